Background: an optimization exercise with open tools, aiming at small area. Do not read the settings as production practice.
Function was checked by simulation only, so behaviour that the tests miss may differ from the original.
The runs stand in the order in which they began. Some may have run side by side, so a run need not build on the results above it, and the first need not be the original design.
Not every run is shown, and edits may drop behaviour that the tests do not exercise.
Power figures rest on the tool's default switching activity, not on a simulated workload.

==> design/flow/design.v <==
module adder_32b (a , b, cin, cout, sum);
  input [31:0] a, b;
  input cin;
  output cout;
  output [31:0] sum;
  assign {cout, sum} = a + b + cin;
endmodule
module alu (a, b, ctrl, y, zero);
  input [31:0] a, b;
  input [2:0] ctrl;
  output [31:0] y;
  output zero;
  assign y =  (ctrl == 3'b000) ? (a & b) :
              (ctrl == 3'b001) ? (a | b) : 
              (ctrl == 3'b010) ? (a + b) :
              (ctrl == 3'b110) ? (a - b) : ((a<b) ? 32'd1: 32'd0);
  assign zero = (y == 32'd0) ? 1'b1 : 1'b0;
endmodule
module alu_controller (alu_op, func, operation);
  input [1:0] alu_op;
  input [5:0] func;
  output [2:0] operation;
  reg [2:0] operation;
  always @(alu_op, func)
  begin
    operation = 3'b000;
    if (alu_op == 2'b00)         
      operation = 3'b010;
    else if (alu_op == 2'b01)    
      operation = 3'b110;
    else if (alu_op == 2'b11)    
      operation = 3'b111;        
    else
      begin
        case (func)
          6'b100000: operation = 3'b010;   
          6'b100011: operation = 3'b110;   
          6'b100100: operation = 3'b000;   
          6'b100101: operation = 3'b001;   
          6'b101010: operation = 3'b111;   
          default:   operation = 3'b000;
        endcase
      end
  end
endmodule
module controller ( opcode, func, zero, reg_dst, mem_to_reg, reg_write, 
                    alu_src, mem_read, mem_write, pc_src, operation, J, write_dst
                  );
    input [5:0] opcode;
    input [5:0] func;
    input zero;
    output  write_dst, mem_to_reg, reg_write, alu_src, 
            mem_read, mem_write, pc_src;
    reg     write_dst, mem_to_reg, reg_write, 
            alu_src, mem_read, mem_write; 
    output [2:0] operation;
    output [1:0]J, reg_dst;
    reg [1:0] alu_op, J, reg_dst;     
    reg branch;   
    alu_controller ALU_CTRL(alu_op, func, operation);
    always @(opcode)
    begin
      {reg_dst, alu_src, mem_to_reg, reg_write, mem_read, mem_write, branch, alu_op, J, write_dst} = 12'd0;
      case (opcode)
        6'b000000 : {reg_dst, reg_write, alu_op, write_dst} = 6'b011100;   
        6'b100011 : {alu_src, mem_to_reg, reg_write, mem_read} = 4'b1111; 
        6'b101011 : {alu_src, mem_write} = 2'b11;                                 
        6'b000100 : {branch, alu_op} = 3'b101; 
        6'b001001: {reg_write, alu_src} = 2'b11; 
	6'b000010: J= 2'b01;  
	6'b000110: J= 2'b10;  
	6'b000011:  {reg_dst, write_dst, reg_write, J} = 6'b101110;  
	6'b001010: {reg_write, alu_src, alu_op, mem_to_reg} = 5'b11110;   
      endcase
    end
    assign pc_src = branch & zero;
endmodule
module mux2to1_32b (i0, i1, sel, y);
  input [31:0] i0, i1;
  input sel;
  output [31:0] y;
  assign y = (sel==1'b1) ? i1 : i0;
endmodule
module mux3to1_32b (i0, i1, i2, sel, y);
  input [31:0] i0, i1, i2;
  input [1:0]sel;
  output [31:0] y;
  assign y = (sel==2'b00) ? i0 :
	     (sel==2'b01) ? i1 :
	     (sel==2'b10) ? i2 : 5'bx;
endmodule
module mux3to1_5b (i0, i1, i2, sel, y);
  input [4:0] i0, i1, i2;
  input [1:0]sel;
  output [4:0] y;
  assign y = (sel==2'b00) ? i0 :
	     (sel==2'b01) ? i1 :
	     (sel==2'b10) ? i2 : 5'bx;
endmodule
module reg_32b (d_in, sclr, ld, clk, d_out);
  input [31:0] d_in;
  input sclr, ld, clk;
  output [31:0] d_out;
  reg [31:0] d_out;
  always @(posedge clk)
  begin
    if (sclr==1'b1)
      d_out <= 32'd0;
    else if (ld)
      d_out <= d_in;
  end
endmodule
module reg_file (wr_data, rd_reg1, rd_reg2, wr_reg, reg_write, rst, clk, rd_data1, rd_data2);
  input [31:0] wr_data;
  input [4:0] rd_reg1, rd_reg2, wr_reg;
  input reg_write, rst, clk;
  output [31:0] rd_data1, rd_data2;
  reg [31:0] register_file [0:31];
  integer i;
  assign rd_data1 = (rd_reg1 == 5'b0) ? 32'd0 : register_file[rd_reg1];
  assign rd_data2 = (rd_reg2 == 5'b0) ? 32'd0 : register_file[rd_reg2];
  always @(posedge clk)
    if (rst == 1'b1)
      for (i=0; i<32 ; i=i+1 )
        register_file[i] <= 32'd0;
    else if (reg_write == 1'b1)
      if(wr_reg != 5'd0)
        register_file[wr_reg] <= wr_data;
endmodule
module shl2 (d_in, d_out);
  input [31:0] d_in;
  output [31:0] d_out;
  assign d_out = d_in << 2;
endmodule
module shl2_26 (d_in, d_out);
  input [25:0] d_in;
  output [27:0] d_out;
  assign d_out = d_in << 2;
endmodule
module sign_ext (d_in, d_out);
  input [15:0] d_in;
  output [31:0] d_out;
  assign d_out = {{16{d_in[15]}}, d_in};
endmodule
module datapath ( clk, rst, inst_adr, inst,
                  data_adr, data_out, data_in, 
                  reg_dst, mem_to_reg, alu_src, pc_src, alu_ctrl, reg_write,
                  zero, J, write_dst
                 );
  input  clk, rst;
  output [31:0] inst_adr;
  input  [31:0] inst;
  output [31:0] data_adr;
  output [31:0] data_out;
  input  [31:0] data_in;
  input  write_dst, mem_to_reg, alu_src, pc_src, reg_write;
  input  [2:0] alu_ctrl;
  input  [1:0] J;
  input  [1:0] reg_dst;
  output zero;
  wire [31:0] pc_out;
  wire [31:0] adder1_out;
  wire [31:0] read_data1, read_data2;
  wire [31:0] sgn_ext_out;
  wire [31:0] mux2_out;
  wire [31:0] alu_out;
  wire [31:0] adder2_out;
  wire [31:0] shl2_out;
  wire [31:0] mux3_out;
  wire [31:0] mux4_out;
  wire [31:0] mux33_out;
  wire [27:0] shift;
  wire [31:0] mux44_out;
  wire [4:0]  mux1_out;
  reg_32b PC(mux33_out, rst, 1'b1, clk, pc_out);
  adder_32b ADDER_1 (pc_out , 32'd4, 1'b0, , adder1_out);
  mux3to1_5b MUX_1(inst[20:16], inst[15:11], 5'b11111, reg_dst, mux1_out);
  mux2to1_32b MUX_11(mux4_out, adder1_out, write_dst, mux44_out);
  reg_file  RF(mux44_out, inst[25:21], inst[20:16], mux1_out, reg_write, rst, clk, read_data1, read_data2);
  sign_ext SGN_EXT(inst[15:0], sgn_ext_out);
  mux2to1_32b MUX_2(read_data2, sgn_ext_out, alu_src, mux2_out);
  alu ALU(read_data1, mux2_out, alu_ctrl, alu_out, zero);
  shl2 SHL2(sgn_ext_out, shl2_out);
  adder_32b ADDER_2(adder1_out, shl2_out, 1'b0, , adder2_out);
  mux2to1_32b MUX_3(adder1_out, adder2_out, pc_src, mux3_out);
  shl2_26 SHL22(inst[25:0],shift);
  mux3to1_32b MUX_33(mux3_out, {adder1_out[31:28],shift}, sgn_ext_out, J, mux33_out);
  mux2to1_32b MUX_4(alu_out, data_in, mem_to_reg, mux4_out);
  assign inst_adr = pc_out;
  assign data_adr = alu_out;
  assign data_out = read_data2;
endmodule
module mips_single_cycle (rst, clk, inst_adr, inst, data_adr, data_in, data_out, mem_read, mem_write);
  input rst, clk;
  output [31:0] inst_adr;
  input  [31:0] inst;
  output [31:0] data_adr;
  input  [31:0] data_in;
  output [31:0] data_out;
  output mem_read, mem_write;
  wire write_dst, mem_to_reg, alu_src, pc_src, reg_write, zero;
  wire [2:0] alu_ctrl;
  wire [1:0] reg_dst, J;
  datapath DP(  clk, rst, inst_adr, inst, data_adr, data_out, data_in, 
                reg_dst, mem_to_reg, alu_src, pc_src, alu_ctrl, reg_write, zero, J, write_dst
            );
  controller CU(  inst[31:26], inst[5:0], zero, reg_dst, mem_to_reg, reg_write, 
                  alu_src, mem_read, mem_write, pc_src, alu_ctrl, J, write_dst
                );
endmodule
==> design/flow/run.sh <==
#!/bin/bash
# synth_recipe.tcl (not shown) runs the flow's synth.tcl, then flattens the netlist and writes it again
# the make line also repeats each setting of config.mk as NAME=value (left out here)
make -C /OpenROAD-flow-scripts/flow DESIGN_CONFIG=/design/flow/config.mk WORK_HOME=/design/flow/orfs CLKGATE_MAP_FILE= SYNTH_SCRIPT=/design/flow/synth_recipe.tcl finish
==> design/flow/config.mk <==
export PLATFORM = sky130hd
export DESIGN_NAME = mips_single_cycle
export DESIGN_NICKNAME = mips_single_cycle
export VERILOG_FILES = /design/flow/design.v
export SDC_FILE = /design/flow/constraint.sdc
export NUM_CORES = 4
export LEC_CHECK = 0
export CAP_MARGIN = 20
export CORE_MARGIN = 2
export CORE_UTILIZATION = 40
export SETUP_SLACK_MARGIN = 0.15
export SLEW_MARGIN = 20
==> design/flow/constraint.sdc <==
create_clock -name core_clock -period 10.0 [get_ports {clk}]
set_input_delay 2.0000 -clock core_clock [delete_from_list [all_inputs] [get_ports {clk}]]
set_output_delay 2.0000 -clock core_clock [all_outputs]
set_load 0.01 [all_outputs]
==> impl_metrics.toml, run 1 <==
[clocking]
cts-hold-fix-buffers = 0
clockBufferDepth = 3
htree_levels = 3
cts_tree = "yes"
clk_pin_slew_ps = 70
cts_made_buffers = 114
clock_sink_count = 1056
cts-root-buf = "clkbuf_16"
insertion_delay_ps = 730

[global_route]
grt_pass1_vias = 45171
grt_max_degree = 61
grt_pass1_wl_mm = 334
antenna_found_initial = 6
grt_usage = 0.298
gr-total-overflow = 0

[floorplanning]
row_count = 144
die_w_um = 397
start_util = 0.402
die_h_um = 397
core_sq_um = 154000
die_area_sq_um = 158000
ioPinCount = 164

[placement]
gp_congestion = 0.994
placedCellCount = 6885
io_buffers = 163
dp_hpwl_mm = 152
placed_cell_area_sq_um = 67300

[timing]
fin_crit_sh = 0.971
final_hold_viol_count = 0
finalMaxSlewViolations = 0
tightest_slew_ps = 1070
fin_crit_ps = 9710
fmax_mhz = 103
tns_ps = 0
setup_viol = 0
maxSlewHeadroom = 0.284
fin_skew_ps = 30.2
rsz0062_at_grt = "true"

[detailed_routing]
vias_per_cell = 6.49
drt-total-wl_mm = 238
wl_per_cell_um = 33.4
dr.pass1.iters = 6
drt_iter0_drc = 7501
via_count = 46079
ant_nets = 0
route.detailed.drc = 0

[synthesis]
synth_compound_area_frac = 0.0637
syn-cell-area_sq_um = 61800
synth_adder_area_share = 0.0265
synthSimpleGateAreaFrac = 0.117
synth_async_sr_flop_share = 0
ys_seq_area_frac = 0.508
synth_mux_area_frac = 0.242
yosys.area_share.xor_xnor = 0.00850
syn_inst = 4814
yosys_register_bits = 1056
ys_types = 85
synth.avg_cell_area_sq_um = 12.8
synthFlopType = "edfxtp_1"
synth_edf_count = 1024
synth_top_family_by_area = "multiplexers"
yosysWarnings = 4

[status]
status = "no timing/DRC/antenna violations"

[setup_path]
critPathRequiredTime_ps = 8000
worstPathMaxFanout = 57
r2r_cells = 20
crit_type = "in2out"
cp-start-kind = "input port"
cp-end-kind = "output port"
cp.arrival_ps = 7710

[layout]
area_growth_syn_to_layout_pct = 15.0
final_cell_area_sq_um = 71100
final_nets = 5155
drive_gt1_frac = 0.251
fin_cells = 7104

[power]
p_int_uw = 8470
p_comb_frac = 0.276
ir_worst_vdd_mv = 0.148
power_density_nw_per_um2 = 179
pwr-share-seq = 0.399
netSwitchingPower_uw = 4280
p_leak_uw = 0.0254
power_frac_clock = 0.325
sw_frac_of_total = 0.335

[hold_path]
hold_path_class = "reg2reg"
worstHoldPathCells = 3

[job]
cap_violations = 0
cell usage in the layout (no fill, tap or decap), types with 48 or more instances in the layout:
master	synthesis	routed
clkbuf_16	0	115
nand3_1	54	53
nand2b_1	95	64
clkdlybuf4s50_1	0	152
nor2_1	1201	1199
a21o_1	56	56
inv_1	118	118
mux4_2	640	640
ha_1	126	122
o21ai_0	109	86
mux2i_1	52	48
edfxtp_1	1024	1024
a21oi_1	163	144
nand2_1	197	166
buf_4	4	252
flip-flops by register name (all words and copies together) (netlist names):
| name | count |
|---|---|
| DP.PC.d_out | 32 |
| DP.RF.register_file | 1024 |
cells by family after synthesis:
kind of cell,after synthesis
other,1
AND/OR/NAND/NOR,1723
buffers and inverters,564
adder cells (fa/ha/maj),129
flip-flops,1056
multiplexers,693
XOR/XNOR,60
AO/OA/AOI/OAI,588
Yosys cell counts (14+ instances only):
master	number	share of area
o22ai_1	14	0.0014
o21ai_0	109	0.0088
xnor2_1	39	0.0055
buf_1	64	0.0039
o21bai_1	17	0.0021
nor3_1	41	0.0033
nor4_1	20	0.0020
inv_1	118	0.0072
nand2b_1	95	0.0096
nor2_1	1201	0.073
a21o_1	56	0.0068
a22oi_1	17	0.0021
dfxtp_1	32	0.010
and3_1	18	0.0018
clkbuf_1	369	0.022
nand2_1	197	0.012
nand4_1	22	0.0022
a21oi_1	163	0.013
mux2i_1	52	0.0084
ha_1	126	0.026
edfxtp_1	1024	0.50
o211ai_1	29	0.0035
xor2_1	21	0.0030
o221ai_1	23	0.0033
a211oi_1	27	0.0033
nand3_1	54	0.0044
mux4_2	640	0.23
critical path, stage by stage:
cell and delay [ps]:
buf_12 270, buf_12 240, buf_12 350, mux4_2 360, mux4_2 470, mux2i_1 390
nor2_1 160, mux2i_1 280, ha_1 440, a21oi_1 200, o21ai_0 390, a22oi_1 210
o211ai_1 180, nand2_1 150, a21oi_2 270, a2111oi_0 160, a32oi_1 340, buf_4 210
clkdlybuf4s50_1 540
timing repair:
item,in CTS,in global routing
pin swaps,0,3
cloned,0,1
setup buffers,0,1
endpoints found under the hold margin,0,0
gates resized for setup,1,45
setup endpoints to repair,1,13
area by class of cell:
class | instances | area (sq um)
Clock buffer | 135 | 2930
Antenna cell | 3 | 7.51
Sequential cell | 1056 | 31400
Clock inverter | 78 | 627
Tap cell | 2044 | 2560
Inverter | 120 | 454
Multi-Input combinational cell | 3225 | 29000
Fill cell | 13515 | 82600
Timing Repair Buffer | 443 | 4160
path summary, 6_finish.rpt:
check                        startpoint         endpoint  slack [ps]
max                            inst[17]     data_adr[29]         290
min                      DP.PC.d_out[1]   DP.PC.d_out[1]         660
max reg2reg  DP.RF.register_file[15][2]  DP.PC.d_out[29]        2960
min reg2reg              DP.PC.d_out[1]   DP.PC.d_out[1]         660
per-layer routing:
layer / part of all wire / global-route usage / vias up
li1: - / - / 18592
met1: 0.36 / 0.392 / 23454
met2: 0.46 / 0.463 / 3418
met3: 0.13 / 0.0668 / 613
met4: 0.059 / 0.157 / 2
met5: 0.000055 / 0 / -
power groups by stage:
| stage | combinational (uW) | clock (uW) | sequential, uW |
|---|---|---|---|
| global placement | 3380 | 0 | 5160 |
| floorplan | 1880 | 0 | 5150 |
| detailed placement | 3390 | 0 | 5170 |
| CTS | 3400 | 4150 | 5080 |
| global route | 3650 | 4310 | 5100 |
| finish | 3520 | 4140 | 5080 |
through the flow:
stage | utilization | setup slack, ps | hold WS [ps] | power [uW]
global placement | 0.438 | 112 | 648 | 8540
floorplan | - | 906 | 651 | 7030
CTS | 0.461 | 184 | 665 | 12600
global route | 0.463 | 96.7 | 693 | 13100
detailed placement | 0.438 | 82.7 | 655 | 8560
finish | 0.463 | 285 | 656 | 12700
==> inputs of run 2 (changes only) <==
==> design/flow/design.v (replaced) <==
module adder_32b (a, b, ci, y, co, p, g);
  input  [31:0] a, b;
  input  ci;
  output [31:0] y;
  output co;
  output [31:0] p, g;
  assign p = a ^ b;
  wire [31:0] g0 = {a[31:1] & b[31:1], (a[0] & b[0]) | (p[0] & ci)};
  assign g = g0;
  wire [31:0] G [0:5];
  wire [31:0] P [0:5];
  assign G[0] = g0;
  assign P[0] = p;
  genvar l, i;
  generate
    for (l = 1; l <= 5; l = l + 1) begin : up
      for (i = 0; i < 32; i = i + 1) begin : n
        if (((i + 1) % (1 << l)) == 0) begin : c
          assign G[l][i] = G[l-1][i] | (P[l-1][i] & G[l-1][i - (1 << (l-1))]);
          assign P[l][i] = P[l-1][i] & P[l-1][i - (1 << (l-1))];
        end else begin : t
          assign G[l][i] = G[l-1][i];
          assign P[l][i] = P[l-1][i];
        end
      end
    end
  endgenerate
  wire [31:0] C;
  generate
    for (i = 0; i < 32; i = i + 1) begin : d
      if (((i + 1) & i) == 0) begin : full
        assign C[i] = G[5][i];
      end else begin : part
        localparam integer J = (i + 1) & ~i;
        localparam integer L = (J == 1) ? 0 : (J == 2) ? 1 : (J == 4) ? 2 : (J == 8) ? 3 : 4;
        assign C[i] = G[L][i] | (P[L][i] & C[i - J]);
      end
    end
  endgenerate
  assign y = p ^ {C[30:0], ci};
  assign co = C[31];
endmodule
module alu (a, b, sub, logic_op, do_or, do_slt, y_n, sum, eq);
  input  [31:0] a, b;
  input  sub, logic_op, do_or, do_slt;
  output [31:0] y_n, sum;    
  output eq;
  wire [31:0] bx = b ^ {32{sub}};
  wire [31:0] p, g;
  wire co;
  adder_32b ADD (.a(a), .b(bx), .ci(sub), .y(sum), .co(co), .p(p), .g(g));
  assign eq = &p;
  wire c_or  = logic_op & do_or;
  wire c_sum = ~logic_op & ~do_slt;
  wire t0_n;
  genvar i;
  generate
    for (i = 1; i < 32; i = i + 1) begin : r
      aoi3 R (logic_op, g[i], c_or, p[i], c_sum, sum[i], y_n[i]);
    end
  endgenerate
  aoi3 R0 (logic_op, g[0], c_or, p[0], c_sum, sum[0], t0_n);
  assign y_n[0] = t0_n & ~(do_slt & ~co);
endmodule
module aoi3 (a0, b0, a1, b1, a2, b2, y);
  input a0, b0, a1, b1, a2, b2;
  output y;
  assign y = ~((a0 & b0) | (a1 & b1) | (a2 & b2));
endmodule
module nand11 (x, y);
  input [10:0] x;
  output y;
  assign y = ~&x;
endmodule
module rd_bit (d, s, y);
  input  [30:0] d, s;
  output y;
  wire [10:0] t;
  genvar k;
  generate
    for (k = 0; k < 10; k = k + 1) begin : a
      aoi3 A (d[3*k], s[3*k], d[3*k+1], s[3*k+1], d[3*k+2], s[3*k+2], t[k]);
    end
  endgenerate
  assign t[10] = ~(d[30] & s[30]);
  nand11 N (t, y);
endmodule
module reg_file (clk, rst, we, wr_reg, wr_data, rd_reg1, rd_reg2, rd_data1, rd_data2);
  input clk, rst, we;
  input [4:0] wr_reg, rd_reg1, rd_reg2;
  input [31:0] wr_data;
  output [31:0] rd_data1, rd_data2;
  reg  [31:0] rf [1:31];
  wire [30:0] s1, s2;
  wire [30:0] col [0:31];
  genvar i, j;
  generate
    for (i = 1; i < 32; i = i + 1) begin : g
      wire wen = rst | (we & (wr_reg == i));
      always @(posedge clk)
        if (wen) rf[i] <= wr_data;
      assign s1[i-1] = (rd_reg1 == i);
      assign s2[i-1] = (rd_reg2 == i);
      for (j = 0; j < 32; j = j + 1) begin : c
        assign col[j][i-1] = rf[i][j];
      end
    end
    for (j = 0; j < 32; j = j + 1) begin : b
      rd_bit P1 (.d(col[j]), .s(s1), .y(rd_data1[j]));
      rd_bit P2 (.d(col[j]), .s(s2), .y(rd_data2[j]));
    end
  endgenerate
endmodule
module shl2 (pc, imm, pc4, btgt);
  input  [31:0] pc;
  input  [15:0] imm;
  output [31:0] pc4, btgt;
  wire [15:0] lo = pc[17:2];
  wire [13:0] hi = pc[31:18];
  wire [13:0] hi_inc = hi + 14'd1;
  wire [13:0] hi_dec = hi - 14'd1;
  wire [15:0] lo_inc = lo + 16'd1;
  wire lo_all = &lo;
  assign pc4 = {lo_all ? hi_inc : hi, lo_inc, pc[1:0]};
  wire [16:0] c;
  wire [15:0] blo;
  assign c[0] = 1'b1;
  genvar i;
  generate
    for (i = 0; i < 16; i = i + 1) begin : r
      assign blo[i] = lo[i] ^ imm[i] ^ c[i];
      assign c[i+1] = (lo[i] & imm[i]) | (lo[i] & c[i]) | (imm[i] & c[i]);
    end
  endgenerate
  wire s = imm[15];
  wire [13:0] bhi = (s == c[16]) ? hi : (c[16] ? hi_inc : hi_dec);
  assign btgt = {bhi, blo, pc[1:0]};
endmodule
module mips_single_cycle (rst, clk, inst_adr, inst, data_adr, data_in, data_out, mem_read, mem_write);
  input rst, clk;
  output [31:0] inst_adr;
  input  [31:0] inst;
  output [31:0] data_adr;
  input  [31:0] data_in;
  output [31:0] data_out;
  output mem_read, mem_write;
  wire [5:0] op = inst[31:26];
  wire [5:0] fn = inst[5:0];
  wire [4:0] rs = inst[25:21];
  wire [4:0] rt = inst[20:16];
  wire [4:0] rd = inst[15:11];
  wire [31:0] se = {{16{inst[15]}}, inst[15:0]};
  wire is_r    = (op == 6'b000000);
  wire is_lw   = (op == 6'b100011);
  wire is_sw   = (op == 6'b101011);
  wire is_beq  = (op == 6'b000100);
  wire is_addi = (op == 6'b001001);
  wire is_slti = (op == 6'b001010);
  wire is_j    = (op == 6'b000010);
  wire is_jal  = (op == 6'b000011);
  wire is_jr   = (op == 6'b000110);
  wire f_add = (fn == 6'b100000);
  wire f_sub = (fn == 6'b100011);
  wire f_or  = (fn == 6'b100101);
  wire f_slt = (fn == 6'b101010);
  wire do_sub   = is_beq | is_slti | (is_r & (f_sub | f_slt));
  wire do_slt   = is_slti | (is_r & f_slt);
  wire logic_op = is_r & ~(f_add | f_sub | f_slt);
  wire do_or    = f_or;
  wire alu_src  = ~(is_r | is_beq);
  reg  [31:0] pc;
  wire [31:0] a, b_reg;
  wire [31:0] alu_y_n, sum;
  wire eq;
  alu ALU (.a(a), .b(alu_src ? se : b_reg), .sub(do_sub), .logic_op(logic_op),
           .do_or(do_or), .do_slt(do_slt), .y_n(alu_y_n), .sum(sum), .eq(eq));
  wire [31:0] pc4, btgt;
  shl2 NPC (.pc(pc), .imm(inst[15:0]), .pc4(pc4), .btgt(btgt));
  always @(posedge clk)
    if (rst) pc <= 32'd0;
    else if (is_j) pc <= {pc4[31:28], inst[25:0], 2'b00};
    else if (is_jal | is_jr) pc <= se;
    else if (is_beq & eq) pc <= btgt;
    else pc <= pc4;
  wire reg_write = is_r | is_lw | is_addi | is_slti | is_jal;
  wire [4:0] wr_reg = is_jal ? 5'd31 : is_r ? rd : rt;
  wire [31:0] wr_data = rst ? 32'd0 : is_jal ? pc4 : is_lw ? data_in : ~alu_y_n;
  reg_file RF (.clk(clk), .rst(rst), .we(reg_write), .wr_reg(wr_reg), .wr_data(wr_data),
               .rd_reg1(rs), .rd_reg2(rt), .rd_data1(a), .rd_data2(b_reg));
  assign inst_adr  = pc;
  assign data_adr  = sum;
  assign data_out  = b_reg;
  assign mem_read  = is_lw;
  assign mem_write = is_sw;
endmodule
==> design/flow/flow/run.sh (new file) <==
#!/bin/bash
set -euo pipefail
export BUFFER_PORTS_ARGS="-buffer_cell sky130_fd_sc_hd__buf_2"
export CTS_ARGS="-sink_clustering_enable -repair_clock_nets -dont_use_dummy_load"
export FASTROUTE_TCL="$(pwd)/flow/fastroute.tcl"
bash standard.sh > standard.log 2>&1
==> design/flow/flow/fastroute.tcl (new file) <==
# Global routing layers: reserve more of met1/met2 for pin access so that
# the global router moves long wires up to met3/met4.
set_global_routing_layer_adjustment met1 0.6
set_global_routing_layer_adjustment met2 0.4
set_global_routing_layer_adjustment met3 0.2
set_global_routing_layer_adjustment met4 0.2
set_global_routing_layer_adjustment met5 0.2
set_routing_layers -clock met3-met5
set_routing_layers -signal met1-met5
==> design/flow/standard.sh (new file) <==
#!/bin/bash
# synth_recipe.tcl (not shown) runs the flow's synth.tcl, then flattens the netlist and writes it again
# the make line also repeats each setting of config.mk as NAME=value (left out here)
make -C /OpenROAD-flow-scripts/flow DESIGN_CONFIG=/design/flow/config.mk WORK_HOME=/design/flow/orfs CLKGATE_MAP_FILE= SYNTH_SCRIPT=/design/flow/synth_recipe.tcl "${@:-finish}"
--- a/design/flow/config.mk
+++ b/design/flow/config.mk
@@ -8,5 +8,8 @@
 export CAP_MARGIN = 20
+export CELL_PAD_IN_SITES_DETAIL_PLACEMENT = 1
 export CORE_MARGIN = 2
-export CORE_UTILIZATION = 40
-export SETUP_SLACK_MARGIN = 0.15
+export CORE_UTILIZATION = 45
+export PLACE_DENSITY = 0.5
+export SETUP_SLACK_MARGIN = 0.0
 export SLEW_MARGIN = 20
+export SYNTH_HIERARCHICAL = 1
removed: design/flow/run.sh
==> run 2 against run 1 <==
- sequential power increased by about 30%
- hold slack got worse by 75 ps
- sequential cell count decreased by 32
- worst setup slack got worse by 0.96 ps
- clock skew increased by 54 ps
- combinational power decreased by 32%
- area after synthesis decreased by 27%
- first-iteration DRC count decreased by 44%
- still clean
- wire length decreased by 16%
- power decreased by 2.1%
- clock power decreased by 17%
- synthesized cell count decreased by 39%
==> impl_metrics.toml, run 2 <==
[setup_path]
cp_num_buf_inv = 4
cp_slowest_cell = "o31ai_1"
cp-end-kind = "output port"
critPathRequiredTime_ps = 8000
cp.arrival_ps = 7720
crit_type = "in2out"
cp-start-kind = "input port"
worstPathMaxFanout = 32
path_cells = "buf_2, nand2b_1, nor3_2, buf_4, a222oi_1, nand4_1, or3_1, mux2_2, xor2_1, ha_1, o211ai_2, o21ai_2, o2111ai_4, o31ai_1, buf_4, fa_1, xor2_1, buf_2"
cp_top_family = "compound AO/OA/AOI/OAI gates"
slowest_delay_ps = 700

[placement]
dp_hpwl_mm = 128
io_buffers = 163
placed_cell_area_sq_um = 49900
placedCellCount = 4468
gp_congestion = 1.06

[synthesis]
netlist.area_leader.share = 0.657
synth_common_cells = "edfxtp_1 (992), a222oi_1 (672), nand4_1 (146), nand2_1 (134), nor2_1 (105)"
synthFlopType = "edfxtp_1"
synth.avg_cell_area_sq_um = 15.6
synth_area_leaders = "edfxtp_1 (66%), a222oi_1 (15%), nand4_1 (2.0%)"
synth_edf_count = 992
ys_seq_area_frac = 0.671
synth_async_sr_flop_share = 0
yosysMostFrequentCell = "edfxtp_1"
yosysWarnings = 11
ys_types = 80
syn_inst = 2913
yosys_register_bits = 1024
yosysTopAreaCell = "edfxtp_1"
syn-cell-area_sq_um = 45300

[layout]
final_common_cell = "edfxtp_1"
reg_top3 = "RF.rf: 992 flops, pc: 32 flops"
top_register = "RF.rf"
final_cell_area_sq_um = 52700
drive_gt1_frac = 0.188
fin_cells = 4586
area_growth_syn_to_layout_pct = 16.3
largest_reg_flops = 992
final_nets = 3417
layout.cells.most_common_list = "edfxtp_1 (992), a222oi_1 (672), buf_4 (165)"

[detailed_routing]
via_count = 34863
wl_per_cell_um = 43.3
dr.pass1.iters = 10
drt_iter0_drc = 4169
drt-total-wl_mm = 198
route.detailed.drc = 0
ant_nets = 0
vias_per_cell = 7.60

[power]
netSwitchingPower_uw = 3780
sw_frac_of_total = 0.303
pwr-share-seq = 0.531
power_frac_clock = 0.276
power_density_nw_per_um2 = 237
p_leak_uw = 0.0183
p_comb_frac = 0.193
p_int_uw = 8700
ir_worst_vdd_mv = 0.146

[clocking]
cts_resized = 0
cts_made_buffers = 108
cts-root-buf = "clkbuf_16"
clk_pin_slew_ps = 50
clock_sink_count = 1024
clockBufferDepth = 3
cts_setup_buffers = 0
htree_levels = 3
cts-hold-fix-buffers = 0
cts_tree = "yes"
insertion_delay_ps = 740

[global_route]
grt_usage = 0.512
antenna_found_initial = 15
grt_pass1_vias = 39600
grt_max_degree = 49
grt_pass1_wl_mm = 280
gr-total-overflow = 0

[floorplanning]
die_h_um = 321
die_w_um = 321
start_util = 0.453
ioPinCount = 164
row_count = 116
core_sq_um = 100000
die_area_sq_um = 103000

[timing]
fin_crit_sh = 0.972
fin_crit_ps = 9720
setup_viol = 0
tightest_slew_ps = 1200
maxSlewHeadroom = 0.203
fmax_mhz = 103
rsz0062_at_grt = "false"
final_hold_viol_count = 0
fin_skew_ps = 84.3
finalMaxSlewViolations = 0

[status]
status = "no timing/DRC/antenna violations"

[job]
cap_violations = 0

[hold_path]
hold_path_class = "reg2reg"
-- run 2: through the flow --
step | hold slack, ps | setup TNS [ps] | power (uW) | worst slack, ps | util
6_report | 581 | 0 | 12500 | 284 | 0.527
3_5_place_dp | 571 | -14.6 | 9040 | -9.95 | 0.499
4_1_cts | 580 | 0 | 12400 | 458 | 0.526
2_1_floorplan | 666 | 0 | 7650 | 606 | -
3_3_place_gp | 558 | -68.6 | 8870 | -53.7 | 0.499
5_1_grt | 621 | 0 | 12900 | 52.2 | 0.527
-- run 2: area by class of cell --
type,instances,area (sq um)
fill,9397,47300
sequential,1024,30400
multi-input combinational,1773,15600
clock buffer,108,2700
timing repair buffer,331,2140
tap,1298,1620
inverter,45,169
antenna,7,17.5
-- run 2: per-module statistics from Yosys (local to each module, per instance) --
module | copies in the design | area [sq um]
adder_32b | 1 | 1410
alu | 1 | 395
aoi3 | 672 | 10.0
mips_single_cycle | 1 | 3060
nand11 | 64 | 23.8
rd_bit | 64 | 3.75
reg_file | 1 | 30600
shl2 | 1 | 1370
-- run 2: final timing paths --
path | to | slack [ps] | depth (start not counted) | from
min | pc[1] | 580 | 2 | pc[1]
max reg2reg | pc[24] | 1660 | 24 | pc[2]
max | data_adr[17] | 280 | 18 | inst[20]
min reg2reg | pc[1] | 580 | 2 | pc[1]
-- run 2: per-layer routing --
layer / wire [um] / part of all wire / track usage
met4: 19500 / 0.098 / 0.368
met5: 189 / 0.00095 / 0.0331
met3: 36700 / 0.18 / 0.346
met1: 60700 / 0.31 / 0.715
met2: 81500 / 0.41 / 0.693
-- run 2: logic make-up (layout without fill, tap and decap cells) --
group,Yosys count,in the layout,share of synthesized area
AOI/OAI and AO/OA,896,896,0.185
DFF,1024,1024,0.671
other,0,7,0
adders and majority gates,68,68,0.0241
and+or+nand+nor,668,668,0.0795
xor gates and xnor gates,91,91,0.0176
muxes,50,50,0.0115
buffers and inverters,116,484,0.0115
-- run 2: worst reg2reg max path: cells and delay by family (launching register included) --
family	cells	cell delay (ps)
XOR/XNOR	1	150
buffers and inverters	2	210
flip-flops	1	390
AO/OA/AOI/OAI	2	180
multiplexers	1	150
AND/OR/NAND/NOR	2	850
adder cells (fa/ha/maj)	16	6300
-- run 2: power groups by stage --
stage / sequential (uW) / combinational (uW) / clock (uW)
after floorplan: 6560 / 1090 / 0
after global placement: 6590 / 2280 / 0
after detailed placement: 6690 / 2340 / 0
after CTS: 6610 / 2350 / 3470
after global routing: 6740 / 2550 / 3610
final: 6620 / 2410 / 3440
==> inputs of run 3 (changes only) <==
==> design/flow/flow/run.sh (replaced) <==
#!/bin/bash
set -euo pipefail
export BUFFER_PORTS_ARGS="-buffer_cell sky130_fd_sc_hd__buf_2"
export CTS_ARGS="-sink_clustering_enable -repair_clock_nets -dont_use_dummy_load -buf_list {sky130_fd_sc_hd__clkbuf_16} -sink_clustering_size 18 -sink_clustering_max_diameter 60"
export FASTROUTE_TCL="$(pwd)/flow/fastroute.tcl"
bash standard.sh > standard.log 2>&1
==> run 3 against run 2 <==
- still clean on timing, DRC and antenna
- critical path depth rose by 1
- synthesized cell count did not move
- via count is 0.36% higher
- worst setup slack got worse by 79 ps
- first-iteration DRC count increased by 4.0%
- non-clock buffer count shrank 1
- core utilization down 0.28 points
- final area down 0.54%
- sequential share of layout area grew 0.31 points
==> impl_metrics.toml, run 3 <==
[synthesis]
syn-cell-area_sq_um = 45300
yosysMostFrequentCell = "edfxtp_1"
synth_common_cells = "edfxtp_1 (992), a222oi_1 (672), nand4_1 (146), nand2_1 (134), nor2_1 (105)"
ys_types = 80
ys_seq_area_frac = 0.671
yosys_register_bits = 1024
yosysTopAreaCell = "edfxtp_1"
yosysWarnings = 11
synth_area_leaders = "edfxtp_1 (66%), a222oi_1 (15%), nand4_1 (2.0%)"
synth.avg_cell_area_sq_um = 15.6
syn_inst = 2913
netlist.area_leader.share = 0.657
synth_async_sr_flop_share = 0
synth_edf_count = 992
synthFlopType = "edfxtp_1"

[detailed_routing]
drt_iter0_drc = 4337
ant_nets = 0
dr.pass1.iters = 10
drt-total-wl_mm = 198
via_count = 34987
vias_per_cell = 7.65
route.detailed.drc = 0
wl_per_cell_um = 43.2

[setup_path]
worstPathMaxFanout = 12
cp.arrival_ps = 7790
crit_type = "in2out"
path_cells = "buf_2, nand2b_2, nor3_2, buf_4, a222oi_1, nand4_1, or3_1, mux2_2, xor2_1, ha_1, a21oi_1, o21ai_0, a21oi_1, o22ai_4, a21boi_1, inv_1, fa_1, xor2_1, buf_2"
cp_num_buf_inv = 4
cp-end-kind = "output port"
cp-start-kind = "input port"
critPathRequiredTime_ps = 8000
slowest_delay_ps = 920
cp_slowest_cell = "nor3_2"
cp_top_family = "simple AND/OR/NAND/NOR gates"

[clocking]
clock_sink_count = 1024
clockBufferDepth = 3
cts-hold-fix-buffers = 0
cts_tree = "yes"
cts_setup_buffers = 0
htree_levels = 3
cts-root-buf = "clkbuf_16"
cts_made_buffers = 98
clk_pin_slew_ps = 30
insertion_delay_ps = 720

[global_route]
grt_pass1_wl_mm = 280
grt_usage = 0.510
grt_max_degree = 49
gr-total-overflow = 0
antenna_found_initial = 16
grt_pass1_vias = 39349

[hold_path]
hold_path_class = "reg2reg"

[layout]
final_nets = 3406
drive_gt1_frac = 0.185
largest_reg_flops = 992
area_growth_syn_to_layout_pct = 15.7
final_common_cell = "edfxtp_1"
top_register = "RF.rf"
layout.cells.most_common_list = "edfxtp_1 (992), a222oi_1 (672), buf_4 (165)"
fin_cells = 4575
final_core_util = 0.524
final_cell_area_sq_um = 52400
reg_top3 = "RF.rf: 992 flops, pc: 32 flops"

[timing]
fin_crit_sh = 0.979
fin_skew_ps = 87.5
rsz0062_at_grt = "false"
fmax_mhz = 102
setup_viol = 0
tightest_slew_ps = 1190
finalMaxSlewViolations = 0
fin_crit_ps = 9790
maxSlewHeadroom = 0.209
timing.final.ws_setup_ps = 206
final_hold_viol_count = 0

[placement]
placedCellCount = 4468
dp_hpwl_mm = 128
placed_cell_area_sq_um = 49900
gp_congestion = 1.06
post-place-ws_ps = -9.95
io_buffers = 163

[power]
ir_worst_vdd_mv = 0.159
power_density_nw_per_um2 = 233
p_leak_uw = 0.0181

[floorplanning]
row_count = 116
die_area_sq_um = 103000
core_sq_um = 100000
die_h_um = 321
start_util = 0.453
ioPinCount = 164
die_w_um = 321

[job]
cap_violations = 0

[status]
status = "no timing/DRC/antenna violations"
-- run 3: path summary, 6_finish.rpt --
path | from | slack [ps] | depth (start not counted) | to
setup reg to reg | pc[2] | 1560 | 24 | pc[24]
setup / recovery | inst[17] | 210 | 19 | data_adr[25]
hold reg to reg | pc[1] | 580 | 2 | pc[1]
hold / removal | pc[1] | 580 | 2 | pc[1]
-- run 3: per-module statistics from Yosys (local to each module, per instance) --
module / copies in the design / flops+latches / cell area (sq um)
reg_file: 1 / 992 / 30600
nand11: 64 / 0 / 23.8
rd_bit: 64 / 0 / 3.75
alu: 1 / 0 / 395
mips_single_cycle: 1 / 32 / 3060
aoi3: 672 / 0 / 10.0
adder_32b: 1 / 0 / 1410
shl2: 1 / 0 / 1370
-- run 3: layer usage --
metal  share of wire  global-route usage
met5          0.0010              0.0307
met4           0.099               0.354
met3            0.18               0.347
met2            0.41               0.697
met1            0.31               0.712
-- run 3: what timing repair did --
action | 4_1_cts | 5_1_grt
hold endpoints to repair | 0 | 0
gates resized for setup | 0 | 1
setup endpoints to repair | 0 | 1
-- run 3: cell families after synthesis --
logic type | count (synthesis) | synth area share
fa+ha+maj | 68 | 0.0241
flops | 1024 | 0.671
buf+inv | 116 | 0.0115
mux | 50 | 0.0115
xor+xnor | 91 | 0.0176
compound gates | 896 | 0.185
simple gates | 668 | 0.0795
-- run 3: cell type report --
type | count | area (sq um)
clock buffers | 98 | 2450
flip-flops and latches | 1024 | 30400
fillers | 9433 | 47600
diodes | 7 | 17.5
multi-input cells | 1773 | 15600
well taps | 1298 | 1620
inverters | 45 | 169
repair buffers | 330 | 2120
-- run 3: worst register-to-register path, stage by stage, from the launching register on --
cell,delay (ps)
dfxtp_1,400
inv_1,170
ha_1,160
inv_1,50
fa_1,430
fa_1,400
fa_1,390
fa_1,400
fa_1,390
fa_1,410
fa_1,400
fa_1,430
fa_1,400
fa_1,400
fa_1,400
fa_1,420
fa_1,410
fa_1,390
fa_1,510
or4b_4,570
nor4b_1,280
a31oi_1,90
xnor2_1,150
mux2i_1,140
o22ai_1,90
-- run 3: per-stage QoR --
stage | hold slack (ps) | TNS [ps] | total power [uW]
after floorplan | 666 | 0 | 7650
after global placement | 558 | -68.6 | 8870
after detailed placement | 571 | -14.6 | 9040
after CTS | 578 | 0 | 12200
after global routing | 619 | 0 | 12700
final | 577 | 0 | 12200
-- run 3: where the power goes --
| part | total (uW) | internal [uW] | switching (uW) |
|---|---|---|---|
| clock network | 3210 | 1710 | 1500 |
| registers | 6620 | 6120 | 498 |
| logic | 2410 | 700 | 1710 |
| total | 12200 | 8530 | 3710 |
==> inputs of run 4 (changes only) <==
==> design/flow/flow/run.sh (replaced) <==
#!/bin/bash
set -euo pipefail
export BUFFER_PORTS_ARGS="-buffer_cell sky130_fd_sc_hd__buf_2"
export CTS_ARGS="-sink_clustering_enable -repair_clock_nets -dont_use_dummy_load -buf_list {sky130_fd_sc_hd__clkbuf_16} -sink_clustering_size 24 -sink_clustering_max_diameter 100"
export FASTROUTE_TCL="$(pwd)/flow/fastroute.tcl"
bash standard.sh > standard.log 2>&1
--- a/design/flow/config.mk
+++ b/design/flow/config.mk
@@ -7,3 +7,3 @@
 export LEC_CHECK = 0
-export CAP_MARGIN = 20
+export CAP_MARGIN = 5
 export CELL_PAD_IN_SITES_DETAIL_PLACEMENT = 1
@@ -13,3 +13,3 @@
 export SETUP_SLACK_MARGIN = 0.0
-export SLEW_MARGIN = 20
+export SLEW_MARGIN = 5
 export SYNTH_HIERARCHICAL = 1
==> run 4 against run 3 <==
- sequential power about the same
- area after synthesis unchanged
- clock skew decreased by 0.80 ps
- via count decreased by 1.6%
- critical path depth increased by 2
- sequential cell count unchanged
- fmax increased by 0.54%
- worst setup slack improved by 52 ps
- sequential share of layout area increased by 1.4 points
- highest routed layer unchanged
- synthesized cell count unchanged
- critical path type unchanged
- hold slack improved by 1.4 ps
- non-clock buffer count decreased by 2
==> impl_metrics.toml, run 4 <==
[synthesis]
netlist.area_leader.share = 0.657
synthFlopType = "edfxtp_1"
yosys_register_bits = 1024
yosysTopAreaCell = "edfxtp_1"
synth_area_leaders = "edfxtp_1 (66%), a222oi_1 (15%), nand4_1 (2.0%)"
synth_common_cells = "edfxtp_1 (992), a222oi_1 (672), nand4_1 (146), nand2_1 (134), nor2_1 (105)"
synth_edf_count = 992
synth_async_sr_flop_share = 0
syn_inst = 2913
ys_seq_area_frac = 0.671
syn-cell-area_sq_um = 45300
yosysMostFrequentCell = "edfxtp_1"
yosysWarnings = 11
synth.avg_cell_area_sq_um = 15.6
ys_types = 80

[clocking]
cts_tree = "yes"
clk_pin_slew_ps = 50
cts-root-buf = "clkbuf_16"
cts-hold-fix-buffers = 0
htree_levels = 2
insertion_delay_ps = 710
cts_made_buffers = 51
clock_sink_count = 1024
clockBufferDepth = 3

[layout]
seq_area_sq_um = 30400
top_register = "RF.rf"
final_common_cell = "edfxtp_1"
final_cell_area_sq_um = 51200
largest_reg_flops = 992
reg_top3 = "RF.rf: 992 flops, pc: 32 flops"
drive_gt1_frac = 0.172
layout.cells.most_common_list = "edfxtp_1 (992), a222oi_1 (672), buf_4 (165)"
final_nets = 3357
nFillCells = 9509
area_growth_syn_to_layout_pct = 12.9
multiInputGateArea_sq_um = 15600

[global_route]
grt_max_degree = 49
grt_pass1_wl_mm = 277
use_met2 = 0.700
grt_pass1_vias = 38611
antenna_found_initial = 10
gr-total-overflow = 0
grt_usage = 0.506
use_met3 = 0.346
grt.met1_usage = 0.706
top_usage_layer = "met1"

[setup_path]
cp_slowest_cell = "fa_1"
slowest_delay_ps = 500
reg2reg_from = "pc[2]"
rr_endpoint = "pc[24]"
rrSetupSlack_ps = 1580
cp-end-kind = "output port"
cp-start-kind = "input port"
r2r_cells = 24
worstPathMaxFanout = 17
path_cells = "buf_2, nand2b_1, nor2_4, a222oi_1, nand4_1, or3_1, mux2_2, xor2_1, inv_1, fa_1, inv_1, fa_1, a211oi_2, o21ai_2, o2111ai_4, o22ai_4, a21boi_1, inv_1, fa_1, xor2_1, buf_2"
cp.arrival_ps = 7740
critPathRequiredTime_ps = 8000
crit_type = "in2out"

[status]
status = "no timing/DRC/antenna violations"

[timing]
fin_crit_sh = 0.974
rsz0062_at_grt = "false"
final_hold_viol_count = 0
setup_viol = 0
fin_crit_ps = 9740
fmax_mhz = 103
finalMaxSlewViolations = 0
fin_skew_ps = 86.7
timing.hold.ws_ps = 579
maxSlewHeadroom = 0.121
tightest_slew_ps = 1320

[detailed_routing]
ant_nets = 0
drt_iter0_drc = 4066
wl_per_cell_um = 43.4
via_count = 34411
route.detailed.drc = 0
vias_per_cell = 7.60
dr.pass1.iters = 11
drt-total-wl_mm = 196

[placement]
gp_congestion = 1.06
dp_hpwl_mm = 128
io_buffers = 163
placed_cell_area_sq_um = 49900

[floorplanning]
core_sq_um = 100000
die_w_um = 321
row_count = 116
die_h_um = 321
start_util = 0.453
ioPinCount = 164
die_area_sq_um = 103000

[power]
power_density_nw_per_um2 = 220
p_leak_uw = 0.0175
ir_worst_vdd_mv = 0.165

[hold_path]
worstHoldStart = "pc[1]"
worstHoldPathCells = 2
hold_path_class = "reg2reg"
min_delay_worst_endpoint = "pc[1]"

[job]
cap_violations = 0
-- run 4: per-stage QoR --
step	total power (uW)	utilization	TNS (ps)	cells	setup slack [ps]
after floorplan	7650	-	0	2913	606
after global placement	8870	0.499	-68.6	4468	-53.7
after detailed placement	9040	0.499	-37.7	4468	-32.0
after CTS	11200	0.512	0	4519	452
after global routing	11700	0.512	0	4521	26.6
final	11300	0.512	0	4525	258
-- run 4: routing by layer --
metal | part of all wire | routed length, um | vias up
li1 | - | - | 14017
met1 | 0.31 | 60700 | 16798
met2 | 0.41 | 81100 | 2826
met3 | 0.18 | 35900 | 768
met4 | 0.095 | 18700 | 2
met5 | 0.000066 | 13 | -
-- run 4: how the worst max path moves through the flow --
stage / startpoint / to / slack, ps / cells after the start
floorplan: inst[19] / RF.rf[10][13] / 610 / 22
global placement: inst[0] / pc[31] / -50 / 25
detailed placement: inst[0] / pc[24] / -30 / 25
CTS: inst[20] / data_adr[25] / 450 / 22
global route: inst[17] / data_adr[25] / 30 / 21
finish: inst[17] / data_adr[25] / 260 / 21
-- run 4: worst max-delay path: cells and delay by family --
| kind | cells | cell delay [ps] |
|---|---|---|
| AO/OA/AOI/OAI | 6 | 1600 |
| AND/OR/NAND/NOR | 4 | 1450 |
| adder cells (fa/ha/maj) | 3 | 1050 |
| buffers and inverters | 5 | 710 |
| XOR/XNOR | 2 | 600 |
| multiplexers | 1 | 300 |
-- run 4: per-module statistics from Yosys, one instance, submodules excluded --
module | area, sq um | cells
mips_single_cycle | 3060 | 409
reg_file | 30600 | 1136
aoi3 | 10.0 | 1
adder_32b | 1410 | 154
shl2 | 1370 | 171
rd_bit | 3.75 | 1
alu | 395 | 51
nand11 | 23.8 | 4
-- run 4: repair_timing --
item | in CTS | in global routing
setup endpoints to repair | 0 | 1
resized for setup | 0 | 3
setup buffers | 0 | 0
-- run 4: cell type report --
cell class	instances	share of cell area
well taps	1298	0.0317
inverters	45	0.00330
multi-input cells	1773	0.305
flip-flops and latches	1024	0.594
repair buffers	328	0.0404
clock buffers	51	0.0249
diodes	6	0.000293
-- run 4: report_power, final --
part / switching [uW] / internal, uW / total [uW]
combinational: 1700 / 699 / 2400
clock: 1340 / 908 / 2250
sequential: 498 / 6110 / 6610
total: 3540 / 7720 / 11300
-- run 4: cells by family (layout without fill, tap and decap cells) --
group | Yosys count | after routing | share of synthesized area
other cells | 0 | 6 | 0
flops | 1024 | 1024 | 0.671
fa+ha+maj | 68 | 68 | 0.0241
simple gates | 668 | 668 | 0.0795
buf+inv | 116 | 424 | 0.0115
xor+xnor | 91 | 91 | 0.0176
mux | 50 | 50 | 0.0115
compound gates | 896 | 896 | 0.185
==> inputs of run 5 (changes only) <==
--- a/design/flow/design.v
+++ b/design/flow/design.v
@@ -186,3 +186,10 @@
   wire [4:0] wr_reg = is_jal ? 5'd31 : is_r ? rd : rt;
-  wire [31:0] wr_data = rst ? 32'd0 : is_jal ? pc4 : is_lw ? data_in : ~alu_y_n;
+  wire [31:0] wr_data_n = rst ? 32'hffffffff : is_jal ? ~pc4 : is_lw ? ~data_in : alu_y_n;
+  wire [31:0] wr_data;
+  genvar k;
+  generate
+    for (k = 0; k < 32; k = k + 1) begin : wd
+      inv_cell I (.a(wr_data_n[k]), .y(wr_data[k]));
+    end
+  endgenerate
   reg_file RF (.clk(clk), .rst(rst), .we(reg_write), .wr_reg(wr_reg), .wr_data(wr_data),
@@ -195 +202,6 @@
 endmodule
+module inv_cell (a, y);
+  input a;
+  output y;
+  assign y = ~a;
+endmodule
==> run 5 against run 4 <==
- clock-buffer cell count grew 1
- combinational power barely moved
- area after synthesis rose by 0.57%
- register-to-register slack lost 370 ps
- core utilization fell by 0.48 points
- sequential cell count unchanged
- first-iteration DRC count rose by 8.6%
- wire length is 1.1% higher
- synthesized cell count is 1.7% higher
- critical endpoint is now data_adr[31]
==> impl_metrics.toml, run 5 <==
[synthesis]
synth_top_family_by_area = "compound AO/OA/AOI/OAI gates"
ys_types = 87
synth_edf_count = 992
synth_area_leaders = "edfxtp_1 (65%), a222oi_1 (15%), nand4_1 (2.0%)"
synth_adder_area_share = 0.0239
synth_common_cells = "edfxtp_1 (992), a222oi_1 (672), nand4_1 (148), nor2_1 (120), nand2_1 (97)"
yosysMostFrequentCell = "edfxtp_1"
yosysTopAreaCell = "edfxtp_1"
ys_seq_area_frac = 0.667
synthSimpleGateAreaFrac = 0.0748
synth.avg_cell_area_sq_um = 15.4
synth_async_sr_flop_share = 0
synth_mux_area_frac = 0.00895
netlist.area_leader.share = 0.653
syn-cell-area_sq_um = 45600
syn_inst = 2963
yosys.area_share.xor_xnor = 0.0175
yosysWarnings = 11
yosys_register_bits = 1024
synth_compound_area_frac = 0.192
synthFlopType = "edfxtp_1"

[timing]
finalMaxSlewViolations = 0
final_hold_viol_count = 0
setup_viol = 0
timing.final.ws_setup_ps = 364
timing.hold.ws_ps = 581
rsz0062_at_grt = "false"
fin_skew_ps = 62.5
fin_crit_ps = 9640
tightest_slew_ps = 1280
maxSlewHeadroom = 0.143
fmax_mhz = 104
fin_crit_sh = 0.964
tns_ps = 0

[setup_path]
crit_top_cell = "a21oi_1"
cp_num_buf_inv = 4
slowest_delay_ps = 560
crit_type = "in2out"
cp.arrival_ps = 7640
reg2reg_from = "pc[2]"
cp-end-kind = "output port"
cp-start-kind = "input port"
worstPathMaxFanout = 19
critPathRequiredTime_ps = 8000
cp_slowest_cell = "or3_1"
startpoint = "inst[19]"
r2r_cells = 26
cp_top_family = "compound AO/OA/AOI/OAI gates"
critical_path_cell_count = 20
path_cells = "buf_2, nand2b_1, buf_4, nor2_4, buf_4, a222oi_1, nand4_1, or3_1, mux2_2, xor2_1, ha_1, a21oi_1, o21ai_0, a21oi_1, o22ai_4, a21oi_2, a21oi_1, fa_1, xor2_1, buf_2"

[layout]
reg_top3 = "RF.rf: 992 flops, pc: 32 flops"
drive_gt1_frac = 0.156
layout.cells.most_common_list = "edfxtp_1 (992), a222oi_1 (672), buf_2 (163)"
area_growth_syn_to_layout_pct = 11.6
final_common_cell = "edfxtp_1"
largest_reg_flops = 992
final_nets = 3383
nFillCells = 9638
fin_cells = 4607
top_register = "RF.rf"

[power]
p_leak_uw = 0.0179
sw_frac_of_total = 0.322
p_comb_frac = 0.213
ir_worst_vdd_mv = 0.163
total_power_uw = 11300
power_density_nw_per_um2 = 222
pwr-share-seq = 0.585
power_frac_clock = 0.201
netSwitchingPower_uw = 3640
p_int_uw = 7680

[global_route]
antenna_found_initial = 10
grt_usage = 0.508
grt_pass1_wl_mm = 280
gr-total-overflow = 0
grt_pass1_vias = 38781
grt_max_degree = 78

[detailed_routing]
drt_iter0_drc = 4417
via_count = 34821
ant_nets = 0
route.detailed.drc = 0
drt-total-wl_mm = 199
dr.pass1.iters = 13
wl_per_cell_um = 43.1
vias_per_cell = 7.56

[floorplanning]
start_util = 0.455
row_count = 116
die_h_um = 322
die_area_sq_um = 104000
die_w_um = 322
ioPinCount = 164
core_sq_um = 100000

[placement]
gp_congestion = 1.07
dp_hpwl_mm = 128
placedCellCount = 4552
post-place-ws_ps = -131
io_buffers = 163

[clocking]
cts_made_buffers = 52
cts_setup_buffers = 0
cts_tree = "yes"
clk_pin_slew_ps = 50
clock_sink_count = 1024
cts_resized = 0
cts-root-buf = "clkbuf_16"
clockBufferDepth = 3
insertion_delay_ps = 700
cts-hold-fix-buffers = 0
htree_levels = 2

[hold_path]
hold_path_class = "reg2reg"
worstHoldStart = "pc[1]"
worstHoldPathCells = 2

[job]
cap_violations = 0

[status]
status = "no timing/DRC/antenna violations"
==> run 5: changes by cell type after synthesis, sizes merged, moves of 13 or more <==
cell,before,now
inv,45,77
a31oi,3,35
o22ai,30,4
a211o,1,34
a311oi,33,0
a21oi,21,65
o221ai,0,13
a22oi,15,2
nand2b,44,10
a211oi,1,14
nor2,106,122
nand2,135,98
==> run 5: layer usage <==
metal	routed length, um	up-vias	GRT usage
met5	989	-	0.0639
met4	17800	20	0.324
met3	35000	721	0.337
met2	83900	2884	0.718
met1	61000	17064	0.709
li1	-	14132	-
==> run 5: area by class of cell <==
type / count / area (sq um) / area share
clock buffers: 52 / 1300 / 0.0256
inverters: 78 / 293 / 0.00576
well taps: 1357 / 1700 / 0.0334
diodes: 3 / 7.51 / 0.000148
repair buffers: 311 / 1990 / 0.0391
flip-flops and latches: 1024 / 30400 / 0.598
multi-input cells: 1782 / 15100 / 0.298
==> run 5: metrics by stage <==
step,util,instance area [sq um]
after CTS,0.507,50900
after global routing,0.507,50900
final,0.507,50900
after detailed placement,0.494,49600
after global placement,0.494,49600
after floorplan,-,45600
==> run 5: worst register-to-register path, cell delays in order (launching register included) <==
cell      delay (ps)
dfxtp_1          460
inv_1            250
ha_1             200
inv_1             60
fa_1             370
fa_1             390
fa_1             400
fa_1             410
fa_1             390
fa_1             390
fa_1             410
fa_1             420
fa_1             420
fa_1             410
fa_1             400
fa_1             400
fa_1             390
fa_1             410
fa_1             500
or4_4            590
buf_4            160
nor2_1            90
a32oi_1          120
xnor2_1          150
and3_1           160
o21ai_0           90
a211oi_1         240
==> run 5: logic make-up (layout without fill, tap and decap cells) <==
family	count (synthesis)	count (layout)
multiplexers	39	39
buffers and inverters	157	441
AND/OR/NAND/NOR	621	621
other	0	3
adder cells (fa/ha/maj)	68	68
XOR/XNOR	91	91
flip-flops	1024	1024
AO/OA/AOI/OAI	963	963
==> run 5: final timing paths <==
check / slack [ps] / to
max: 360 / data_adr[31]
min: 580 / pc[1]
max reg2reg: 1210 / pc[23]
min reg2reg: 580 / pc[1]
==> run 5: modules after synthesis (local to each module, per instance) <==
module | cells | times used
aoi3 | 1 | 672
reg_file | 1136 | 1
alu | 51 | 1
rd_bit | 1 | 64
nand11 | 4 | 64
adder_32b | 154 | 1
inv_cell | 1 | 32
mips_single_cycle | 427 | 1
shl2 | 171 | 1
==> run 5: power groups by stage <==
stage	registers [uW]	logic [uW]	clock network (uW)
floorplan	6530	1150	0
global placement	6610	2280	0
detailed placement	6710	2340	0
CTS	6610	2350	2310
global route	6740	2560	2430
finish	6620	2410	2280
==> inputs of run 6 (changes only) <==
--- a/design/flow/design.v
+++ b/design/flow/design.v
@@ -87,2 +87,12 @@
 endmodule
+module dec31 (a, s);
+  input  [4:0] a;
+  output [30:0] s;
+  genvar i;
+  generate
+    for (i = 1; i < 32; i = i + 1) begin : d
+      assign s[i-1] = (a == i);
+    end
+  endgenerate
+endmodule
 module reg_file (clk, rst, we, wr_reg, wr_data, rd_reg1, rd_reg2, rd_data1, rd_data2);
@@ -93,3 +103,7 @@
   reg  [31:0] rf [1:31];
-  wire [30:0] s1, s2;
+  wire [30:0] s1a, s1b, s2a, s2b;
+  dec31 D1A (rd_reg1, s1a);
+  dec31 D1B (rd_reg1, s1b);
+  dec31 D2A (rd_reg2, s2a);
+  dec31 D2B (rd_reg2, s2b);
   wire [30:0] col [0:31];
@@ -101,4 +115,2 @@
         if (wen) rf[i] <= wr_data;
-      assign s1[i-1] = (rd_reg1 == i);
-      assign s2[i-1] = (rd_reg2 == i);
       for (j = 0; j < 32; j = j + 1) begin : c
@@ -108,4 +120,4 @@
     for (j = 0; j < 32; j = j + 1) begin : b
-      rd_bit P1 (.d(col[j]), .s(s1), .y(rd_data1[j]));
-      rd_bit P2 (.d(col[j]), .s(s2), .y(rd_data2[j]));
+      rd_bit P1 (.d(col[j]), .s(j < 16 ? s1a : s1b), .y(rd_data1[j]));
+      rd_bit P2 (.d(col[j]), .s(j < 16 ? s2a : s2b), .y(rd_data2[j]));
     end
==> run 6 against run 5 <==
- clock-buffer cell count down 1
- highest routed layer unchanged
- area after synthesis rose by 1.0%
- sequential share of layout area fell by 0.22 points
==> impl_metrics.toml, run 6 <==
[placement]
gp_congestion = 1.04
io_buffers = 163
dp_hpwl_mm = 131
placedCellCount = 4682

[global_route]
use_met2 = 0.710
grt_pass1_vias = 40226
gr-total-overflow = 0
grt_usage = 0.500
use_met3 = 0.306
top_usage_layer = "met2"
antenna_found_initial = 25
grt_max_degree = 65
grt_pass1_wl_mm = 279
grt.met1_usage = 0.684

[setup_path]
critPathRequiredTime_ps = 8000
r2r_cells = 25
cp.arrival_ps = 7630
startpoint = "inst[20]"
crit_path_end = "data_adr[21]"
worstPathMaxFanout = 10
rrSetupSlack_ps = 1410
crit_type = "in2out"
reg2reg_from = "pc[2]"
cp-end-kind = "output port"
rr_endpoint = "pc[31]"
cp-start-kind = "input port"

[timing]
rsz0062_at_grt = "false"
maxSlewHeadroom = 0.119
fin_crit_ps = 9630
finalMaxSlewViolations = 0
fin_skew_ps = 113
final_hold_viol_count = 0
fmax_mhz = 104
tightest_slew_ps = 1320
fin_crit_sh = 0.963
setup_viol = 0

[detailed_routing]
wl_per_cell_um = 41.4
vias_per_cell = 7.46
dr.pass1.iters = 13
route.detailed.drc = 0
drt-total-wl_mm = 196
drt_iter0_drc = 4344
via_count = 35415
ant_nets = 0

[hold_path]
hold_path_class = "reg2reg"

[power]
pwr-share-seq = 0.590
power_density_nw_per_um2 = 221
p_comb_frac = 0.211
total_power_uw = 11300
power_frac_clock = 0.200
p_int_uw = 7640
sw_frac_of_total = 0.322
p_leak_uw = 0.0181
ir_worst_vdd_mv = 0.183
netSwitchingPower_uw = 3630

[synthesis]
yosysTopAreaCell = "edfxtp_1"
synth_area_leaders = "edfxtp_1 (65%), a222oi_1 (15%), nand4_1 (2.0%)"
syn-cell-area_sq_um = 46100
netlist.area_leader.share = 0.647
ys_seq_area_frac = 0.661
synth_async_sr_flop_share = 0
ys_types = 86
synth_common_cells = "edfxtp_1 (992), a222oi_1 (672), nor2_1 (193), nand4_1 (148), nand2_1 (100)"
synth_edf_count = 992
syn_inst = 3064
synthFlopType = "edfxtp_1"
yosys_register_bits = 1024
yosysWarnings = 11
synth.avg_cell_area_sq_um = 15.0
yosysMostFrequentCell = "edfxtp_1"

[layout]
fin_cells = 4749
reg_top3 = "RF.rf: 992 flops, pc: 32 flops"
area_growth_syn_to_layout_pct = 10.8
final_nets = 3501
largest_reg_flops = 992
drive_gt1_frac = 0.147
final_common_cell = "edfxtp_1"
top_register = "RF.rf"
layout.cells.most_common_list = "edfxtp_1 (992), a222oi_1 (672), nor2_1 (188)"

[clocking]
cts_resized = 0
cts_setup_buffers = 0
clockBufferDepth = 3
insertion_delay_ps = 730
cts-hold-fix-buffers = 0
cts_made_buffers = 51
clk_pin_slew_ps = 70
cts_tree = "yes"
clock_sink_count = 1024
cts-root-buf = "clkbuf_16"
htree_levels = 2

[status]
status = "no timing/DRC/antenna violations"

[floorplanning]
die_area_sq_um = 105000
start_util = 0.453
die_w_um = 324
core_sq_um = 102000
row_count = 117
ioPinCount = 164
die_h_um = 324

[job]
cap_violations = 0
run 6: Yosys stat by module, one instance, submodules excluded, excerpt:
module	flip-flops and latches	cells inside	cell area, sq um	copies in the design
dec31	0	46	218	4
shl2	0	173	1380	1
mips_single_cycle	32	427	3200	1
inv_cell	0	1	3.75	32
nand11	0	4	23.8	64
rd_bit	0	1	3.75	64
run 6: metrics by stage:
step,TNS (ps),hold slack [ps],util,setup slack (ps),instance area [sq um]
floorplan,0,676,-,480,46100
global placement,0,561,0.489,32.4,49700
detailed placement,-207,569,0.489,-97.5,49700
CTS,0,581,0.502,406,51000
global route,0,621,0.502,17.2,51000
finish,0,582,0.503,375,51100
run 6: worst min-delay path by stage:
stage | from | to | slack [ps] | cells past startpoint
detailed placement | pc[1] | pc[1] | 570 | 2
global placement | pc[1] | pc[1] | 560 | 2
finish | pc[1] | pc[1] | 580 | 2
floorplan | pc[2] | pc[2] | 680 | 3
global route | pc[1] | pc[1] | 620 | 2
CTS | pc[1] | pc[1] | 580 | 2
run 6: power by group through the flow:
| stage | combinational (uW) | clock [uW] | sequential, uW |
|---|---|---|---|
| after detailed placement | 2300 | 0 | 6730 |
| after global routing | 2520 | 2390 | 6760 |
| final | 2380 | 2250 | 6650 |
| after CTS | 2310 | 2280 | 6640 |
| after global placement | 2230 | 0 | 6640 |
| after floorplan | 1160 | 0 | 6540 |
run 6: cell families after synthesis:
logic type               Yosys count  share of synthesized area
flip-flops                      1024                      0.661
AO/OA/AOI/OAI                    963                      0.190
AND/OR/NAND/NOR                  711                     0.0839
buffers and inverters            168                     0.0162
XOR/XNOR                          91                     0.0173
adder cells (fa/ha/maj)           68                     0.0237
multiplexers                      39                    0.00885
run 6: routing by layer:
layer  wire length [um]  up-vias  part of all wire
met3              32400      906              0.16
met2              83500     2734              0.42
met4              21200       18              0.11
li1                   -    14468                 -
met5                210        -            0.0011
met1              59100    17289              0.30
run 6: final cells by class:
type	instances	area (sq um)
clock buffer	51	1280
inverter	80	300
timing repair buffer	338	2130
sequential	1024	30400
multi-input combinational	1872	15200
tap	1368	1710
antenna	16	40.0
fill	9976	50500
run 6: worst max-delay path, stage by stage:
cell and delay [ps]:
buf_2 360, or2_2 320, nor2_1 230, buf_4 280, a222oi_1 390, nand4_1 430
or3_1 570, mux2_2 300, xor2_1 140, ha_1 400, a21oi_1 250, o21ai_0 120
a21oi_1 320, o22ai_4 200, o21a_1 230, fa_1 370, xor2_1 460, buf_2 230
==> inputs of run 7 (changes only) <==
--- a/design/flow/design.v
+++ b/design/flow/design.v
@@ -87,12 +87,2 @@
 endmodule
-module dec31 (a, s);
-  input  [4:0] a;
-  output [30:0] s;
-  genvar i;
-  generate
-    for (i = 1; i < 32; i = i + 1) begin : d
-      assign s[i-1] = (a == i);
-    end
-  endgenerate
-endmodule
 module reg_file (clk, rst, we, wr_reg, wr_data, rd_reg1, rd_reg2, rd_data1, rd_data2);
@@ -103,7 +93,3 @@
   reg  [31:0] rf [1:31];
-  wire [30:0] s1a, s1b, s2a, s2b;
-  dec31 D1A (rd_reg1, s1a);
-  dec31 D1B (rd_reg1, s1b);
-  dec31 D2A (rd_reg2, s2a);
-  dec31 D2B (rd_reg2, s2b);
+  wire [30:0] s1, s2;
   wire [30:0] col [0:31];
@@ -115,2 +101,4 @@
         if (wen) rf[i] <= wr_data;
+      assign s1[i-1] = (rd_reg1 == i);
+      assign s2[i-1] = (rd_reg2 == i);
       for (j = 0; j < 32; j = j + 1) begin : c
@@ -120,4 +108,4 @@
     for (j = 0; j < 32; j = j + 1) begin : b
-      rd_bit P1 (.d(col[j]), .s(j < 16 ? s1a : s1b), .y(rd_data1[j]));
-      rd_bit P2 (.d(col[j]), .s(j < 16 ? s2a : s2b), .y(rd_data2[j]));
+      rd_bit P1 (.d(col[j]), .s(s1), .y(rd_data1[j]));
+      rd_bit P2 (.d(col[j]), .s(s2), .y(rd_data2[j]));
     end
==> design/flow/flow/run.sh (replaced) <==
#!/bin/bash
set -euo pipefail
export BUFFER_PORTS_ARGS="-buffer_cell sky130_fd_sc_hd__buf_1"
export CTS_ARGS="-sink_clustering_enable -repair_clock_nets -dont_use_dummy_load -buf_list {sky130_fd_sc_hd__clkbuf_16} -sink_clustering_size 24 -sink_clustering_max_diameter 100"
export FASTROUTE_TCL="$(pwd)/flow/fastroute.tcl"
bash standard.sh > standard.log 2>&1
==> run 7 against run 6 <==
- area after synthesis shrank 1.0%
- clock-buffer cell count grew 1
- critical path depth grew 2
- synthesized cell count shrank 3.3%
- sequential cell count is the same
- highest routed layer unchanged
- still clean
- final area shrank 0.56%
==> impl_metrics.toml, run 7 <==
[status]
status = "no timing/DRC/antenna violations"

[clocking]
insertion_delay_ps = 730
cts_resized = 0
cts-root-buf = "clkbuf_16"
cts_tree = "yes"
cts_made_buffers = 52
clk_pin_slew_ps = 40
clock_sink_count = 1024
htree_levels = 2
cts_setup_buffers = 0
cts-hold-fix-buffers = 0
clockBufferDepth = 3

[setup_path]
critPathRequiredTime_ps = 8000
cp_slowest_cell = "nor3_2"
cp-end-kind = "output port"
slowest_delay_ps = 600
cp_num_buf_inv = 4
worstPathMaxFanout = 23
cp-start-kind = "input port"
cp_top_family = "simple AND/OR/NAND/NOR gates"
crit_top_cell = "a21oi_1"
cp.arrival_ps = 7790
crit_type = "in2out"
path_cells = "buf_1, nand2_1, nor3_2, buf_4, buf_4, a222oi_1, nand4_1, or3_1, a21o_1, xor2_1, ha_1, a21oi_1, o21ai_0, a21oi_1, o22ai_4, a21oi_2, a21oi_1, fa_1, xor2_2, buf_1"

[floorplanning]
die_h_um = 322
ioPinCount = 164
row_count = 116
core_sq_um = 100000
die_w_um = 322
die_area_sq_um = 104000
start_util = 0.455

[global_route]
grt_usage = 0.510
grt_max_degree = 78
gr-total-overflow = 0
antenna_found_initial = 13
grt_pass1_vias = 38723
grt_pass1_wl_mm = 280

[layout]
area_growth_syn_to_layout_pct = 11.4
final_cell_area_sq_um = 50800
final_core_util = 0.506
top_register = "RF.rf"
layout.cells.most_common_list = "edfxtp_1 (992), a222oi_1 (672), buf_1 (160)"
final_nets = 3386
drive_gt1_frac = 0.108
final_common_cell = "edfxtp_1"
largest_reg_flops = 992
reg_top3 = "RF.rf: 992 flops, pc: 32 flops"

[synthesis]
ys_types = 87
yosysMostFrequentCell = "edfxtp_1"
synth_edf_count = 992
yosys_register_bits = 1024
synth_area_leaders = "edfxtp_1 (65%), a222oi_1 (15%), nand4_1 (2.0%)"
syn-cell-area_sq_um = 45600
yosysTopAreaCell = "edfxtp_1"
ys_seq_area_frac = 0.667
synth_async_sr_flop_share = 0
synthFlopType = "edfxtp_1"
syn_inst = 2963
synth.avg_cell_area_sq_um = 15.4
netlist.area_leader.share = 0.653
synth_common_cells = "edfxtp_1 (992), a222oi_1 (672), nand4_1 (148), nor2_1 (120), nand2_1 (97)"
yosysWarnings = 11

[timing]
fin_crit_ps = 9790
fin_skew_ps = 105
finalMaxSlewViolations = 0
setup_viol = 0
rsz0062_at_grt = "false"
final_hold_viol_count = 0
fin_crit_sh = 0.979
tns_ps = 0
tightest_slew_ps = 1290
maxSlewHeadroom = 0.140
fmax_mhz = 102

[detailed_routing]
ant_nets = 0
wl_per_cell_um = 43.2
vias_per_cell = 7.53
drt_iter0_drc = 4500
drt-total-wl_mm = 199
dr.pass1.iters = 10
route.detailed.drc = 0
via_count = 34722

[placement]
io_buffers = 163
dp_hpwl_mm = 129
gp_congestion = 1.00
placed_cell_area_sq_um = 49400

[hold_path]
hold_path_class = "reg2reg"

[job]
cap_violations = 0

[power]
ir_worst_vdd_mv = 0.145
power_density_nw_per_um2 = 222
p_leak_uw = 0.0174
[run 7: path summary, 6_finish.rpt]
path,from,to,slack [ps],cells after the start
hold reg to reg,pc[1],pc[1],600,2
hold / removal,pc[1],pc[1],600,2
setup / recovery,inst[19],data_adr[31],210,20
setup reg to reg,pc[2],pc[31],1370,25
[run 7: routing by layer]
| metal | part of all wire | GRT usage |
|---|---|---|
| met5 | 0.0011 | 0.0190 |
| met4 | 0.094 | 0.337 |
| met3 | 0.19 | 0.343 |
| met2 | 0.41 | 0.710 |
| met1 | 0.30 | 0.714 |
[run 7: power by group]
group	internal, uW	switching, uW
clock network	924	1330
registers	6130	501
logic	590	1790
[run 7: cell type report]
cell class / count / area, sq um
fill: 9608 / 49500
sequential: 1024 / 30400
clock buffer: 52 / 1300
tap: 1357 / 1700
antenna: 6 / 15.0
inverter: 78 / 293
timing repair buffer: 314 / 1900
multi-input combinational: 1782 / 15100
[run 7: Yosys stat by module (local to each module, per instance)]
module / cells / area [sq um]
adder_32b: 154 / 1410
alu: 51 / 395
aoi3: 1 / 10.0
inv_cell: 1 / 3.75
mips_single_cycle: 427 / 3200
nand11: 4 / 23.8
rd_bit: 1 / 3.75
reg_file: 1136 / 30600
shl2: 171 / 1370
[run 7: kinds of logic (layout without fill, tap and decap cells)]
group | count (synthesis) | in the layout | synth area share
adder cells (fa/ha/maj) | 68 | 68 | 0.0239
other | 0 | 6 | 0
multiplexers | 39 | 39 | 0.00895
AND/OR/NAND/NOR | 621 | 621 | 0.0748
XOR/XNOR | 91 | 91 | 0.0175
AO/OA/AOI/OAI | 963 | 963 | 0.192
flip-flops | 1024 | 1024 | 0.667
buffers and inverters | 157 | 444 | 0.0150
[run 7: through the flow]
| step | hold slack [ps] | cells | power (uW) | worst slack (ps) |
|---|---|---|---|---|
| floorplan | 676 | 2963 | 7680 | 482 |
| global placement | 565 | 4555 | 8840 | -30.4 |
| detailed placement | 596 | 4555 | 9010 | -135 |
| CTS | 602 | 4607 | 11200 | 332 |
| global route | 615 | 4610 | 11700 | 74.2 |
| finish | 600 | 4613 | 11300 | 214 |
[run 7: tightest hold or removal path, stage by stage (launching register included)]
cell and delay (ps):
dfxtp_1 330, mux2i_1 130, a21oi_1 80
==> inputs of run 8 (changes only) <==
==> design/flow/flow/run.sh (replaced) <==
#!/bin/bash
set -euo pipefail
export BUFFER_PORTS_ARGS="-buffer_cell sky130_fd_sc_hd__buf_1"
export CTS_ARGS="-sink_clustering_enable -repair_clock_nets -dont_use_dummy_load -buf_list {sky130_fd_sc_hd__clkbuf_16} -sink_clustering_size 24 -sink_clustering_max_diameter 100 -root_buf sky130_fd_sc_hd__clkbuf_8 -tree_buf sky130_fd_sc_hd__clkbuf_8"
export FASTROUTE_TCL="$(pwd)/flow/fastroute.tcl"
bash standard.sh > standard.log 2>&1
==> run 8 against run 7 <==
- critical path depth unchanged
- final cell count barely moved
- sequential power is essentially flat
- die area unchanged
- area after synthesis unchanged
- clock-buffer cell count stayed put
- wire length barely moved
- largest power group unchanged
==> impl_metrics.toml, run 8 <==
[status]
status = "no timing/DRC/antenna violations"

[setup_path]
path_cells = "buf_1, nand2_1, nor3_2, buf_4, buf_4, a222oi_1, nand4_1, or3_1, a21o_1, xor2_1, ha_1, a21oi_1, o21ai_0, a21oi_1, o22ai_4, a21oi_2, a21oi_1, fa_1, xor2_2, buf_1"
reg2reg_from = "pc[2]"
rrSetupSlack_ps = 1330
cp-end-kind = "output port"
crit_type = "in2out"
cp_num_buf_inv = 4
worstPathMaxFanout = 23
cp_slowest_cell = "nor3_2"
cp_top_family = "simple AND/OR/NAND/NOR gates"
crit_top_cell = "a21oi_1"
slowest_delay_ps = 540
rr_endpoint = "pc[31]"
cp-start-kind = "input port"
critPathRequiredTime_ps = 8000
r2r_cells = 25
startpoint = "inst[18]"
cp.arrival_ps = 7710

[layout]
multiInputGateArea_sq_um = 15100
seq_area_sq_um = 30400
final_common_cell = "edfxtp_1"
largest_reg_flops = 992
area_growth_syn_to_layout_pct = 11.3
layout.cells.most_common_list = "edfxtp_1 (992), a222oi_1 (672), buf_1 (160)"
drive_gt1_frac = 0.108
nFillCells = 9610
reg_top3 = "RF.rf: 992 flops, pc: 32 flops"
fin_cells = 4617
final_nets = 3386
top_register = "RF.rf"

[timing]
tightest_slew_ps = 1270
timing.hold.ws_ps = 601
fmax_mhz = 103
rsz0062_at_grt = "false"
fin_crit_ps = 9710
setup_viol = 0
fin_crit_sh = 0.971
maxSlewHeadroom = 0.151
finalMaxSlewViolations = 0
fin_skew_ps = 163
final_hold_viol_count = 0

[hold_path]
hold_path_class = "reg2reg"
min_delay_worst_endpoint = "pc[1]"
worstHoldPathCells = 2
worstHoldStart = "pc[1]"

[clocking]
cts-hold-fix-buffers = 0
insertion_delay_ps = 920
cts-root-buf = "clkbuf_8"
clockBufferDepth = 3
cts_setup_buffers = 0
cts_made_buffers = 52
clock_sink_count = 1024
cts_resized = 0
cts_tree = "yes"
htree_levels = 2
clk_pin_slew_ps = 40

[floorplanning]
core_sq_um = 100000
die_area_sq_um = 104000
die_w_um = 322
ioPinCount = 164
start_util = 0.455
row_count = 116
die_h_um = 322

[synthesis]
synthFlopType = "edfxtp_1"
ys_types = 87
synth.avg_cell_area_sq_um = 15.4
ys_seq_area_frac = 0.667
synth_area_leaders = "edfxtp_1 (65%), a222oi_1 (15%), nand4_1 (2.0%)"
netlist.area_leader.share = 0.653
yosysTopAreaCell = "edfxtp_1"
synth_async_sr_flop_share = 0
syn-cell-area_sq_um = 45600
syn_inst = 2963
yosysWarnings = 11
synth_common_cells = "edfxtp_1 (992), a222oi_1 (672), nand4_1 (148), nor2_1 (120), nand2_1 (97)"
synth_edf_count = 992
yosysMostFrequentCell = "edfxtp_1"
yosys_register_bits = 1024

[detailed_routing]
drt-total-wl_mm = 199
drt_iter0_drc = 4427
vias_per_cell = 7.54
wl_per_cell_um = 43.2
via_count = 34827
dr.pass1.iters = 9
route.detailed.drc = 0
ant_nets = 0

[power]
total_power_uw = 11200
ir_worst_vdd_mv = 0.145
p_leak_uw = 0.0174
power_density_nw_per_um2 = 221

[global_route]
grt_pass1_vias = 38702
grt_max_degree = 78
grt_usage = 0.510
gr-total-overflow = 0
antenna_found_initial = 15
grt_pass1_wl_mm = 281

[placement]
placedCellCount = 4555
gp_congestion = 1.00
io_buffers = 163
dp_hpwl_mm = 129

[job]
cap_violations = 0
run 8: power by group:
part	switching, uW	total, uW	leakage, uW	internal [uW]
Combinational	1790	2380	0.00636	589
Clock	1330	2190	0.000615	870
Sequential	501	6630	0.0104	6130
run 8: how the worst max path moves through the flow:
stage / cells after the start / to
3_5_place_dp: 26 / pc[31]
5_1_grt: 20 / data_adr[31]
3_3_place_gp: 26 / pc[31]
2_1_floorplan: 26 / pc[31]
6_report: 20 / data_adr[31]
4_1_cts: 22 / data_adr[31]
run 8: layer usage:
metal	vias up	track usage	routed length [um]
li1	14137	-	-
met1	16996	0.717	60700
met2	2921	0.707	82200
met3	755	0.342	36900
met4	18	0.339	19100
met5	-	0.0356	439
run 8: logic make-up after synthesis:
kind of cell	Yosys count	synth area share
adders and majority gates	68	0.0239
xor gates and xnor gates	91	0.0175
and+or+nand+nor	621	0.0748
buffers and inverters	157	0.0150
AOI/OAI and AO/OA	963	0.192
DFF	1024	0.667
muxes	39	0.00895
run 8: final cells by class:
cell class / count / area share
antenna: 10 / 0.000493
clock buffer: 52 / 0.0245
inverter: 78 / 0.00577
multi-input combinational: 1782 / 0.298
sequential: 1024 / 0.600
tap: 1357 / 0.0335
timing repair buffer: 314 / 0.0375
run 8: tightest hold or removal path, delay by kind of cell, from the launching register on:
family / cells / cell delay, ps
AO/OA/AOI/OAI: 1 / 80
flip-flops: 1 / 330
multiplexers: 1 / 130
run 8: stage by stage:
step	worst slack (ps)	instance area (sq um)	setup TNS [ps]	util
after CTS	332	50700	0	0.505
after global placement	-30.4	49400	-30.4	0.493
final	288	50700	0	0.506
after detailed placement	-135	49400	-239	0.493
after global routing	46.9	50700	0	0.506
after floorplan	482	45600	0	-
run 8: per-module statistics from Yosys (local to each module, per instance), excerpt:
module             cells inside  copies in the design  flip-flops and latches  area [sq um]
reg_file                   1136                     1                     992         30600
mips_single_cycle           427                     1                      32          3200
adder_32b                   154                     1                       0          1410
shl2                        171                     1                       0          1370
nand11                        4                    64                       0          23.8
aoi3                          1                   672                       0          10.0
rd_bit                        1                    64                       0          3.75
inv_cell                      1                    32                       0          3.75
==> inputs of run 9 (changes only) <==
==> design/flow/flow/run.sh (replaced) <==
#!/bin/bash
set -euo pipefail
export BUFFER_PORTS_ARGS="-buffer_cell sky130_fd_sc_hd__buf_1"
export CTS_ARGS="-sink_clustering_enable -repair_clock_nets -dont_use_dummy_load -buf_list {sky130_fd_sc_hd__clkbuf_16} -sink_clustering_size 28 -sink_clustering_max_diameter 100 -root_buf sky130_fd_sc_hd__clkbuf_8 -tree_buf sky130_fd_sc_hd__clkbuf_8"
export FASTROUTE_TCL="$(pwd)/flow/fastroute.tcl"
bash standard.sh > standard.log 2>&1
==> run 9 against run 8 <==
- synthesized cell count unchanged
- critical path depth unchanged
- hold slack lost 1.1 ps
- non-clock buffer count unchanged
- clock power decreased by 5%
- fmax down 0.75%
- sequential power about the same
- register-to-register slack hardly changed
- clock skew decreased by 53 ps
- global-route usage decreased by 0.25 points
- sequential cell count is the same
- power fell by 0.98%
- critical endpoint unchanged
- largest cell class unchanged
- highest routed layer unchanged
==> impl_metrics.toml, run 9 <==
[layout]
final_nets = 3381
final_core_util = 0.504
layout.cells.most_common_list = "edfxtp_1 (992), a222oi_1 (672), buf_1 (160)"
reg_top3 = "RF.rf: 992 flops, pc: 32 flops"
area_growth_syn_to_layout_pct = 11.0
drive_gt1_frac = 0.107
top_register = "RF.rf"
largest_reg_flops = 992
final_common_cell = "edfxtp_1"

[setup_path]
cp-end-kind = "output port"
r2r_cells = 25
rrSetupSlack_ps = 1340
worstPathMaxFanout = 23
startpoint = "inst[18]"
reg2reg_from = "pc[2]"
cp-start-kind = "input port"
crit_path_end = "data_adr[31]"
cp.arrival_ps = 7790
crit_type = "in2out"
rr_endpoint = "pc[31]"
critPathRequiredTime_ps = 8000

[power]
ir_worst_vdd_mv = 0.200
p_int_uw = 7500
p_leak_uw = 0.0173
sw_frac_of_total = 0.323
total_power_uw = 11100
netSwitchingPower_uw = 3590
power_frac_clock = 0.188
p_comb_frac = 0.214
power_density_nw_per_um2 = 219
pwr-share-seq = 0.598

[synthesis]
yosysTopAreaCell = "edfxtp_1"
yosys_register_bits = 1024
ys_types = 87
synthFlopType = "edfxtp_1"
synth_area_leaders = "edfxtp_1 (65%), a222oi_1 (15%), nand4_1 (2.0%)"
syn-cell-area_sq_um = 45600
ys_seq_area_frac = 0.667
yosysMostFrequentCell = "edfxtp_1"
syn_inst = 2963
synth_edf_count = 992
synth_async_sr_flop_share = 0
synth_common_cells = "edfxtp_1 (992), a222oi_1 (672), nand4_1 (148), nor2_1 (120), nand2_1 (97)"
netlist.area_leader.share = 0.653
synth.avg_cell_area_sq_um = 15.4
yosysWarnings = 11

[placement]
dp_hpwl_mm = 129
gp_congestion = 1.00
io_buffers = 163
post-place-ws_ps = -135

[global_route]
grt_max_degree = 78
grt_pass1_vias = 38630
gr-total-overflow = 0
grt_usage = 0.508
grt_pass1_wl_mm = 279
antenna_found_initial = 14

[clocking]
htree_levels = 2
cts_tree = "yes"
insertion_delay_ps = 860
cts-hold-fix-buffers = 0
clk_pin_slew_ps = 40
cts-root-buf = "clkbuf_8"
cts_setup_buffers = 0
clock_sink_count = 1024
cts_resized = 0
cts_made_buffers = 47
clockBufferDepth = 3

[timing]
timing.final.ws_setup_ps = 215
fin_skew_ps = 110
setup_viol = 0
maxSlewHeadroom = 0.142
finalMaxSlewViolations = 0
fin_crit_ps = 9790
timing.hold.ws_ps = 600
fin_crit_sh = 0.979
tightest_slew_ps = 1290
final_hold_viol_count = 0
rsz0062_at_grt = "false"
fmax_mhz = 102

[floorplanning]
die_h_um = 322
die_area_sq_um = 104000
ioPinCount = 164
start_util = 0.455
row_count = 116
core_sq_um = 100000
die_w_um = 322

[detailed_routing]
route.detailed.drc = 0
drt-total-wl_mm = 199
dr.pass1.iters = 11
wl_per_cell_um = 43.1
ant_nets = 0
vias_per_cell = 7.55
via_count = 34804
drt_iter0_drc = 4395

[hold_path]
hold_path_class = "reg2reg"

[status]
status = "no timing/DRC/antenna violations"

[job]
cap_violations = 0
## run 9: critical path, cell delays in order
cell and delay [ps]:
buf_1 310, nand2_1 420, nor3_2 600, buf_4 510, buf_4 300, a222oi_1 120, nand4_1 240, or3_1 170
a21o_1 140, xor2_1 420, ha_1 400, a21oi_1 170, o21ai_0 100, a21oi_1 280, o22ai_4 210, a21oi_2 250
a21oi_1 120, fa_1 420, xor2_2 340, buf_1 200
## run 9: metrics by stage
| step | setup TNS (ps) | area (sq um) | instances |
|---|---|---|---|
| after floorplan | 0 | 45600 | 2963 |
| after global placement | -30.4 | 49400 | 4555 |
| after detailed placement | -239 | 49400 | 4555 |
| after CTS | 0 | 50600 | 4602 |
| after global routing | 0 | 50600 | 4606 |
| final | 0 | 50600 | 4609 |
## run 9: layer usage
metal  global-route usage  routed length, um
met5               0.0213                242
met4                0.343              19200
met3                0.335              36600
met2                0.704              81700
met1                0.719              61000
## run 9: how the worst min path moves through the flow
stage	start	to	slack, ps	cells after the start
after global placement	pc[1]	pc[1]	560	2
after CTS	pc[1]	pc[1]	600	2
final	pc[1]	pc[1]	600	2
after detailed placement	pc[1]	pc[1]	600	2
after global routing	pc[1]	pc[1]	620	2
after floorplan	pc[2]	pc[2]	680	3
## run 9: layout make-up
cell class                      count  area (sq um)
Clock buffer                       47          1120
Antenna cell                        7          17.5
Sequential cell                  1024         30400
Timing Repair Buffer              314          1900
Inverter                           78           293
Fill cell                        9611         49700
Multi-Input combinational cell   1782         15100
Tap cell                         1357          1700
## run 9: logic make-up after synthesis
logic type,Yosys count,share of synthesized area
buf+inv,157,0.0150
flops,1024,0.667
xor+xnor,91,0.0175
mux,39,0.00895
fa+ha+maj,68,0.0239
compound gates,963,0.192
simple gates,621,0.0748
## run 9: per-module statistics from Yosys (local to each module, per instance), excerpt
module / cells / flip-flops and latches
mips_single_cycle: 427 / 32
nand11: 4 / 0
inv_cell: 1 / 0
shl2: 171 / 0
alu: 51 / 0
reg_file: 1136 / 992
aoi3: 1 / 0
## run 9: power groups by stage
stage                     logic (uW)  clock network [uW]  registers, uW
after floorplan                 1150                   0           6530
after global placement          2230                   0           6610
after detailed placement        2300                   0           6710
after CTS                       2310                2120           6610
after global routing            2520                2230           6740
final                           2370                2090           6620
==> inputs of run 10 (changes only) <==
==> design/flow/flow/run.sh (replaced) <==
#!/bin/bash
set -euo pipefail
export BUFFER_PORTS_ARGS="-buffer_cell sky130_fd_sc_hd__buf_1"
export CTS_ARGS="-sink_clustering_enable -repair_clock_nets -dont_use_dummy_load -buf_list {sky130_fd_sc_hd__clkbuf_16} -sink_clustering_size 26 -sink_clustering_max_diameter 100 -root_buf sky130_fd_sc_hd__clkbuf_8 -tree_buf sky130_fd_sc_hd__clkbuf_8"
export FASTROUTE_TCL="$(pwd)/flow/fastroute.tcl"
bash standard.sh > standard.log 2>&1
==> run 10 against run 9 <==
- still clean on timing, DRC and antenna
- critical path depth is the same
- worst setup slack got worse by 83 ps
- via count is 0.20% lower
- synthesized cell count unchanged
- first-iteration DRC count rose by 2.3%
- core utilization rose by 0.086 points
- clock-buffer cell count increased by 3
- die area stayed put
- wire length grew 0.33%
- combinational power is essentially flat
- hold slack gained 2.6 ps
- clock power grew 4%
==> impl_metrics.toml, run 10 <==
[status]
status = "no timing/DRC/antenna violations"

[layout]
final_nets = 3384
final_cell_area_sq_um = 50700
nFillCells = 9616
layout.cells.most_common_list = "edfxtp_1 (992), a222oi_1 (672), buf_1 (159)"
reg_top3 = "RF.rf: 992 flops, pc: 32 flops"
area_growth_syn_to_layout_pct = 11.2
fin_cells = 4611
multiInputGateArea_sq_um = 15100
top_register = "RF.rf"
drive_gt1_frac = 0.109
seq_area_sq_um = 30400
final_common_cell = "edfxtp_1"
largest_reg_flops = 992

[timing]
setup_viol = 0
rsz0062_at_grt = "false"
final_hold_viol_count = 0
tightest_slew_ps = 1310
fin_crit_ps = 9870
fin_skew_ps = 132
finalMaxSlewViolations = 0
fmax_mhz = 101
fin_crit_sh = 0.987
maxSlewHeadroom = 0.127

[placement]
io_buffers = 163
placed_cell_area_sq_um = 49400
dp_hpwl_mm = 129
placedCellCount = 4555
gp_congestion = 1.00

[setup_path]
path_cells = "buf_1, nand2_1, nor3_2, buf_4, buf_4, a222oi_1, nand4_1, or3_1, a21o_1, xor2_1, ha_1, a21oi_1, o21ai_0, a21oi_1, o22ai_4, a21oi_2, a21oi_1, fa_1, xor2_2, buf_1"
crit_type = "in2out"
cp-start-kind = "input port"
crit_top_cell = "a21oi_1"
cp_slowest_cell = "nor3_2"
slowest_delay_ps = 640
worstPathMaxFanout = 23
cp_top_family = "simple AND/OR/NAND/NOR gates"
cp-end-kind = "output port"
critPathRequiredTime_ps = 8000
cp_num_buf_inv = 4
cp.arrival_ps = 7870

[detailed_routing]
dr.pass1.iters = 10
drt-total-wl_mm = 199
route.detailed.drc = 0
via_count = 34734
ant_nets = 0
wl_per_cell_um = 43.3
drt_iter0_drc = 4498
vias_per_cell = 7.53

[global_route]
use_met3 = 0.338
grt_pass1_wl_mm = 280
antenna_found_initial = 12
gr-total-overflow = 0
grt_usage = 0.509
use_met2 = 0.700
top_usage_layer = "met1"
grt.met1_usage = 0.716
grt_pass1_vias = 38574
grt_max_degree = 78

[power]
power_density_nw_per_um2 = 220
p_leak_uw = 0.0173
ir_worst_vdd_mv = 0.190

[clocking]
cts-root-buf = "clkbuf_8"
clk_pin_slew_ps = 40
insertion_delay_ps = 910
cts_setup_buffers = 0
cts_tree = "yes"
clockBufferDepth = 3
cts_made_buffers = 50
cts-hold-fix-buffers = 0
clock_sink_count = 1024
htree_levels = 2

[synthesis]
synth_async_sr_flop_share = 0
yosysMostFrequentCell = "edfxtp_1"
synth_common_cells = "edfxtp_1 (992), a222oi_1 (672), nand4_1 (148), nor2_1 (120), nand2_1 (97)"
netlist.area_leader.share = 0.653
syn-cell-area_sq_um = 45600
ys_seq_area_frac = 0.667
synthSimpleGateAreaFrac = 0.0748
synth_adder_area_share = 0.0239
synth_top_family_by_area = "compound AO/OA/AOI/OAI gates"
ys_types = 87
yosys_register_bits = 1024
synthFlopType = "edfxtp_1"
synth_area_leaders = "edfxtp_1 (65%), a222oi_1 (15%), nand4_1 (2.0%)"
yosysWarnings = 11
yosys.area_share.xor_xnor = 0.0175
yosysTopAreaCell = "edfxtp_1"
synth_compound_area_frac = 0.192
syn_inst = 2963
synth_edf_count = 992
synth_mux_area_frac = 0.00895
synth.avg_cell_area_sq_um = 15.4

[hold_path]
hold_path_class = "reg2reg"

[floorplanning]
die_h_um = 322
ioPinCount = 164
core_sq_um = 100000
start_util = 0.455
die_w_um = 322
die_area_sq_um = 104000
row_count = 116

[job]
cap_violations = 0
==> run 10: cell count changes in the layout (fill, tap and decap cells not counted) <==
cell,previous run,this run
buf_1,160,159
clkbuf_16,42,45
clkbuf_2,2,3
diode_2,7,6
nand2b_1,9,8
nand2b_2,1,2
or3_1,69,67
or3_4,0,2
==> run 10: area by class of cell <==
type / instances / area share
inverter: 78 / 0.00578
timing repair buffer: 314 / 0.0376
sequential: 1024 / 0.600
multi-input combinational: 1782 / 0.299
clock buffer: 50 / 0.0236
tap: 1357 / 0.0335
antenna: 6 / 0.000296
==> run 10: final timing paths <==
path         cells after the start  startpoint      endpoint  slack (ps)
max                             20    inst[18]  data_adr[31]         130
min                              2       pc[1]         pc[1]         600
max reg2reg                     25       pc[2]        pc[31]        1330
min reg2reg                      2       pc[1]         pc[1]         600
==> run 10: repair_timing <==
| item | in CTS | in global routing |
|---|---|---|
| hold endpoints to repair | 0 | 0 |
| endpoints found under the setup margin | 0 | 12 |
| gates resized for setup | 0 | 7 |
==> run 10: worst register-to-register path, delay by kind of cell (launching register included) <==
kind / cells / cell delay [ps]
and+or+nand+nor: 3 / 920
adders and majority gates: 16 / 6270
AOI/OAI and AO/OA: 3 / 520
xor gates and xnor gates: 1 / 170
DFF: 1 / 410
buffers and inverters: 2 / 250
==> run 10: kinds of logic (layout without fill, tap and decap cells) <==
family,count (synthesis),after routing
flops,1024,1024
compound gates,963,963
simple gates,621,621
buf+inv,157,442
xor+xnor,91,91
fa+ha+maj,68,68
mux,39,39
other cells,0,6
==> run 10: per-stage QoR <==
step | power, uW | setup WS, ps | hold slack, ps | utilization | TNS (ps)
after detailed placement | 9010 | -135 | 596 | 0.493 | -239
after CTS | 11100 | 331 | 602 | 0.505 | 0
final | 11200 | 132 | 602 | 0.505 | 0
after global placement | 8840 | -30.4 | 565 | 0.493 | -30.4
after global routing | 11600 | 10.7 | 615 | 0.505 | 0
after floorplan | 7680 | 482 | 676 | - | 0
==> run 10: routing by layer <==
| metal | part of all wire | vias up |
|---|---|---|
| li1 | - | 14126 |
| met5 | 0.0034 | - |
| met2 | 0.41 | 2935 |
| met4 | 0.10 | 18 |
| met3 | 0.18 | 799 |
| met1 | 0.31 | 16856 |
==> run 10: power by group <==
| group | total (uW) | internal (uW) | switching, uW | leakage [uW] |
|---|---|---|---|---|
| Sequential | 6630 | 6130 | 503 | 0.0104 |
| Clock | 2170 | 837 | 1330 | 0.000591 |
| Combinational | 2370 | 590 | 1780 | 0.00637 |
| Total | 11200 | 7550 | 3610 | 0.0173 |
==> run 10: Yosys stat by module (local to each module, per instance) <==
module / cells inside / cell area, sq um / copies in the design
inv_cell: 1 / 3.75 / 32
aoi3: 1 / 10.0 / 672
mips_single_cycle: 427 / 3200 / 1
adder_32b: 154 / 1410 / 1
nand11: 4 / 23.8 / 64
reg_file: 1136 / 30600 / 1
alu: 51 / 395 / 1
shl2: 171 / 1370 / 1
rd_bit: 1 / 3.75 / 64

re-timing with driven ports:
In the flow no input, the clock included, has a driving cell. The finished layouts below were timed again as built, in two steps. Step 1, drivers: a clkbuf_16 drives clk and a buf_2 each remaining input, both assumed. Step 2 times the ports against the registers' clock, not the clock port: input delays grow and output delays shrink by t, the midpoint of the rising clock arrivals with the driver on. a / b / c = ideal / step 1 / step 2; a / b = the first two.
run	t (ns)	setup slack, ns	hold slack, ns	worst slew at a driven data input, ns
run 1	0.805	0.285 / 0.156 / 0.156	0.656 / 0.656 / 0.656	0.13
run 2	0.763	0.284 / 0.256 / 0.006	0.581 / 0.581 / 0.581	0.06
run 3	0.749	0.206 / 0.185 / -0.066	0.577 / 0.577 / 0.577	0.07
run 4	0.742	0.258 / 0.236 / -0.054	0.579 / 0.579 / 0.579	0.07
run 5	0.738	0.364 / 0.340 / -0.196	0.581 / 0.581 / 0.581	0.07
run 6	0.750	0.375 / 0.298 / -0.136	0.582 / 0.582 / 0.582	0.11
run 7	0.752	0.214 / 0.187 / -0.167	0.600 / 0.600 / 0.600	0.06
run 8	0.915	0.288 / 0.259 / -0.206	0.601 / 0.601 / 0.601	0.06
run 9	0.876	0.215 / 0.186 / -0.184	0.600 / 0.600 / 0.600	0.06
run 10	0.914	0.132 / 0.104 / -0.186	0.602 / 0.602 / 0.602	0.06
Met with ideal ports but missed after step 2: setup timing in 8 of these runs. For run 5, which loses most, drivers alone change the setup slack by -0.024 ns; drivers and shift together by -0.560 ns.
